Background: an optimization exercise with open tools, aiming at small area and a short achievable clock period. Do not read the settings as production practice.
RTL that was checked went through simulation tests only; none was proved equivalent to the original.
Runs are listed by start time; runs that overlapped did not see each other's results, and the first one shown may already differ from the original design.
Some runs may be left out. An edit can pass the tests and still lose a function that they never use.
Function not checked in runs 4 and 5: the RTL went through the layout flow alone.
Power figures rest on the tool's default switching activity, not on a simulated workload.

**flow/design.v**
```verilog
module procesadorVonNeumann(
	input wire clk,			   
	input wire reset,		   
	input wire wr,			   
	input wire [5:0] direccion,	   
	input wire [11:0] datoEntrante,    
	output wire [11:0] datoSaliente    
);
parameter NOP   = 4'b0000;  
parameter LOAD  = 4'b0001;  
parameter STORE = 4'b0010;  
parameter ADD   = 4'b0011;  
parameter SUB   = 4'b0100;  
parameter MUL   = 4'b0101;  
parameter DIV   = 4'b0110;  
parameter AND   = 4'b0111;  
parameter OR    = 4'b1000;  
parameter XOR   = 4'b1001;  
parameter NOT   = 4'b1010;  
parameter JMP   = 4'b1011;  
parameter INC   = 4'b1100;  
parameter DEC   = 4'b1101;  
parameter SHL	= 4'b1110;  
parameter SHR   = 4'b1111;  
parameter LARGO_DIRECCION = 6;
parameter LARGO_DATO      = 12;
parameter LARGO_CODIGOOP  = 4;
reg [LARGO_DATO-1:0] acumulador;
reg [LARGO_CODIGOOP-1:0] registroInstruccion;
reg [LARGO_DATO-1:0] memoria [0:63];
reg [LARGO_DIRECCION-1:0] contador;
reg [LARGO_DATO-1:0] direccionOperando;
assign datoSaliente = acumulador;
always @(posedge clk or posedge reset) begin
	if (reset) begin
		acumulador          <= 0;
		registroInstruccion <= NOP;
		contador 	    <= 0;
	end else begin
		if (wr) begin
			memoria[direccion] <= datoEntrante;
		end else begin
			registroInstruccion <= memoria[contador][LARGO_DATO-1:LARGO_DATO-LARGO_CODIGOOP];
			direccionOperando   <= memoria[contador][LARGO_DATO-LARGO_CODIGOOP-1:0];
			case (registroInstruccion)
				NOP:   acumulador = acumulador;
				LOAD:  acumulador = memoria[direccionOperando[LARGO_DIRECCION-1:0]];
				STORE: memoria[direccionOperando[LARGO_DIRECCION-1:0]] = acumulador;
				ADD:   acumulador = acumulador + memoria[direccionOperando[LARGO_DIRECCION-1:0]];
				SUB:   acumulador = acumulador - memoria[direccionOperando[LARGO_DIRECCION-1:0]];
				MUL:   acumulador = acumulador * memoria[direccionOperando[LARGO_DIRECCION-1:0]];
				DIV:   acumulador = (memoria[direccionOperando[LARGO_DIRECCION-1:0]] == 0) ? {LARGO_DATO{1'b1}} : acumulador / memoria[direccionOperando[LARGO_DIRECCION-1:0]];
				AND:   acumulador = acumulador & memoria[direccionOperando[LARGO_DIRECCION-1:0]];
				OR:    acumulador = acumulador | memoria[direccionOperando[LARGO_DIRECCION-1:0]];
				XOR:   acumulador = acumulador ^ memoria[direccionOperando[LARGO_DIRECCION-1:0]];
				NOT:   acumulador = ~memoria[direccionOperando[LARGO_DIRECCION-1:0]][7:0];
				JMP:   contador   = memoria[direccionOperando[LARGO_DIRECCION-1:0]] - 1;
				INC:   acumulador = memoria[direccionOperando[LARGO_DIRECCION-1:0]] + 1;
				DEC:   acumulador = memoria[direccionOperando[LARGO_DIRECCION-1:0]] - 1;
				SHL:   acumulador = memoria[direccionOperando[LARGO_DIRECCION-1:0]] << 1;
				SHR:   acumulador = memoria[direccionOperando[LARGO_DIRECCION-1:0]] >> 1;
			endcase
			contador <= contador + 1;
		end
	end
end
endmodule
```
**flow/run.sh**
```bash
#!/bin/bash
# synth_recipe.tcl (not shown) runs the flow's synth.tcl, then flattens the netlist and writes it again
# the make line also repeats each setting of config.mk as NAME=value (left out here)
make -C /OpenROAD-flow-scripts/flow DESIGN_CONFIG=/design/flow/config.mk WORK_HOME=/design/flow/orfs CLKGATE_MAP_FILE= SYNTH_SCRIPT=/design/flow/synth_recipe.tcl finish
```
**flow/config.mk**
```make
export PLATFORM = sky130hd
export DESIGN_NAME = procesadorVonNeumann
export DESIGN_NICKNAME = procesadorVonNeumann
export VERILOG_FILES = /design/flow/design.v
export SDC_FILE = /design/flow/constraint.sdc
export NUM_CORES = 4
export LEC_CHECK = 0
export CAP_MARGIN = 20
export CORE_MARGIN = 2
export CORE_UTILIZATION = 40
export PLACE_DENSITY = 0.6
export SETUP_SLACK_MARGIN = 1.0
export SLEW_MARGIN = 20
```
**flow/constraint.sdc**
```tcl
create_clock -name core_clock -period 23.0 [get_ports {clk}]
set_input_delay 4.6000 -clock core_clock [delete_from_list [all_inputs] [get_ports {clk}]]
set_output_delay 4.6000 -clock core_clock [all_outputs]
set_load 0.01 [all_outputs]
```
==> metrics.md, run 1 <==
| Metric | Value |
|---|---|
| Mapped Avg Cell Area | 11.39 um^2 |
| Final setup fails | 0 |
| Net count reported at finish | 4,424 |
| Portion of the post-synthesis area used by sequential elements | 54.40% |
| Fraction of layout instances using a drive strength above 1 | 21.38% |
| Skew-Pair Late Insertion Delay | 0.73 ns |
| Global-route wire length before repair | 351,800 um |
| Number of buffer and inverter instances along the worst setup path | 10 |
| Library cells used by synthesis | 99 |
| Number of DRC markers after the initial detailed-route iteration | 8,315 |
| Routed length per instance | 46.93 um |
| Die outline width | 334.7 um |
| Maximum fanout along the worst path | 24 |
| CTS sink count | 796 |
| Share of the cycle needed by the critical path after routing | 92.37% |
| Input/output buffers | 32 |
| CTS clock-pin slew for the worst setup and hold paths | 0.07 ns |
| Post-Synthesis Cell Area | 0.04373 mm^2 |
| Setup Skew | 0.05225 ns |
| Arrival @ worst endpoint | 21.80 ns |
| Required time of the critical path | 23.55 ns |
| Most used flip-flop cell after synthesis | edfxtp_1 |
| Max stage delay cell, worst path | edfxtp_1 |
| Via Count | 42,820 |
| Least-Margin Pin Slew | 1.272 ns |
| CP endpoint kind | flop |
| Synthesized net count | 4,064 |
| Final Hold Vio Count | 0 |
| Row count | 121 |
| TritonCTS clock tree | built |
| EDFF count, synth | 774 |
| Post-synthesis async set-or-reset flop share | 2.764% |
| Element type at the critical path start | flop |
| Outcome | no timing/DRC/antenna violations |
| Weighted congestion at the end of routability-driven global placement | 1.069 |
| Library cell occupying the most area in the post-synthesis netlist | edfxtp_1 |
| Max-slew headroom | 15.02% |
| Total track usage | 46.78% |
| Post-Route Utilization | 48.91% |
| Root buffer cell | clkbuf_16 |
| R2R Setup Slk | 1.75 ns |
| Number of iterations in the first detailed-routing pass | 7 |
| Worst-case clock buffer depth | 3 |
| Largest cells by area after synthesis | edfxtp_1 (53%), nand3_1 (5.6%), ha_1 (4.6%) |
| Drc violations | 0 |
| Largest delay share family, worst path | compound AO/OA/AOI/OAI gates |
| Post-synthesis sequential element count | 796 |
| Gate Count Post-Synth | 3,841 |
| Ports | 33 |
| DIE AREA | 0.1120 mm^2 |
| Total number of H-tree levels | 3 |
| Number of antenna violations at the first check in global routing | 25 |
| Path type of the worst setup path | flop to flop |
| # Max-Cap Violations | 0 |
| RSZ-0062 raised after global routing | no |
| Detail-routed via count per cell | 7.481 |
| Pin count of the biggest net entering global routing | 66 |
| HPWL reported at the end of detailed placement | 182,300 um |
| Number of max-slew violations in the final report | 0 |
| Area Overhead vs Synth | 21.57% |
| Initial core utilization | 40.23% |
| Final Critical Period | 21.25 ns |
| Total wire length after detailed routing | 268,600 um |
| Number of buffers created by CTS | 87 |
| Yosys warns | 2 |
| Number of global-route vias before repair | 38,640 |
| Core outline area | 0.1087 mm^2 |
| Upper clock frequency limit | 47.07 MHz |
| Chip Height | 334.7 um |
| Crit path largest cell delay | 0.53 ns |
| Path class of the lowest-slack min-delay path | flop to flop |
| Area fraction of the dominant cell type after synthesis | 53.14% |
| Total overflow reported by the global router | 0 |
| Antenna viol nets, final | 0 |
| TNS Setup | 0 ns |
[worst register-to-register path: cells and delay by family, from the launching register on]
kind / cells / cell delay (ns)
mux: 5 / 1.67
buf+inv: 10 / 1.32
compound gates: 64 / 10.98
flops: 1 / 0.53
fa+ha+maj: 11 / 2.99
simple gates: 22 / 3.60
[final cells by class]
| cell class | instances | area (um^2) |
|---|---|---|
| fill | 9816 | 55530 |
| sequential | 796 | 23790 |
| multi-input combinational | 2664 | 19760 |
| timing repair buffer | 517 | 4284 |
| clock buffer | 98 | 2240 |
| tap | 1414 | 1769 |
| clock inverter | 65 | 730.7 |
| inverter | 135 | 510.5 |
| antenna | 34 | 85.08 |
[cell usage in the layout, fill, tap and decap left out, types with 69 or more instances in the layout]
| cell | Yosys | layout |
|---|---|---|
| buf_4 | 3 | 445 |
| a22o_1 | 81 | 81 |
| ha_1 | 161 | 158 |
| a22oi_1 | 210 | 209 |
| nand4_1 | 173 | 173 |
| nand3_1 | 493 | 491 |
| a32oi_1 | 79 | 77 |
| nand2_1 | 159 | 157 |
| nor2_1 | 267 | 190 |
| edfxtp_1 | 774 | 774 |
| a221oi_1 | 90 | 88 |
| inv_1 | 133 | 131 |
| and3_1 | 79 | 79 |
| o21ai_0 | 103 | 69 |
| clkbuf_16 | 0 | 89 |
[metal layers]
metal / routed length (um) / GRT usage, %
met5: 286 / 0.6079
met4: 23750 / 31.31
met3: 44000 / 22.23
met2: 105800 / 63.87
met1: 94750 / 58.33
[final timing paths]
kind	from	to	cells past startpoint
setup / recovery	direccionOperando[0]	acumulador[0]	112
hold / removal	contador[4]	contador[4]	2
setup reg to reg	direccionOperando[0]	acumulador[0]	112
hold reg to reg	contador[4]	contador[4]	2
max in group asynchronous	reset	registroInstruccion[2]	4
min in group asynchronous	reset	acumulador[11]	4
[timing repair]
item,CTS,global route
pin swaps,11,72
setup endpoints to repair,1,2
setup buffers,9,45
hold buffers,0,0
gates resized for setup,39,155
cloned,0,2
[through the flow]
stage	cell area, um^2	worst slack (ns)	hold slack [ns]	std cells
6_report	53170	1.755	0.6044	5723
5_1_grt	53090	0.7953	0.6575	5691
4_1_cts	51980	1.018	0.5970	5640
3_5_place_dp	48820	-0.1623	0.5763	5468
3_3_place_gp	48730	-0.4994	0.5717	5464
2_1_floorplan	43790	1.024	0.5122	3841
[cells in the mapped netlist, types with 26 or more instances]
master    number
a32oi_1       79
nor3_1        62
and3_1        79
xnor2_1       60
inv_1        133
mux2i_1       26
clkbuf_1     154
a22o_1        81
nand2_1      159
ha_1         161
o21ai_0      103
nor2_1       267
a21oi_1       72
a22oi_1      210
nand2b_1      32
a221oi_1      90
nor4_1        46
nand3_1      493
edfxtp_1     774
buf_2         52
fa_1          41
buf_1         28
nand4_1      173
mux2_2        36
[registers in the layout (all words and copies together), names as in the netlist]
register and flops:
acumulador 12, contador 6, direccionOperando 6, memoria 768
registroInstruccion 4
[logic make-up after synthesis]
logic type / count (synthesis) / synth area share [%]
XOR/XNOR: 78 / 1.594
buffers and inverters: 382 / 3.625
AO/OA/AOI/OAI: 876 / 15.22
flip-flops: 796 / 54.40
AND/OR/NAND/NOR: 1444 / 17.12
adder cells (fa/ha/maj): 202 / 6.483
multiplexers: 63 / 1.556
Power of run 1 is not shown: the default activity estimate is doubtful for this run.
==> inputs of run 2 (changes only) <==
==> flow/design.v (replaced) <==
module procesadorVonNeumann(
	input wire clk,
	input wire reset,
	input wire wr,
	input wire [5:0] direccion,
	input wire [11:0] datoEntrante,
	output wire [11:0] datoSaliente
);
localparam NOP   = 4'd0,  LOAD = 4'd1,  STORE = 4'd2,  ADD = 4'd3;
localparam SUB   = 4'd4,  MUL  = 4'd5,  DIV   = 4'd6,  AND = 4'd7;
localparam OR    = 4'd8,  XOR  = 4'd9,  NOT   = 4'd10, JMP = 4'd11;
localparam INC   = 4'd12, DEC  = 4'd13, SHL   = 4'd14, SHR = 4'd15;
reg [11:0] acumulador;
reg [3:0]  registroInstruccion;
reg [5:0]  contador;
reg [5:0]  direccionOperando;
reg [11:0] operando;       
reg [13:0] operando3;      
reg [11:0] memoria [0:63];
assign datoSaliente = acumulador;
function [63:0] decode6(input [5:0] a);
	integer i;
	begin
		for (i = 0; i < 64; i = i + 1) decode6[i] = (a == i);
	end
endfunction
wire [63:0] selPC = decode6(contador);
reg  [9:0]  instr;           
integer ri;
always @* begin
	instr = 10'd0;
	for (ri = 0; ri < 64; ri = ri + 1)
		instr = instr | ({10{selPC[ri]}} & {memoria[ri][11:8], memoria[ri][5:0]});
end
wire [5:0] oaNext = instr[5:0];
wire [63:0] selOA = decode6(oaNext);
reg  [11:0] rdOA;
always @* begin
	rdOA = 12'd0;
	for (ri = 0; ri < 64; ri = ri + 1)
		rdOA = rdOA | ({12{selOA[ri]}} & memoria[ri]);
end
function [14:0] sub14(input [13:0] x, input [13:0] k);
	reg [13:0] p, g, pp, gg;
	integer i, j;
	begin
		p = x ^ ~k;
		g = x & ~k;
		gg = g; pp = p;
		gg[0] = g[0] | p[0];
		for (i = 0; i < 4; i = i + 1)
			for (j = 13; j >= (1 << i); j = j - 1) begin
				gg[j] = gg[j] | (pp[j] & gg[j - (1 << i)]);
				pp[j] = pp[j] & pp[j - (1 << i)];
			end
		sub14[14] = gg[13];
		sub14[0]  = ~p[0];
		for (i = 1; i < 14; i = i + 1) sub14[i] = p[i] ^ gg[i-1];
	end
endfunction
reg [11:0] cociente;
reg [11:0] rem;
reg [13:0] x;
reg [14:0] d1, d2, d3;
reg s1, s2, s3;
integer dj;
always @* begin
	rem = 12'd0;
	for (dj = 5; dj >= 0; dj = dj - 1) begin
		x  = {rem, acumulador[2*dj+1], acumulador[2*dj]};
		d1 = sub14(x, {2'b00, operando});
		d2 = sub14(x, {1'b0, operando, 1'b0});
		d3 = sub14(x, operando3);
		s3 = d3[14];
		s2 = d2[14] & ~d3[14];
		s1 = d1[14] & ~d2[14];
		cociente[2*dj+1] = d2[14];
		cociente[2*dj]   = d3[14] | s1;
		rem = ({12{s3}} & d3[11:0]) | ({12{s2}} & d2[11:0]) |
		      ({12{s1}} & d1[11:0]) | ({12{~d1[14]}} & x[11:0]);
	end
end
reg [11:0] resultado;
always @* begin
	case (registroInstruccion)
		LOAD:    resultado = operando;
		ADD:     resultado = acumulador + operando;
		SUB:     resultado = acumulador - operando;
		MUL:     resultado = acumulador * operando;
		DIV:     resultado = cociente;
		AND:     resultado = acumulador & operando;
		OR:      resultado = acumulador | operando;
		XOR:     resultado = acumulador ^ operando;
		NOT:     resultado = {4'hF, ~operando[7:0]};
		INC:     resultado = operando + 12'd1;
		DEC:     resultado = operando - 12'd1;
		SHL:     resultado = {operando[10:0], 1'b0};
		SHR:     resultado = {1'b0, operando[11:1]};
		default: resultado = acumulador;    
	endcase
end
wire esStore = (registroInstruccion == STORE);
wire esJmp   = (registroInstruccion == JMP);
wire fwd     = esStore & (direccionOperando == oaNext);
wire [11:0] opNext = fwd ? acumulador : rdOA;
wire portHit = (direccion == direccionOperando);
always @(posedge clk or posedge reset) begin
	if (reset) begin
		acumulador          <= 12'd0;
		registroInstruccion <= NOP;
		contador            <= 6'd0;
	end else if (!wr) begin
		acumulador          <= resultado;
		registroInstruccion <= instr[9:6];
		contador            <= esJmp ? operando[5:0] : contador + 6'd1;
	end
end
always @(posedge clk) begin
	if (!reset) begin
		if (wr) begin
			memoria[direccion] <= datoEntrante;
			if (portHit) begin
				operando  <= datoEntrante;
				operando3 <= {2'b00, datoEntrante} + {1'b0, datoEntrante, 1'b0};
			end
		end else begin
			if (esStore) memoria[direccionOperando] <= acumulador;
			direccionOperando <= oaNext;
			operando  <= opNext;
			operando3 <= {2'b00, opNext} + {1'b0, opNext, 1'b0};
		end
	end
end
endmodule
==> flow/flow/run.sh (new file) <==
#!/bin/bash
# The standard layout, with Yosys's adder extraction (extract_fa and the
# sky130 fa/ha map) turned off so that ABC maps the arithmetic itself.
export ADDER_MAP_FILE=
bash standard.sh synth > synth.log 2>&1 || exit 1
bash standard.sh finish > layout.log 2>&1 || exit 1
==> flow/standard.sh (new file) <==
#!/bin/bash
# synth_recipe.tcl (not shown) runs the flow's synth.tcl, then flattens the netlist and writes it again
# the make line also repeats each setting of config.mk as NAME=value (left out here)
make -C /OpenROAD-flow-scripts/flow DESIGN_CONFIG=/design/flow/config.mk WORK_HOME=/design/flow/orfs CLKGATE_MAP_FILE= SYNTH_SCRIPT=/design/flow/synth_recipe.tcl "${@:-finish}"
removed: flow/run.sh
==> run 2 against run 1 <==
Die area up 0.85%. Final area down 3.3%. Sequential share of layout area increased by 3.0 points. Setup slack better by 9.1 ns. Critical path type unchanged.
==> metrics.md, run 2 <==
| Metric | Value |
|---|---|
| Row count | 121 |
| Portion of the post-synthesis area used by sequential elements | 55.64% |
| Weighted congestion at the end of routability-driven global placement | 1.083 |
| Worst Min Path Start | contador[1] |
| Endpoint, Worst Hold | contador[1] |
| Cell count of the worst hold path | 1 |
| Core outline area | 0.1092 mm^2 |
| FF/Latch Area | 0.02454 mm^2 |
| TritonCTS clock tree | built |
| Total wire length after detailed routing | 281,200 um |
| Global-route wire length before repair | 362,100 um |
| Worst setup slack after layout | 10.82 ns |
| Worst reg2reg endpoint | acumulador[0] |
| Number of iterations in the first detailed-routing pass | 12 |
| Total track usage | 48.62% |
| Initial core utilization | 40.41% |
| Skew-Pair Late Insertion Delay | 0.74 ns |
| Via Count | 44,090 |
| Pre-CTS setup slack | 11.39 ns |
| Max-slew headroom | 7.987% |
| Element type at the critical path start | flop |
| Root buffer cell | clkbuf_16 |
| Combined area of the multi-input logic cells | 0.01925 mm^2 |
| CP endpoint kind | flop |
| Most common library cell in the layout ignoring fill and taps | edfxtp_1 |
| Final Hold Vio Count | 0 |
| Input/output buffers | 32 |
| HPWL reported at the end of detailed placement | 187,300 um |
| Max FFs per register | 768 |
| CTS clock-pin slew for the worst setup and hold paths | 0.07 ns |
| Ports | 33 |
| Gate Count Post-Synth | 3,912 |
| Number of buffers inserted by post-CTS setup repair | 0 |
| Arrival @ worst endpoint | 12.74 ns |
| Chip Height | 336.1 um |
| EDFF count, synth | 799 |
| Maximum fanout along the worst path | 45 |
| Path type of the worst setup path | flop to flop |
| Largest delay share family, worst path | compound AO/OA/AOI/OAI gates |
| Number of hold-repair buffers added at the cts stage | 0 |
| Post-synthesis sequential element count | 821 |
| Fraction of layout instances using a drive strength above 1 | 14.70% |
| CTS sink count | 821 |
| Routed length per instance | 49.68 um |
| Yosys warns | 1 |
| Post-Synthesis Cell Area | 0.04411 mm^2 |
| DIE AREA | 0.1130 mm^2 |
| Worst slack on hold paths | 0.7277 ns |
| Worst-case clock buffer depth | 3 |
| Top flop regs | memoria x768, operando3 x14, acumulador x12 |
| Detail-routed via count per cell | 7.790 |
| Count of cells along the worst register-to-register path | 36 |
| Crit path largest cell delay | 0.86 ns |
| Total number of H-tree levels | 3 |
| Path class of the lowest-slack min-delay path | flop to flop |
| Die outline width | 336.1 um |
| Post_cts resized | 0 |
| Fill cells | 9,991 |
| Max stage delay cell, worst path | nor3_1 |
| Upper clock frequency limit | 82.11 MHz |
| Required time of the critical path | 23.56 ns |
| RSZ-0062 raised after global routing | no |
| Number of buffer and inverter instances along the worst setup path | 1 |
| Number of DRC markers after the initial detailed-route iteration | 10,140 |
| TNS Setup | 0 ns |
| Drc violations | 0 |
| Area Overhead vs Synth | 16.59% |
| Launch instance of the worst register-to-register path | operando[3] |
| Least-Margin Pin Slew | 1.375 ns |
| Commonest cells in the netlist | edfxtp_1 (799), a22oi_1 (405), nor2_1 (372) |
| Antenna viol nets, final | 0 |
| Library cells used by synthesis | 114 |
| Number of max-slew violations in the final report | 0 |
| Pin count of the biggest net entering global routing | 65 |
| Largest cells by area after synthesis | edfxtp_1 (54%), a22oi_1 (6.9%), xnor2_1 (3.9%) |
| Outcome | no timing/DRC/antenna violations |
| Final setup fails | 0 |
| Synthesized net count | 3,933 |
| Most frequent cells in the layout | edfxtp_1 (799), a22oi_1 (405), nand2_1 (328), nor2_1 (281), buf_4 (236) |
| Number of global-route vias before repair | 38,390 |
| Final Critical Period | 12.18 ns |
| Library cell occupying the most area in the post-synthesis netlist | edfxtp_1 |
| # Max-Cap Violations | 0 |
| Total overflow reported by the global router | 0 |
| Share of the cycle needed by the critical path after routing | 52.95% |
| Most used flip-flop cell after synthesis | edfxtp_1 |
| Mapped Avg Cell Area | 11.28 um^2 |
| Top register by number of flip-flops | memoria |
| Post-synthesis async set-or-reset flop share | 2.680% |
| Number of antenna violations at the first check in global routing | 26 |
| Area fraction of the dominant cell type after synthesis | 54.39% |
| Most repeated cell in the gate-level netlist after synthesis | edfxtp_1 |
| R2R Setup Slk | 10.82 ns |
| Setup Skew | 0.06930 ns |
| Net count reported at finish | 4,097 |
| Number of buffers created by CTS | 89 |
==> run 2: cell count changes in the layout (fill, tap and decap cells not counted), sizes merged, moves of 68 or more <==
cell    change
nand3     -355
buf       -223
a22oi     +197
nand2     +174
ha        -161
xnor2     +135
nor2      +111
inv        -85
nand4      -71
a221oi     +69
a32oi      -69
and3       -69
maj3       +68
==> run 2: worst max-delay path by stage <==
stage	start	endpoint	depth (start not counted)
after global routing	operando[3]	acumulador[0]	36
final	operando[3]	acumulador[0]	36
after global placement	operando[3]	acumulador[0]	36
after detailed placement	operando[3]	acumulador[0]	36
after CTS	operando[3]	acumulador[0]	36
after floorplan	operando3[13]	acumulador[0]	37
==> run 2: per-stage QoR <==
step	cells	util, %	instance area (um^2)
final	5660	47.12	51430
after floorplan	3912	-	44110
after global placement	5437	43.89	47900
after detailed placement	5438	43.90	47920
after global routing	5631	47.05	51360
after CTS	5602	46.53	50790
==> run 2: kinds of logic after synthesis <==
group | Yosys count | synth area share, %
multiplexers | 27 | 0.6552
XOR/XNOR | 264 | 5.242
buffers and inverters | 271 | 2.445
flip-flops | 821 | 55.64
adder cells (fa/ha/maj) | 68 | 1.577
AND/OR/NAND/NOR | 1205 | 12.84
AO/OA/AOI/OAI | 1256 | 21.60
==> run 2: cell type report <==
class | instances | area share [%]
antenna | 35 | 0.1703
clock buffer | 111 | 4.569
clock inverter | 53 | 1.010
inverter | 53 | 0.3868
multi-input combinational | 2820 | 37.43
sequential | 821 | 47.72
tap | 1476 | 3.591
timing repair buffer | 291 | 5.126
==> run 2: metal layers <==
layer	share of wire, %	global-route usage [%]	vias up
met5	0.38	6.936	-
met4	8.2	31.55	36
met3	18	29.08	1362
met2	37	62.14	4994
met1	36	60.20	21690
li1	-	-	16010
Power of run 2 is not shown: the default activity estimate is doubtful for this run.
==> inputs of run 3 (changes only) <==
==> flow/design.v (replaced) <==
module procesadorVonNeumann(
	input wire clk,
	input wire reset,
	input wire wr,
	input wire [5:0] direccion,
	input wire [11:0] datoEntrante,
	output wire [11:0] datoSaliente
);
localparam NOP   = 4'd0,  LOAD = 4'd1,  STORE = 4'd2,  ADD = 4'd3;
localparam SUB   = 4'd4,  MUL  = 4'd5,  DIV   = 4'd6,  AND = 4'd7;
localparam OR    = 4'd8,  XOR  = 4'd9,  NOT   = 4'd10, JMP = 4'd11;
localparam INC   = 4'd12, DEC  = 4'd13, SHL   = 4'd14, SHR = 4'd15;
reg [11:0] acumulador;
reg [3:0]  registroInstruccion;
reg [5:0]  contador;
reg [5:0]  direccionOperando;
reg [11:0] operando1;      
reg [14:0] operando3;       
reg [14:0] operando5;       
reg [14:0] operando7;       
reg [11:0] memoria [0:63];
assign datoSaliente = acumulador;
wire [11:0] palabraPC = memoria[contador];
wire [5:0]  oaNext    = palabraPC[5:0];
wire [11:0] rdOA      = memoria[oaNext];
wire [11:0] cociente;
function [15:0] subw(input [14:0] x, input [14:0] k);
	reg [14:0] p, g, pp, gg;
	integer i, j;
	begin
		p = x ^ ~k;
		g = x & ~k;
		gg = g; pp = p;
		gg[0] = g[0] | p[0];
		for (i = 0; i < 4; i = i + 1)
			for (j = 14; j >= (1 << i); j = j - 1) begin
				gg[j] = gg[j] | (pp[j] & gg[j - (1 << i)]);
				pp[j] = pp[j] & pp[j - (1 << i)];
			end
		subw[15] = gg[14];
		subw[0]  = ~p[0];
		for (i = 1; i < 15; i = i + 1) subw[i] = p[i] ^ gg[i-1];
	end
endfunction
wire [14:0] dx0 = {12'd0, acumulador[11:9]};
wire [15:0] dd0_1 = subw(dx0, 15'(operando1));
wire [15:0] dd0_2 = subw(dx0, 15'({operando1, 1'd0}));
wire [15:0] dd0_3 = subw(dx0, 15'(operando3));
wire [15:0] dd0_4 = subw(dx0, 15'({operando1, 2'd0}));
wire [15:0] dd0_5 = subw(dx0, 15'(operando5));
wire [15:0] dd0_6 = subw(dx0, 15'({operando3, 1'd0}));
wire [15:0] dd0_7 = subw(dx0, 15'(operando7));
wire ds0_1 = dd0_1[15] & ~dd0_2[15];
wire ds0_2 = dd0_2[15] & ~dd0_3[15];
wire ds0_3 = dd0_3[15] & ~dd0_4[15];
wire ds0_4 = dd0_4[15] & ~dd0_5[15];
wire ds0_5 = dd0_5[15] & ~dd0_6[15];
wire ds0_6 = dd0_6[15] & ~dd0_7[15];
wire ds0_7 = dd0_7[15];
assign cociente[9] = ds0_1 | ds0_3 | ds0_5 | ds0_7;
assign cociente[10] = ds0_2 | ds0_3 | ds0_6 | ds0_7;
assign cociente[11] = ds0_4 | ds0_5 | ds0_6 | ds0_7;
wire [11:0] dr0 = ({12{ds0_1}} & dd0_1[11:0]) |
	({12{ds0_2}} & dd0_2[11:0]) |
	({12{ds0_3}} & dd0_3[11:0]) |
	({12{ds0_4}} & dd0_4[11:0]) |
	({12{ds0_5}} & dd0_5[11:0]) |
	({12{ds0_6}} & dd0_6[11:0]) |
	({12{ds0_7}} & dd0_7[11:0]) |
	({12{~dd0_1[15]}} & dx0[11:0]);
wire [14:0] dx1 = {9'd0, dr0[2:0], acumulador[8:6]};
wire [15:0] dd1_1 = subw(dx1, 15'(operando1));
wire [15:0] dd1_2 = subw(dx1, 15'({operando1, 1'd0}));
wire [15:0] dd1_3 = subw(dx1, 15'(operando3));
wire [15:0] dd1_4 = subw(dx1, 15'({operando1, 2'd0}));
wire [15:0] dd1_5 = subw(dx1, 15'(operando5));
wire [15:0] dd1_6 = subw(dx1, 15'({operando3, 1'd0}));
wire [15:0] dd1_7 = subw(dx1, 15'(operando7));
wire ds1_1 = dd1_1[15] & ~dd1_2[15];
wire ds1_2 = dd1_2[15] & ~dd1_3[15];
wire ds1_3 = dd1_3[15] & ~dd1_4[15];
wire ds1_4 = dd1_4[15] & ~dd1_5[15];
wire ds1_5 = dd1_5[15] & ~dd1_6[15];
wire ds1_6 = dd1_6[15] & ~dd1_7[15];
wire ds1_7 = dd1_7[15];
assign cociente[6] = ds1_1 | ds1_3 | ds1_5 | ds1_7;
assign cociente[7] = ds1_2 | ds1_3 | ds1_6 | ds1_7;
assign cociente[8] = ds1_4 | ds1_5 | ds1_6 | ds1_7;
wire [11:0] dr1 = ({12{ds1_1}} & dd1_1[11:0]) |
	({12{ds1_2}} & dd1_2[11:0]) |
	({12{ds1_3}} & dd1_3[11:0]) |
	({12{ds1_4}} & dd1_4[11:0]) |
	({12{ds1_5}} & dd1_5[11:0]) |
	({12{ds1_6}} & dd1_6[11:0]) |
	({12{ds1_7}} & dd1_7[11:0]) |
	({12{~dd1_1[15]}} & dx1[11:0]);
wire [14:0] dx2 = {6'd0, dr1[5:0], acumulador[5:3]};
wire [15:0] dd2_1 = subw(dx2, 15'(operando1));
wire [15:0] dd2_2 = subw(dx2, 15'({operando1, 1'd0}));
wire [15:0] dd2_3 = subw(dx2, 15'(operando3));
wire [15:0] dd2_4 = subw(dx2, 15'({operando1, 2'd0}));
wire [15:0] dd2_5 = subw(dx2, 15'(operando5));
wire [15:0] dd2_6 = subw(dx2, 15'({operando3, 1'd0}));
wire [15:0] dd2_7 = subw(dx2, 15'(operando7));
wire ds2_1 = dd2_1[15] & ~dd2_2[15];
wire ds2_2 = dd2_2[15] & ~dd2_3[15];
wire ds2_3 = dd2_3[15] & ~dd2_4[15];
wire ds2_4 = dd2_4[15] & ~dd2_5[15];
wire ds2_5 = dd2_5[15] & ~dd2_6[15];
wire ds2_6 = dd2_6[15] & ~dd2_7[15];
wire ds2_7 = dd2_7[15];
assign cociente[3] = ds2_1 | ds2_3 | ds2_5 | ds2_7;
assign cociente[4] = ds2_2 | ds2_3 | ds2_6 | ds2_7;
assign cociente[5] = ds2_4 | ds2_5 | ds2_6 | ds2_7;
wire [11:0] dr2 = ({12{ds2_1}} & dd2_1[11:0]) |
	({12{ds2_2}} & dd2_2[11:0]) |
	({12{ds2_3}} & dd2_3[11:0]) |
	({12{ds2_4}} & dd2_4[11:0]) |
	({12{ds2_5}} & dd2_5[11:0]) |
	({12{ds2_6}} & dd2_6[11:0]) |
	({12{ds2_7}} & dd2_7[11:0]) |
	({12{~dd2_1[15]}} & dx2[11:0]);
wire [14:0] dx3 = {3'd0, dr2[8:0], acumulador[2:0]};
wire [15:0] dd3_1 = subw(dx3, 15'(operando1));
wire [15:0] dd3_2 = subw(dx3, 15'({operando1, 1'd0}));
wire [15:0] dd3_3 = subw(dx3, 15'(operando3));
wire [15:0] dd3_4 = subw(dx3, 15'({operando1, 2'd0}));
wire [15:0] dd3_5 = subw(dx3, 15'(operando5));
wire [15:0] dd3_6 = subw(dx3, 15'({operando3, 1'd0}));
wire [15:0] dd3_7 = subw(dx3, 15'(operando7));
wire ds3_1 = dd3_1[15] & ~dd3_2[15];
wire ds3_2 = dd3_2[15] & ~dd3_3[15];
wire ds3_3 = dd3_3[15] & ~dd3_4[15];
wire ds3_4 = dd3_4[15] & ~dd3_5[15];
wire ds3_5 = dd3_5[15] & ~dd3_6[15];
wire ds3_6 = dd3_6[15] & ~dd3_7[15];
wire ds3_7 = dd3_7[15];
assign cociente[0] = ds3_1 | ds3_3 | ds3_5 | ds3_7;
assign cociente[1] = ds3_2 | ds3_3 | ds3_6 | ds3_7;
assign cociente[2] = ds3_4 | ds3_5 | ds3_6 | ds3_7;
reg [11:0] resultado;
always @* begin
	case (registroInstruccion)
		LOAD:    resultado = operando1;
		ADD:     resultado = acumulador + operando1;
		SUB:     resultado = acumulador - operando1;
		MUL:     resultado = acumulador * operando1;
		DIV:     resultado = cociente;
		AND:     resultado = acumulador & operando1;
		OR:      resultado = acumulador | operando1;
		XOR:     resultado = acumulador ^ operando1;
		NOT:     resultado = {4'hF, ~operando1[7:0]};
		INC:     resultado = operando1 + 12'd1;
		DEC:     resultado = operando1 - 12'd1;
		SHL:     resultado = {operando1[10:0], 1'b0};
		SHR:     resultado = {1'b0, operando1[11:1]};
		default: resultado = acumulador;    
	endcase
end
wire esStore = (registroInstruccion == STORE);
wire esJmp   = (registroInstruccion == JMP);
wire fwd     = esStore & (direccionOperando == oaNext);
wire [11:0] opNext = fwd ? acumulador : rdOA;
wire portHit = (direccion == direccionOperando);
wire [11:0] opNew = wr ? datoEntrante : opNext;
wire [14:0] mNext3 = 15'd3 * opNew;
wire [14:0] mNext5 = 15'd5 * opNew;
wire [14:0] mNext7 = 15'd7 * opNew;
always @(posedge clk or posedge reset) begin
	if (reset) begin
		acumulador          <= 12'd0;
		registroInstruccion <= NOP;
		contador            <= 6'd0;
	end else if (!wr) begin
		acumulador          <= resultado;
		registroInstruccion <= palabraPC[11:8];
		contador            <= esJmp ? operando1[5:0] : contador + 6'd1;
	end
end
always @(posedge clk) begin
	if (!reset) begin
		if (wr) memoria[direccion] <= datoEntrante;
		else if (esStore) memoria[direccionOperando] <= acumulador;
		if (!wr) direccionOperando <= oaNext;
		if (!wr || portHit) begin
			operando1 <= opNew;
			operando3 <= mNext3;
			operando5 <= mNext5;
			operando7 <= mNext7;
		end
	end
end
endmodule
==> flow/flow/run.sh (replaced) <==
#!/bin/bash
# Own flow: the standard ORFS flow (standard.sh) with three changes.
#  - Yosys's adder extraction (extract_fa + sky130 fa/ha map) is off, so ABC
#    maps the arithmetic itself (much shorter paths through the divider).
#  - repair_timing works to a larger setup margin, so that the resizer also
#    improves paths that already meet the 23 ns clock; the SDC is unchanged.
#  - CTS builds the tree without dummy loads.
MARGIN=$(cat flow/margin.txt 2>/dev/null || echo 16)
export ADDER_MAP_FILE=
export CTS_ARGS="-sink_clustering_enable -repair_clock_nets -dont_use_dummy_load"
sed -e "s/SETUP_SLACK_MARGIN=[-0-9.]*/SETUP_SLACK_MARGIN=$MARGIN/" standard.sh > flow_standard.sh
bash flow_standard.sh synth > synth.log 2>&1 || exit 1
bash flow_standard.sh finish > layout.log 2>&1 || exit 1
==> flow/flow/margin.txt (new file) <==
16
--- a/flow/config.mk
+++ b/flow/config.mk
@@ -8,6 +8,6 @@
 export CAP_MARGIN = 20
 export CORE_MARGIN = 2
-export CORE_UTILIZATION = 40
-export PLACE_DENSITY = 0.6
+export CORE_UTILIZATION = 55
+export PLACE_DENSITY = 0.7
 export SETUP_SLACK_MARGIN = 1.0
 export SLEW_MARGIN = 20
==> run 3 against run 2 <==
Sequential share of layout area decreased by 6.7 points. Synthesized area increased by 14%. Via count decreased by 13%. Highest routed layer unchanged. Still clean on timing, DRC and antenna.
==> metrics.md, run 3 <==
| Metric | Value |
|---|---|
| Outcome | no timing/DRC/antenna violations |
| Pre-CTS setup slack | 11.72 ns |
| Endpoint, Worst Hold | contador[3] |
| Final Hold Vio Count | 0 |
| Worst setup slack after layout | 14.97 ns |
| Path type of the worst setup path | flop to flop |
| Global-route wire length before repair | 246,900 um |
| Setup Skew | 0.06950 ns |
| Fraction of layout instances using a drive strength above 1 | 37.39% |
| TNS Setup | 0 ns |
| Count of cells along the worst register-to-register path | 32 |
| R2R Setup Slk | 14.97 ns |
| Commonest cells in the netlist | edfxtp_1 (825), mux4_2 (401), nand2_1 (292) |
| Top flop regs | memoria x768, operando7 x15, operando5 x14 |
| Die outline width | 306.0 um |
| Portion of the post-synthesis area used by sequential elements | 50.47% |
| Largest cells by area after synthesis | edfxtp_1 (49%), mux4_2 (18%), xnor2_1 (4.5%) |
| Top register by number of flip-flops | memoria |
| Least-Margin Pin Slew | 1.086 ns |
| Pin count of the biggest net entering global routing | 65 |
| Detail-routed via count per cell | 7.267 |
| Input/output buffers | 32 |
| Worst-case clock buffer depth | 3 |
| Final Critical Period | 8.026 ns |
| Number of iterations in the first detailed-routing pass | 6 |
| Area fraction of the dominant cell type after synthesis | 49.38% |
| Chip Height | 306.0 um |
| Largest delay share family, worst path | compound AO/OA/AOI/OAI gates |
| CTS sink count | 847 |
| DIE AREA | 0.09365 mm^2 |
| Most used flip-flop cell after synthesis | edfxtp_1 |
| Max FFs per register | 768 |
| Routed length per instance | 32.73 um |
| Arrival @ worst endpoint | 8.56 ns |
| Crit path largest cell delay | 0.73 ns |
| Via Count | 38,160 |
| # Max-Cap Violations | 0 |
| Required time of the critical path | 23.54 ns |
| Core outline area | 0.09015 mm^2 |
| Launch instance of the worst register-to-register path | operando5[1] |
| Root buffer cell | clkbuf_16 |
| Row count | 110 |
| Mapped Avg Cell Area | 13.48 um^2 |
| Worst slack on hold paths | 0.5507 ns |
| Max-slew headroom | 27.60% |
| Most frequent cells in the layout | edfxtp_1 (825), mux4_2 (401), buf_4 (336), nand2_1 (278), xnor2_1 (248) |
| Worst Min Path Start | contador[3] |
| TritonCTS clock tree | built |
| Element type at the critical path start | flop |
| Critical path's most frequent cell | buf_6 |
| Number of hold-repair buffers added at the cts stage | 0 |
| Share of the cycle needed by the critical path after routing | 34.89% |
| Drc violations | 0 |
| RSZ-0062 raised after global routing | yes |
| Total wire length after detailed routing | 171,900 um |
| Most common library cell in the layout ignoring fill and taps | edfxtp_1 |
| Total number of H-tree levels | 3 |
| Number of global-route vias before repair | 36,570 |
| Initial core utilization | 55.66% |
| CTS clock-pin slew for the worst setup and hold paths | 0.06 ns |
| Final setup fails | 0 |
| Post-synthesis sequential element count | 847 |
| Most repeated cell in the gate-level netlist after synthesis | edfxtp_1 |
| CP endpoint kind | flop |
| HPWL reported at the end of detailed placement | 93,460 um |
| Total overflow reported by the global router | 0 |
| Gate Count Post-Synth | 3,723 |
| Synthesized net count | 3,744 |
| Post-synthesis async set-or-reset flop share | 2.597% |
| Worst reg2reg endpoint | acumulador[0] |
| Antenna viol nets, final | 0 |
| Number of buffer and inverter instances along the worst setup path | 8 |
| Number of buffers created by CTS | 87 |
| Yosys warns | 1 |
| Net count reported at finish | 4,096 |
| Path class of the lowest-slack min-delay path | flop to flop |
| Post-Synthesis Cell Area | 0.05017 mm^2 |
| Cell count of the worst hold path | 1 |
| Filler-free cell count of the finished design | 5,251 |
| EDFF count, synth | 825 |
| Number of antenna violations at the first check in global routing | 5 |
| Weighted congestion at the end of routability-driven global placement | 0.9633 |
| Number of max-slew violations in the final report | 0 |
| Area Overhead vs Synth | 23.12% |
| Ports | 33 |
| Number of placed instances with taps included | 4,720 |
| Maximum fanout along the worst path | 44 |
| Total track usage | 35.88% |
| Upper clock frequency limit | 124.6 MHz |
| Library cell occupying the most area in the post-synthesis netlist | edfxtp_1 |
| Library cells used by synthesis | 111 |
| Skew-Pair Late Insertion Delay | 0.67 ns |
| Max stage delay cell, worst path | a2111oi_0 |
| Number of DRC markers after the initial detailed-route iteration | 6,050 |
==> run 3: worst reg2reg max path, delay by kind of cell, from the launching register on <==
family	cells	cell delay, ns
flops	1	0.40
fa+ha+maj	2	0.81
simple gates	5	0.91
buf+inv	8	1.34
compound gates	17	4.45
==> run 3: per-layer routing <==
layer	up-vias	global-route usage, %	routed length, um
li1	15440	-	-
met1	18890	46.58	59040
met2	3048	56.42	79180
met3	783	8.004	20920
met4	4	20.05	12730
met5	-	0	20
==> run 3: logic make-up (layout without fill, tap and decap cells) <==
group	Yosys count	in the layout	share of synthesized area (%)
buffers and inverters	363	699	3.035
AND/OR/NAND/NOR	815	822	7.524
multiplexers	495	501	19.96
adder cells (fa/ha/maj)	109	109	2.212
flip-flops	847	847	50.47
other	0	2	0
XOR/XNOR	348	348	6.075
AO/OA/AOI/OAI	746	747	10.72
==> run 3: how the worst max path moves through the flow <==
| stage | startpoint | endpoint | slack, ns | cells after the start |
|---|---|---|---|---|
| after floorplan | wr | operando5[11] | 15.43 | 15 |
| after global placement | contador[0] | operando7[13] | 11.82 | 29 |
| after detailed placement | contador[0] | operando7[13] | 11.72 | 29 |
| after CTS | operando7[0] | acumulador[0] | 15.49 | 29 |
| after global routing | operando7[0] | acumulador[1] | 14.91 | 33 |
| final | operando5[1] | acumulador[0] | 14.97 | 32 |
==> run 3: timing repair <==
action,in CTS,in global routing
gates resized for setup,373,145
setup endpoints to repair,826,496
pin swaps,198,109
setup buffers,289,114
cloned,35,3
==> run 3: cell type report <==
cell class              count  area, um^2
multi-input cells        2527       26170
well taps                1176        1471
fillers                  5771       28370
inverters                  63       281.5
flip-flops and latches    847       25330
diodes                      2       5.005
clock buffers              87        2177
repair buffers            549        6341
==> run 3: stage by stage <==
| stage | utilization [%] | instance area, um^2 |
|---|---|---|
| 2_1_floorplan | - | 51090 |
| 3_3_place_gp | 57.98 | 52260 |
| 3_5_place_dp | 57.98 | 52270 |
| 4_1_cts | 66.57 | 60020 |
| 5_1_grt | 68.52 | 61770 |
| 6_report | 68.53 | 61780 |
Power of run 3 is left out: the tool's default activity adds up to more than one toggle a clock period on the data nets, which glitch-free logic cannot reach.
==> inputs of run 4 (changes only) <==
--- a/flow/design.v
+++ b/flow/design.v
@@ -21,7 +21,18 @@
 reg [11:0] memoria [0:63];
 assign datoSaliente = acumulador;
-wire [11:0] palabraPC = memoria[contador];
-wire [5:0]  oaNext    = palabraPC[5:0];
-wire [11:0] rdOA      = memoria[oaNext];
+reg  [11:0] palabraPC;      
+reg  [11:0] rdOA;           
+wire [5:0]  oaNext = palabraPC[5:0];
+integer ri;
+always @* begin
+	palabraPC = 12'd0;
+	for (ri = 0; ri < 64; ri = ri + 1)
+		palabraPC = palabraPC | ({12{contador == ri}} & memoria[ri]);
+end
+always @* begin
+	rdOA = 12'd0;
+	for (ri = 0; ri < 64; ri = ri + 1)
+		rdOA = rdOA | ({12{oaNext == ri}} & memoria[ri]);
+end
 wire [11:0] cociente;
 function [15:0] subw(input [14:0] x, input [14:0] k);
--- a/flow/config.mk
+++ b/flow/config.mk
@@ -8,6 +8,7 @@
 export CAP_MARGIN = 20
 export CORE_MARGIN = 2
-export CORE_UTILIZATION = 55
-export PLACE_DENSITY = 0.7
+export CORE_UTILIZATION = 40
+export PLACE_DENSITY = 0.6
 export SETUP_SLACK_MARGIN = 1.0
 export SLEW_MARGIN = 20
+export TNS_END_PERCENT = 1
==> run 4 against run 3 <==
Critical path type unchanged. Critical endpoint is now operando7[11]. Register-to-register slack worse by 0.34 ns. Die area is 35% higher. Still clean. Synthesized area is 1.8% lower.
==> metrics.md, run 4 <==
| Metric | Value |
|---|---|
| CTS sink count | 847 |
| TNS Setup | 0 ns |
| DIE AREA | 0.1260 mm^2 |
| Die outline width | 355 um |
| Crit path largest cell delay | 0.55 ns |
| Yosys warns | 1 |
| Total track usage | 52.18% |
| Antenna viol nets, final | 0 |
| Number of iterations in the first detailed-routing pass | 9 |
| Most used flip-flop cell after synthesis | edfxtp_1 |
| Element type at the critical path start | flop |
| Post-synthesis mux area share | 0.7363% |
| Drc violations | 0 |
| Initial core utilization | 40.38% |
| Required time of the critical path | 23.46 ns |
| Most repeated cell in the gate-level netlist after synthesis | edfxtp_1 |
| Fraction of layout instances using a drive strength above 1 | 27.52% |
| Detail-routed via count per cell | 7.709 |
| CTS clock-pin slew for the worst setup and hold paths | 0.06 ns |
| Portion of the post-synthesis area used by sequential elements | 51.39% |
| Number of buffers created by CTS | 93 |
| HPWL reported at the end of detailed placement | 230,000 um |
| Fill cells | 10,740 |
| Total wire length after detailed routing | 341,300 um |
| # Max-Cap Violations | 0 |
| Compound-Gate Fraction of Synth Area | 18.69% |
| Largest cells by area after synthesis | edfxtp_1 (50%), xnor2_1 (4.5%), a22oi_1 (4.3%) |
| Xor and xnor area share after synthesis | 5.603% |
| Post-synthesis async set-or-reset flop share | 2.597% |
| Area Overhead vs Synth | 27.28% |
| Global-route wire length before repair | 437,400 um |
| Max stage delay cell, worst path | or4_4 |
| Worst slack on hold paths | 0.7380 ns |
| Path class of the lowest-slack min-delay path | flop to flop |
| Area fraction of the dominant cell type after synthesis | 50.27% |
| Worst setup slack after layout | 14.64 ns |
| Synthesized net count | 4,615 |
| Final Critical Period | 8.363 ns |
| Final setup fails | 0 |
| Share of the cycle needed by the critical path after routing | 36.36% |
| Ports | 33 |
| Area share of and/or/nand/nor cells after synthesis | 17.35% |
| Post-Synthesis Cell Area | 0.04928 mm^2 |
| Chip Height | 355 um |
| Synth Area in Adders | 2.282% |
| CP endpoint kind | flop |
| Worst-case clock buffer depth | 3 |
| EDFF count, synth | 825 |
| Combinational family with the most area after synthesis | compound AO/OA/AOI/OAI gates |
| Library cell occupying the most area in the post-synthesis netlist | edfxtp_1 |
| Final Hold Vio Count | 0 |
| RSZ-0062 raised after global routing | yes |
| Path type of the worst setup path | flop to flop |
| Via Count | 51,670 |
| Number of antenna violations at the first check in global routing | 19 |
| Core outline area | 0.1220 mm^2 |
| Input/output buffers | 32 |
| Row count | 128 |
| Number of placed instances with taps included | 6,140 |
| Outcome | no timing/DRC/antenna violations |
| Most frequent cells in the layout | edfxtp_1 (825), buf_4 (510), nand3_1 (376), a22oi_1 (274), nand2_1 (268) |
| Number of max-slew violations in the final report | 0 |
| Gate Count Post-Synth | 4,594 |
| Max FFs per register | 768 |
| Net count reported at finish | 5,067 |
| TritonCTS clock tree | built |
| Max-slew headroom | 14.41% |
| Mapped Avg Cell Area | 10.73 um^2 |
| Number of global-route vias before repair | 45,560 |
| Library cells used by synthesis | 135 |
| Setup Skew | 0.07637 ns |
| Maximum fanout along the worst path | 39 |
| Routed length per instance | 50.93 um |
| Weighted congestion at the end of routability-driven global placement | 1.105 |
| Number of DRC markers after the initial detailed-route iteration | 10,600 |
| Total overflow reported by the global router | 0 |
| Root buffer cell | clkbuf_16 |
| Upper clock frequency limit | 119.6 MHz |
| Total number of H-tree levels | 3 |
| Most common library cell in the layout ignoring fill and taps | edfxtp_1 |
| Filler-free cell count of the finished design | 6,702 |
| Top flop regs | memoria x768, operando7 x15, operando5 x14 |
| Least-Margin Pin Slew | 1.281 ns |
| Top register by number of flip-flops | memoria |
| Post-synthesis sequential element count | 847 |
| Commonest cells in the netlist | edfxtp_1 (825), nand3_1 (396), a22oi_1 (283) |
| Skew-Pair Late Insertion Delay | 0.73 ns |
| Critical path's most frequent cell | buf_12 |
| Arrival @ worst endpoint | 8.83 ns |
| Pre-CTS setup slack | 12.40 ns |
| Pin count of the biggest net entering global routing | 65 |
## run 4: changes by cell type after synthesis, moves of 34 or more
cell,before,now
xor2_1,92,56
mux2i_1,59,25
clkbuf_1,169,214
a22oi_1,9,283
and2_1,14,64
nand3_1,45,396
nand4_1,14,178
and3_1,10,87
nor3_1,48,111
mux4_2,401,2
a22o_1,4,109
a221oi_1,12,108
a211oi_1,88,31
## run 4: cell families (layout without fill, tap and decap cells)
family	after synthesis	after routing
AND/OR/NAND/NOR	1627	1633
AO/OA/AOI/OAI	1210	1210
flip-flops	847	847
buffers and inverters	454	897
XOR/XNOR	312	312
adder cells (fa/ha/maj)	111	111
multiplexers	33	34
other	0	33
## run 4: routing by layer
| layer | vias to the layer above | part of all wire [%] | GRT usage, % |
|---|---|---|---|
| li1 | 19020 | - | - |
| met1 | 25750 | 37 | 66.85 |
| met4 | 10 | 8.4 | 33.45 |
| met2 | 5499 | 37 | 67.67 |
| met3 | 1386 | 17 | 27.53 |
| met5 | - | 0.074 | 0.6415 |
## run 4: repair_timing
item,4_1_cts,5_1_grt
gates resized for setup,581,170
hold endpoints to repair,0,0
setup buffers,296,116
gates cloned,18,5
endpoints found under the setup margin,826,795
hold buffers,0,0
pin swaps,176,98
## run 4: through the flow
| step | util [%] | cell area [um^2] |
|---|---|---|
| after floorplan | - | 49390 |
| after detailed placement | 43.44 | 53010 |
| final | 51.40 | 62720 |
| after global placement | 43.28 | 52820 |
| after CTS | 49.80 | 60780 |
| after global routing | 51.34 | 62650 |
## run 4: path summary, 6_finish.rpt
kind / start / endpoint / slack [ns] / depth (start not counted)
max in group asynchronous: reset / acumulador[11] / 17.95 / 3
worst min register to register: memoria[6][9] / registroInstruccion[1] / 0.74 / 4
min in group asynchronous: reset / acumulador[1] / 4.67 / 3
worst max register to register: contador[4] / operando7[11] / 14.64 / 35
worst max-delay path: contador[4] / operando7[11] / 14.64 / 35
worst min-delay path: memoria[6][9] / registroInstruccion[1] / 0.74 / 4
## run 4: worst max-delay path, delay by kind of cell (launching register included)
family          cells  cell delay, ns
simple gates       12            3.10
mux                 1            0.14
fa+ha+maj           1            0.34
flops               1            0.44
xor+xnor            1            0.13
compound gates     11            2.55
buf+inv             9            1.39
## run 4: layout make-up
cell class                      instances  area [um^2]  area share [%]
Timing Repair Buffer                  716         7062           11.26
Sequential cell                       847        25340           40.40
Clock buffer                           93         2327           3.710
Inverter                               88        375.4          0.5984
Multi-Input combinational cell       3300        25510           40.66
Antenna cell                           33        82.58          0.1317
Tap cell                             1625         2033           3.242
Power of run 4 is not shown: the default activity estimate is doubtful for this run.
==> inputs of run 5 (changes only) <==
==> flow/flow/margin.txt (replaced) <==
14
==> run 5 against run 4 <==
Global-route usage shrank 2.0 points. Final area shrank 9.2%. Clock skew grew 0.058 ns. Synthesized cell count is the same. Fmax shrank 6.7%. Wire length shrank 4.6%. Synthesized area is the same. Non-clock buffer count shrank 360. Utilization shrank 4.7 points. Cell count shrank 5.4%. Flip-flop and latch count is the same. Critical path type unchanged. Highest routed layer unchanged.
==> metrics.md, run 5 <==
| Metric | Value |
|---|---|
| Final Hold Vio Count | 0 |
| Weighted congestion at the end of routability-driven global placement | 1.120 |
| Detail-routed via count per cell | 7.718 |
| Largest cells by area after synthesis | edfxtp_1 (50%), xnor2_1 (4.5%), a22oi_1 (4.3%) |
| Row count | 128 |
| Area fraction of the dominant cell type after synthesis | 50.27% |
| Timing startpoint of the critical path | contador[5] |
| Most used flip-flop cell after synthesis | edfxtp_1 |
| Path type of the worst setup path | flop to flop |
| Root buffer cell | clkbuf_16 |
| HPWL reported at the end of detailed placement | 227,500 um |
| Post-synthesis sequential element count | 847 |
| Antenna viol nets, final | 0 |
| Commonest cells in the netlist | edfxtp_1 (825), nand3_1 (396), a22oi_1 (283) |
| Library cell occupying the most area in the post-synthesis netlist | edfxtp_1 |
| Number of hold-repair buffers added at the cts stage | 0 |
| Mapped Avg Cell Area | 10.73 um^2 |
| Die outline width | 355 um |
| Number of buffers created by CTS | 95 |
| Synthesized net count | 4,615 |
| Initial core utilization | 40.38% |
| EDFF count, synth | 825 |
| Total track usage | 50.20% |
| CTS clock-pin slew for the worst setup and hold paths | 0.06 ns |
| Number of max-slew violations in the final report | 0 |
| Final setup fails | 0 |
| Most common library cell in the layout ignoring fill and taps | edfxtp_1 |
| Launch instance of the worst register-to-register path | contador[5] |
| Most frequent cells in the layout | edfxtp_1 (825), nand3_1 (391), buf_4 (295), a22oi_1 (282), nand2_1 (270) |
| DIE AREA | 0.1260 mm^2 |
| Total number of H-tree levels | 3 |
| Top register by number of flip-flops | memoria |
| Input/output buffers | 32 |
| Number of buffer and inverter instances along the worst setup path | 6 |
| Portion of the post-synthesis area used by sequential elements | 51.39% |
| Library cells used by synthesis | 135 |
| Max stage delay cell, worst path | or4_4 |
| Total overflow reported by the global router | 0 |
| Arrival @ worst endpoint | 9.45 ns |
| Worst setup slack after layout | 14.04 ns |
| Skew-Pair Late Insertion Delay | 0.77 ns |
| Number of global-route vias before repair | 43,330 |
| Number of antenna violations at the first check in global routing | 30 |
| Crit path largest cell delay | 0.67 ns |
| Top flop regs | memoria x768, operando7 x15, operando5 x14 |
| Chip Height | 355 um |
| Most repeated cell in the gate-level netlist after synthesis | edfxtp_1 |
| Max FFs per register | 768 |
| Share of the cycle needed by the critical path after routing | 38.96% |
| Outcome | no timing/DRC/antenna violations |
| Ports | 33 |
| Gate Count Post-Synth | 4,594 |
| Path class of the lowest-slack min-delay path | flop to flop |
| CTS sink count | 847 |
| Drc violations | 0 |
| Global-route wire length before repair | 420,500 um |
| Largest delay share family, worst path | simple AND/OR/NAND/NOR gates |
| Post-Synthesis Cell Area | 0.04928 mm^2 |
| Upper clock frequency limit | 111.6 MHz |
| # Max-Cap Violations | 0 |
| Total wire length after detailed routing | 325,500 um |
| TNS Setup | 0 ns |
| Via Count | 48,910 |
| Worst-case clock buffer depth | 3 |
| Least-Margin Pin Slew | 1.328 ns |
| Final Critical Period | 8.960 ns |
| Pin count of the biggest net entering global routing | 65 |
| Setup Skew | 0.1344 ns |
| Routed length per instance | 51.37 um |
| Fraction of layout instances using a drive strength above 1 | 17.84% |
| Core outline area | 0.1220 mm^2 |
| Maximum fanout along the worst path | 34 |
| Pre-CTS setup slack | 12.18 ns |
| Yosys warns | 1 |
| Area Overhead vs Synth | 15.60% |
| Post-synthesis async set-or-reset flop share | 2.597% |
| Max-slew headroom | 11.27% |
| TritonCTS clock tree | built |
| Worst Min Path Start | contador[5] |
| Required time of the critical path | 23.49 ns |
| RSZ-0062 raised after global routing | yes |
| CP endpoint kind | flop |
| Element type at the critical path start | flop |
| Number of DRC markers after the initial detailed-route iteration | 10,440 |
| Net count reported at finish | 4,704 |
| Number of iterations in the first detailed-routing pass | 7 |
run 5: cell counts after synthesis:
Identical to the previous run, type by type.
run 5: kinds of logic after synthesis:
family,count (synthesis),share of synthesized area (%)
multiplexers,33,0.7363
flip-flops,847,51.39
AO/OA/AOI/OAI,1210,18.69
buffers and inverters,454,3.951
adder cells (fa/ha/maj),111,2.282
XOR/XNOR,312,5.603
AND/OR/NAND/NOR,1627,17.35
run 5: cell type report:
class | instances | area [um^2]
antenna | 31 | 77.57
clock buffer | 95 | 2377
fill | 11280 | 65070
inverter | 88 | 332.8
multi-input combinational | 3295 | 23770
sequential | 847 | 25340
tap | 1625 | 2033
timing repair buffer | 356 | 3037
run 5: metrics by stage:
stage | hold WS [ns] | utilization [%] | instances | cell area (um^2)
4_1_cts | 0.6566 | 45.76 | 6249 | 55850
5_1_grt | 0.6447 | 46.62 | 6308 | 56900
3_3_place_gp | 0.5642 | 43.21 | 6122 | 52740
2_1_floorplan | 0.6236 | - | 4594 | 49280
3_5_place_dp | 0.5878 | 43.28 | 6125 | 52820
6_report | 0.6033 | 46.68 | 6337 | 56970
run 5: layer usage:
layer | part of all wire [%] | wire length [um] | GRT usage (%) | vias to the layer above
met2 | 39 | 126400 | 66.82 | 5082
li1 | - | - | - | 18270
met1 | 36 | 117800 | 64.33 | 24200
met4 | 8.7 | 28250 | 34.27 | 20
met3 | 16 | 52830 | 22.91 | 1336
met5 | 0.078 | 254 | 0.6415 | -
run 5: repair_timing:
action	in CTS	in global routing
resized for setup	121	116
endpoints found under the hold margin	0	0
buffers inserted	28	46
gates cloned	1	1
pin swaps	11	21
setup endpoints to repair	24	13
run 5: final timing paths:
check                                    endpoint  slack, ns  cells after the start
setup reg to reg                    operando5[14]      14.04                     32
hold / removal                        contador[5]       0.60                      1
min in group asynchronous  registroInstruccion[2]       4.63                      3
hold reg to reg                       contador[5]       0.60                      1
setup / recovery                    operando5[14]      14.04                     32
max in group asynchronous             contador[2]      18.02                      3
run 5: worst register-to-register path, delay by kind of cell (launching register included):
| family | cells | cell delay (ns) |
|---|---|---|
| and+or+nand+nor | 15 | 4.46 |
| buffers and inverters | 6 | 1.32 |
| AOI/OAI and AO/OA | 8 | 1.57 |
| DFF | 1 | 0.45 |
| adders and majority gates | 3 | 1.06 |
Power of run 5 is not shown: the default activity estimate is doubtful for this run.
==> inputs of run 6 (changes only) <==
--- a/flow/design.v
+++ b/flow/design.v
@@ -21,18 +21,7 @@
 reg [11:0] memoria [0:63];
 assign datoSaliente = acumulador;
-reg  [11:0] palabraPC;      
-reg  [11:0] rdOA;           
-wire [5:0]  oaNext = palabraPC[5:0];
-integer ri;
-always @* begin
-	palabraPC = 12'd0;
-	for (ri = 0; ri < 64; ri = ri + 1)
-		palabraPC = palabraPC | ({12{contador == ri}} & memoria[ri]);
-end
-always @* begin
-	rdOA = 12'd0;
-	for (ri = 0; ri < 64; ri = ri + 1)
-		rdOA = rdOA | ({12{oaNext == ri}} & memoria[ri]);
-end
+wire [11:0] palabraPC = memoria[contador];
+wire [5:0]  oaNext    = palabraPC[5:0];
+wire [11:0] rdOA      = memoria[oaNext];
 wire [11:0] cociente;
 function [15:0] subw(input [14:0] x, input [14:0] k);
==> flow/flow/margin.txt (replaced) <==
16
--- a/flow/config.mk
+++ b/flow/config.mk
@@ -12,3 +12,2 @@
 export SETUP_SLACK_MARGIN = 1.0
 export SLEW_MARGIN = 20
-export TNS_END_PERCENT = 1
==> run 6 against run 5 <==
Critical path depth rose by 1. Clock skew down 0.089 ns. Non-clock buffer count grew 230. Sequential share of layout area fell by 4.2 points. Hold slack worse by 0.055 ns. Utilization increased by 4.0 points. Global-route usage shrank 24 points. Count of clock-buffer cells in the layout down 7.
==> metrics.md, run 6 <==
| Metric | Value |
|---|---|
| Outcome | no timing/DRC/antenna violations |
| Worst reg2reg endpoint | acumulador[0] |
| Arrival @ worst endpoint | 8.41 ns |
| Yosys warns | 1 |
| Top register by number of flip-flops | memoria |
| Area fraction of the dominant cell type after synthesis | 49.38% |
| Area Overhead vs Synth | 25.26% |
| Fraction of layout instances using a drive strength above 1 | 38.19% |
| Number of hold-repair buffers added at the cts stage | 0 |
| CTS sink count | 847 |
| Post-synthesis async set-or-reset flop share | 2.597% |
| Worst Min Path Start | contador[3] |
| Input/output buffers | 32 |
| Total number of H-tree levels | 3 |
| Least-Margin Pin Slew | 1.157 ns |
| Number of global-route vias before repair | 35,490 |
| Fill cells | 10,080 |
| Most used flip-flop cell after synthesis | edfxtp_1 |
| Setup Skew | 0.04582 ns |
| Synthesized net count | 3,744 |
| Net count reported at finish | 4,134 |
| Element type at the critical path start | flop |
| Final setup fails | 0 |
| RSZ-0062 raised after global routing | yes |
| Number of max-slew violations in the final report | 0 |
| Path class of the lowest-slack min-delay path | flop to flop |
| Maximum fanout along the worst path | 9 |
| Pin count of the biggest net entering global routing | 65 |
| HPWL reported at the end of detailed placement | 95,050 um |
| Drc violations | 0 |
| Placed Area | 0.05288 mm^2 |
| Detail-routed via count per cell | 6.489 |
| Initial core utilization | 40.42% |
| Skew-Pair Late Insertion Delay | 0.66 ns |
| DIE AREA | 0.1283 mm^2 |
| Library cells used by synthesis | 111 |
| Upper clock frequency limit | 127.4 MHz |
| Commonest cells in the netlist | edfxtp_1 (825), mux4_2 (401), nand2_1 (292) |
| Number of buffers created by CTS | 88 |
| Required time of the critical path | 23.56 ns |
| # Max-Cap Violations | 0 |
| Top flop regs | memoria x768, operando7 x15, operando5 x14 |
| Cell count of the worst hold path | 1 |
| Finished layout cell area | 0.06285 mm^2 |
| Max-slew headroom | 22.04% |
| Path type of the worst setup path | flop to flop |
| Number of iterations in the first detailed-routing pass | 8 |
| Library cell occupying the most area in the post-synthesis netlist | edfxtp_1 |
| Weighted congestion at the end of routability-driven global placement | 0.9327 |
| Number of DRC markers after the initial detailed-route iteration | 4,771 |
| Portion of the post-synthesis area used by sequential elements | 50.47% |
| Ports | 33 |
| Endpoint, Worst Hold | contador[3] |
| Launch instance of the worst register-to-register path | operando1[9] |
| CTS clock-pin slew for the worst setup and hold paths | 0.06 ns |
| Max FFs per register | 768 |
| Post-synthesis sequential element count | 847 |
| EDFF count, synth | 825 |
| TNS Setup | 0 ns |
| CP endpoint kind | flop |
| Count of cells along the worst register-to-register path | 33 |
| Crit path largest cell delay | 0.46 ns |
| TritonCTS clock tree | built |
| Number of antenna violations at the first check in global routing | 6 |
| Total wire length after detailed routing | 173,700 um |
| Root buffer cell | clkbuf_16 |
| Via Count | 37,310 |
| R2R Setup Slk | 15.15 ns |
| Most common library cell in the layout ignoring fill and taps | edfxtp_1 |
| Die outline width | 358.2 um |
| Gate Count Post-Synth | 3,723 |
| Total track usage | 26.08% |
| Most repeated cell in the gate-level netlist after synthesis | edfxtp_1 |
| Mapped Avg Cell Area | 13.48 um^2 |
| Largest cells by area after synthesis | edfxtp_1 (49%), mux4_2 (18%), xnor2_1 (4.5%) |
| Final Critical Period | 7.851 ns |
| Routed length per instance | 30.20 um |
| Row count | 129 |
| Worst-case clock buffer depth | 3 |
| Post-Synthesis Cell Area | 0.05017 mm^2 |
| Most frequent cells in the layout | edfxtp_1 (825), mux4_2 (403), buf_4 (361), nand2_1 (270), xnor2_1 (247) |
| Critical path's most frequent cell | buf_4 |
| Max stage delay cell, worst path | o211ai_1 |
| Post-Route Utilization | 50.63% |
| Core outline area | 0.1241 mm^2 |
| Global-route wire length before repair | 244,200 um |
| Antenna viol nets, final | 0 |
| Final Hold Vio Count | 0 |
| Share of the cycle needed by the critical path after routing | 34.14% |
| Chip Height | 358.2 um |
| Total overflow reported by the global router | 0 |
[run 6: cell types whose count changed in the layout (fill, tap and decap cells not counted), sizes merged, moves of 57 or more]
cell    change
mux4      +407
nand3     -351
a22oi     -271
buf       +212
nand4     -164
a22o      -105
a221oi     -95
and3       -78
nor3       -62
a211oi     +60
and2       -57
[run 6: how the worst max path moves through the flow]
stage            startpoint            end  slack (ns)  cells after the start
2_1_floorplan            wr  operando5[11]       15.43                     15
3_3_place_gp    contador[0]  operando7[13]       12.38                     28
3_5_place_dp    contador[0]  operando7[13]       12.32                     28
4_1_cts        operando7[0]  acumulador[0]       15.55                     33
5_1_grt        operando7[0]  acumulador[0]       15.02                     34
6_report       operando1[9]  acumulador[0]       15.15                     33
[run 6: kinds of logic after synthesis]
kind of cell | Yosys count | synth area share (%)
flops | 847 | 50.47
simple gates | 815 | 7.524
xor+xnor | 348 | 6.075
mux | 495 | 19.96
compound gates | 746 | 10.72
fa+ha+maj | 109 | 2.212
buf+inv | 363 | 3.035
[run 6: final cells by class]
cell class              count  area [um^2]  area share [%]
diodes                      2        5.005        0.007964
clock buffers              88         2202           3.504
inverters                  63        267.8          0.4260
multi-input cells        2527        26340           41.91
flip-flops and latches    847        25330           40.31
well taps                1637         2048           3.259
repair buffers            586         6651           10.58
[run 6: worst max-delay path, delay by kind of cell (launching register included)]
family	cells	cell delay [ns]
compound gates	9	2.12
buf+inv	8	1.23
flops	1	0.42
fa+ha+maj	3	0.96
simple gates	13	3.03
[run 6: per-layer routing]
layer | GRT usage [%] | wire (um) | vias to the layer above
met5 | 0 | 7 | -
met4 | 11.96 | 9680 | 2
met3 | 5.150 | 17590 | 552
met2 | 42.12 | 81490 | 2340
met1 | 34.02 | 64910 | 18890
li1 | - | - | 15530
[run 6: what timing repair did]
| action | 4_1_cts | 5_1_grt |
|---|---|---|
| setup endpoints to repair | 829 | 401 |
| buffers inserted | 279 | 147 |
| cloned | 40 | 10 |
| pin swaps | 169 | 175 |
| gates resized for setup | 387 | 188 |
[run 6: per-stage QoR]
stage	hold slack (ns)	setup WS, ns	cells
CTS	0.5454	15.55	5590
finish	0.5480	15.15	5750
floorplan	0.4817	15.43	3723
global placement	0.5247	12.38	5183
detailed placement	0.5325	12.32	5183
global route	0.5731	15.02	5748
Power of run 6 is left out: the tool's default activity adds up to more than one toggle a clock period on the data nets, which glitch-free logic cannot reach.
==> inputs of run 7 (changes only) <==
==> flow/design.v (replaced) <==
module procesadorVonNeumann(
	input wire clk,
	input wire reset,
	input wire wr,
	input wire [5:0] direccion,
	input wire [11:0] datoEntrante,
	output wire [11:0] datoSaliente
);
localparam NOP   = 4'd0,  LOAD = 4'd1,  STORE = 4'd2,  ADD = 4'd3;
localparam SUB   = 4'd4,  MUL  = 4'd5,  DIV   = 4'd6,  AND = 4'd7;
localparam OR    = 4'd8,  XOR  = 4'd9,  NOT   = 4'd10, JMP = 4'd11;
localparam INC   = 4'd12, DEC  = 4'd13, SHL   = 4'd14, SHR = 4'd15;
reg [11:0] acumulador;
reg [3:0]  registroInstruccion;
reg [5:0]  contador;
reg [5:0]  direccionOperando;
reg [11:0] operando1;      
reg        operandoMenor9;   
reg        operandoMenor6;   
reg        operandoMenor3;   
reg [11:0] memoria [0:63];
reg [9:0]  palabra;        
reg        recienReset;    
reg        escPend;        
reg [5:0]  escDir;
reg [11:0] escDato;
assign datoSaliente = acumulador;
wire [11:0] palabra0  = (escPend && escDir == 6'd0) ? escDato : memoria[0];
wire [9:0]  palabraM0 = {palabra0[11:8], palabra0[5:0]};
wire [9:0]  palabraPC = recienReset ? palabraM0 : palabra;
wire [5:0]  oaNext    = palabraPC[5:0];
function [11:0] leer(input [5:0] dir);
	integer i;
	begin
		leer = 12'd0;
		for (i = 0; i < 64; i = i + 1)
			leer = leer | ({12{dir == i}} & memoria[i]);
		if (escPend && escDir == dir) leer = escDato;
	end
endfunction
wire [11:0] rdOA = leer(oaNext);
wire [14:0] operando3 = 15'd3 * operando1;
wire [14:0] operando5 = 15'd5 * operando1;
wire [14:0] operando7 = 15'd7 * operando1;
wire [11:0] cociente;
function [12:0] subn(input [11:0] x, input [11:0] k);
	reg [11:0] p, g, pp, gg;
	integer i, j;
	begin
		p = x ^ ~k;
		g = x & ~k;
		gg = g; pp = p;
		gg[0] = g[0] | p[0];
		for (i = 0; i < 4; i = i + 1)
			for (j = 11; j >= (1 << i); j = j - 1) begin
				gg[j] = gg[j] | (pp[j] & gg[j - (1 << i)]);
				pp[j] = pp[j] & pp[j - (1 << i)];
			end
		subn[12] = gg[11];
		subn[0]  = ~p[0];
		for (i = 1; i < 12; i = i + 1) subn[i] = p[i] ^ gg[i-1];
	end
endfunction
wire [14:0] dk1 = 15'(operando1);
wire [14:0] dk2 = 15'({operando1, 1'd0});
wire [14:0] dk3 = 15'(operando3);
wire [14:0] dk4 = 15'({operando1, 2'd0});
wire [14:0] dk5 = 15'(operando5);
wire [14:0] dk6 = 15'({operando3, 1'd0});
wire [14:0] dk7 = 15'(operando7);
wire [2:0] dx0 = acumulador[11:9];
wire [12:0] dd0_1 = subn({9'd0, dx0}, {9'd0, dk1[2:0]});
wire ge0_1 = operandoMenor3 & ~|dk1[5:3] & dd0_1[12];
wire [12:0] dd0_2 = subn({9'd0, dx0}, {9'd0, dk2[2:0]});
wire ge0_2 = operandoMenor3 & ~|dk2[5:3] & dd0_2[12];
wire [12:0] dd0_3 = subn({9'd0, dx0}, {9'd0, dk3[2:0]});
wire ge0_3 = operandoMenor3 & ~|dk3[5:3] & dd0_3[12];
wire [12:0] dd0_4 = subn({9'd0, dx0}, {9'd0, dk4[2:0]});
wire ge0_4 = operandoMenor3 & ~|dk4[5:3] & dd0_4[12];
wire [12:0] dd0_5 = subn({9'd0, dx0}, {9'd0, dk5[2:0]});
wire ge0_5 = operandoMenor3 & ~|dk5[5:3] & dd0_5[12];
wire [12:0] dd0_6 = subn({9'd0, dx0}, {9'd0, dk6[2:0]});
wire ge0_6 = operandoMenor3 & ~|dk6[5:3] & dd0_6[12];
wire [12:0] dd0_7 = subn({9'd0, dx0}, {9'd0, dk7[2:0]});
wire ge0_7 = operandoMenor3 & ~|dk7[5:3] & dd0_7[12];
wire ds0_1 = ge0_1 & ~ge0_2;
wire ds0_2 = ge0_2 & ~ge0_3;
wire ds0_3 = ge0_3 & ~ge0_4;
wire ds0_4 = ge0_4 & ~ge0_5;
wire ds0_5 = ge0_5 & ~ge0_6;
wire ds0_6 = ge0_6 & ~ge0_7;
wire ds0_7 = ge0_7;
assign cociente[9] = ds0_1 | ds0_3 | ds0_5 | ds0_7;
assign cociente[10] = ds0_2 | ds0_3 | ds0_6 | ds0_7;
assign cociente[11] = ds0_4 | ds0_5 | ds0_6 | ds0_7;
wire [2:0] dr0 = ({3{ds0_1}} & dd0_1[2:0]) |
	({3{ds0_2}} & dd0_2[2:0]) |
	({3{ds0_3}} & dd0_3[2:0]) |
	({3{ds0_4}} & dd0_4[2:0]) |
	({3{ds0_5}} & dd0_5[2:0]) |
	({3{ds0_6}} & dd0_6[2:0]) |
	({3{ds0_7}} & dd0_7[2:0]) |
	({3{~ge0_1}} & dx0);
wire [5:0] dx1 = {dr0, acumulador[8:6]};
wire [12:0] dd1_1 = subn({6'd0, dx1}, {6'd0, dk1[5:0]});
wire ge1_1 = operandoMenor6 & ~|dk1[8:6] & dd1_1[12];
wire [12:0] dd1_2 = subn({6'd0, dx1}, {6'd0, dk2[5:0]});
wire ge1_2 = operandoMenor6 & ~|dk2[8:6] & dd1_2[12];
wire [12:0] dd1_3 = subn({6'd0, dx1}, {6'd0, dk3[5:0]});
wire ge1_3 = operandoMenor6 & ~|dk3[8:6] & dd1_3[12];
wire [12:0] dd1_4 = subn({6'd0, dx1}, {6'd0, dk4[5:0]});
wire ge1_4 = operandoMenor6 & ~|dk4[8:6] & dd1_4[12];
wire [12:0] dd1_5 = subn({6'd0, dx1}, {6'd0, dk5[5:0]});
wire ge1_5 = operandoMenor6 & ~|dk5[8:6] & dd1_5[12];
wire [12:0] dd1_6 = subn({6'd0, dx1}, {6'd0, dk6[5:0]});
wire ge1_6 = operandoMenor6 & ~|dk6[8:6] & dd1_6[12];
wire [12:0] dd1_7 = subn({6'd0, dx1}, {6'd0, dk7[5:0]});
wire ge1_7 = operandoMenor6 & ~|dk7[8:6] & dd1_7[12];
wire ds1_1 = ge1_1 & ~ge1_2;
wire ds1_2 = ge1_2 & ~ge1_3;
wire ds1_3 = ge1_3 & ~ge1_4;
wire ds1_4 = ge1_4 & ~ge1_5;
wire ds1_5 = ge1_5 & ~ge1_6;
wire ds1_6 = ge1_6 & ~ge1_7;
wire ds1_7 = ge1_7;
assign cociente[6] = ds1_1 | ds1_3 | ds1_5 | ds1_7;
assign cociente[7] = ds1_2 | ds1_3 | ds1_6 | ds1_7;
assign cociente[8] = ds1_4 | ds1_5 | ds1_6 | ds1_7;
wire [5:0] dr1 = ({6{ds1_1}} & dd1_1[5:0]) |
	({6{ds1_2}} & dd1_2[5:0]) |
	({6{ds1_3}} & dd1_3[5:0]) |
	({6{ds1_4}} & dd1_4[5:0]) |
	({6{ds1_5}} & dd1_5[5:0]) |
	({6{ds1_6}} & dd1_6[5:0]) |
	({6{ds1_7}} & dd1_7[5:0]) |
	({6{~ge1_1}} & dx1);
wire [8:0] dx2 = {dr1, acumulador[5:3]};
wire [12:0] dd2_1 = subn({3'd0, dx2}, {3'd0, dk1[8:0]});
wire ge2_1 = operandoMenor9 & ~|dk1[11:9] & dd2_1[12];
wire [12:0] dd2_2 = subn({3'd0, dx2}, {3'd0, dk2[8:0]});
wire ge2_2 = operandoMenor9 & ~|dk2[11:9] & dd2_2[12];
wire [12:0] dd2_3 = subn({3'd0, dx2}, {3'd0, dk3[8:0]});
wire ge2_3 = operandoMenor9 & ~|dk3[11:9] & dd2_3[12];
wire [12:0] dd2_4 = subn({3'd0, dx2}, {3'd0, dk4[8:0]});
wire ge2_4 = operandoMenor9 & ~|dk4[11:9] & dd2_4[12];
wire [12:0] dd2_5 = subn({3'd0, dx2}, {3'd0, dk5[8:0]});
wire ge2_5 = operandoMenor9 & ~|dk5[11:9] & dd2_5[12];
wire [12:0] dd2_6 = subn({3'd0, dx2}, {3'd0, dk6[8:0]});
wire ge2_6 = operandoMenor9 & ~|dk6[11:9] & dd2_6[12];
wire [12:0] dd2_7 = subn({3'd0, dx2}, {3'd0, dk7[8:0]});
wire ge2_7 = operandoMenor9 & ~|dk7[11:9] & dd2_7[12];
wire ds2_1 = ge2_1 & ~ge2_2;
wire ds2_2 = ge2_2 & ~ge2_3;
wire ds2_3 = ge2_3 & ~ge2_4;
wire ds2_4 = ge2_4 & ~ge2_5;
wire ds2_5 = ge2_5 & ~ge2_6;
wire ds2_6 = ge2_6 & ~ge2_7;
wire ds2_7 = ge2_7;
assign cociente[3] = ds2_1 | ds2_3 | ds2_5 | ds2_7;
assign cociente[4] = ds2_2 | ds2_3 | ds2_6 | ds2_7;
assign cociente[5] = ds2_4 | ds2_5 | ds2_6 | ds2_7;
wire [8:0] dr2 = ({9{ds2_1}} & dd2_1[8:0]) |
	({9{ds2_2}} & dd2_2[8:0]) |
	({9{ds2_3}} & dd2_3[8:0]) |
	({9{ds2_4}} & dd2_4[8:0]) |
	({9{ds2_5}} & dd2_5[8:0]) |
	({9{ds2_6}} & dd2_6[8:0]) |
	({9{ds2_7}} & dd2_7[8:0]) |
	({9{~ge2_1}} & dx2);
wire [11:0] dx3 = {dr2, acumulador[2:0]};
wire [12:0] dd3_1 = subn(dx3, dk1[11:0]);
wire ge3_1 = ~|dk1[14:12] & dd3_1[12];
wire [12:0] dd3_2 = subn(dx3, dk2[11:0]);
wire ge3_2 = ~|dk2[14:12] & dd3_2[12];
wire [12:0] dd3_3 = subn(dx3, dk3[11:0]);
wire ge3_3 = ~|dk3[14:12] & dd3_3[12];
wire [12:0] dd3_4 = subn(dx3, dk4[11:0]);
wire ge3_4 = ~|dk4[14:12] & dd3_4[12];
wire [12:0] dd3_5 = subn(dx3, dk5[11:0]);
wire ge3_5 = ~|dk5[14:12] & dd3_5[12];
wire [12:0] dd3_6 = subn(dx3, dk6[11:0]);
wire ge3_6 = ~|dk6[14:12] & dd3_6[12];
wire [12:0] dd3_7 = subn(dx3, dk7[11:0]);
wire ge3_7 = ~|dk7[14:12] & dd3_7[12];
wire ds3_1 = ge3_1 & ~ge3_2;
wire ds3_2 = ge3_2 & ~ge3_3;
wire ds3_3 = ge3_3 & ~ge3_4;
wire ds3_4 = ge3_4 & ~ge3_5;
wire ds3_5 = ge3_5 & ~ge3_6;
wire ds3_6 = ge3_6 & ~ge3_7;
wire ds3_7 = ge3_7;
assign cociente[0] = ds3_1 | ds3_3 | ds3_5 | ds3_7;
assign cociente[1] = ds3_2 | ds3_3 | ds3_6 | ds3_7;
assign cociente[2] = ds3_4 | ds3_5 | ds3_6 | ds3_7;
reg [11:0] resultado;
always @* begin
	case (registroInstruccion)
		LOAD:    resultado = operando1;
		ADD:     resultado = acumulador + operando1;
		SUB:     resultado = acumulador - operando1;
		MUL:     resultado = acumulador * operando1;
		DIV:     resultado = cociente;
		AND:     resultado = acumulador & operando1;
		OR:      resultado = acumulador | operando1;
		XOR:     resultado = acumulador ^ operando1;
		NOT:     resultado = {4'hF, ~operando1[7:0]};
		INC:     resultado = operando1 + 12'd1;
		DEC:     resultado = operando1 - 12'd1;
		SHL:     resultado = {operando1[10:0], 1'b0};
		SHR:     resultado = {1'b0, operando1[11:1]};
		default: resultado = acumulador;    
	endcase
end
wire esStore = (registroInstruccion == STORE);
wire esJmp   = (registroInstruccion == JMP);
wire [5:0] pcNext = esJmp ? operando1[5:0] : contador + 6'd1;
wire fwd     = esStore & (direccionOperando == oaNext);
wire [11:0] opNext = fwd ? acumulador : rdOA;
wire fwdPC   = esStore & (direccionOperando == pcNext);
wire [11:0] rdPC = leer(pcNext);
wire [9:0]  palabraNext = fwdPC ? {acumulador[11:8], acumulador[5:0]} : {rdPC[11:8], rdPC[5:0]};
wire portHit   = (direccion == direccionOperando);
wire portHitPC = (direccion == contador);
wire [11:0] opNew = wr ? datoEntrante : opNext;
always @(posedge clk or posedge reset) begin
	if (reset) begin
		acumulador          <= 12'd0;
		registroInstruccion <= NOP;
		contador            <= 6'd0;
		recienReset         <= 1'b1;
	end else if (!wr) begin
		acumulador          <= resultado;
		registroInstruccion <= palabraPC[9:6];
		contador            <= pcNext;
		recienReset         <= 1'b0;
	end
end
always @(posedge clk) begin
	if (escPend) memoria[escDir] <= escDato;
	if (reset) escPend <= 1'b0;
	else begin
		escPend <= wr | esStore;
		escDir  <= wr ? direccion : direccionOperando;
		escDato <= wr ? datoEntrante : acumulador;
		if (!wr) direccionOperando <= oaNext;
		if (!wr || portHit) begin
			operando1 <= opNew;
			operandoMenor9 <= (opNew[11:9] == 0);
			operandoMenor6 <= (opNew[11:6] == 0);
			operandoMenor3 <= (opNew[11:3] == 0);
		end
		if (!wr) palabra <= palabraNext;
		else if (portHitPC) palabra <= {datoEntrante[11:8], datoEntrante[5:0]};
	end
end
endmodule
--- a/flow/flow/run.sh
+++ b/flow/flow/run.sh
@@ -8,5 +8,5 @@
 MARGIN=$(cat flow/margin.txt 2>/dev/null || echo 16)
 export ADDER_MAP_FILE=
-export CTS_ARGS="-sink_clustering_enable -repair_clock_nets -dont_use_dummy_load"
+export CTS_ARGS="-sink_clustering_enable -repair_clock_nets -dont_use_dummy_load $(cat flow/cts_args.txt 2>/dev/null)"
 sed -e "s/SETUP_SLACK_MARGIN=[-0-9.]*/SETUP_SLACK_MARGIN=$MARGIN/" standard.sh > flow_standard.sh
 bash flow_standard.sh synth > synth.log 2>&1 || exit 1
==> flow/flow/cts_args.txt (new file) <==
-sink_clustering_size 20 -sink_clustering_max_diameter 150
==> run 7 against run 6 <==
Now fails the layout checks on slew limit. Synthesized area decreased by 4.9%. Critical endpoint unchanged. First-iteration DRC count increased by 110%. Final area decreased by 10%. Die area decreased by 4.9%.
==> metrics.md, run 7 <==
| Metric | Value |
|---|---|
| Outcome | finished with violations |
| Blocking Checks | slew limit |
| Post-synthesis async set-or-reset flop share | 2.735% |
| Library cells used by synthesis | 112 |
| Most common library cell in the layout ignoring fill and taps | edfxtp_1 |
| Number of global-route vias before repair | 42,880 |
| Net count reported at finish | 4,602 |
| Max FFs per register | 768 |
| Mapped Avg Cell Area | 10.96 um^2 |
| Worst Min Path Start | contador[5] |
| Synthesized net count | 4,373 |
| Pin count of the biggest net entering global routing | 69 |
| Portion of the post-synthesis area used by sequential elements | 52.68% |
| Post-Synthesis Cell Area | 0.04770 mm^2 |
| CTS clock-pin slew for the worst setup and hold paths | 0.10 ns |
| Arrival @ worst endpoint | 8.39 ns |
| Initial core utilization | 40.35% |
| Pre-CTS setup slack | 13.04 ns |
| Most used flip-flop cell after synthesis | edfxtp_1 |
| Maximum fanout along the worst path | 6 |
| Total track usage | 48.13% |
| Number of hold-repair buffers added at the cts stage | 0 |
| FF/Latch Area | 0.02514 mm^2 |
| Least-Margin Pin Slew | 1.648 ns |
| Chip Height | 349.3 um |
| Number of antenna violations at the first check in global routing | 29 |
| HPWL reported at the end of detailed placement | 193,400 um |
| Largest cells by area after synthesis | edfxtp_1 (51%), xnor2_1 (5.1%), a221oi_1 (5.0%) |
| Final setup fails | 0 |
| Worst reg2reg endpoint | acumulador[0] |
| Count of cells along the worst register-to-register path | 32 |
| Total wire length after detailed routing | 302,700 um |
| Commonest cells in the netlist | edfxtp_1 (817), nor2_1 (390), nand2_1 (360) |
| Gate Count Post-Synth | 4,352 |
| Total overflow reported by the global router | 0 |
| Crit path largest cell delay | 0.48 ns |
| Number of iterations in the first detailed-routing pass | 10 |
| Launch instance of the worst register-to-register path | operando1[0] |
| R2R Setup Slk | 15.09 ns |
| Yosys warns | 1 |
| Area fraction of the dominant cell type after synthesis | 51.43% |
| Cell count of the worst hold path | 2 |
| Final Critical Period | 7.911 ns |
| RSZ-0062 raised after global routing | yes |
| Detail-routed via count per cell | 7.879 |
| Area Overhead vs Synth | 18.46% |
| Endpoint, Worst Hold | contador[5] |
| Skew-Pair Late Insertion Delay | 0.69 ns |
| # Max-Cap Violations | 1 |
| Core outline area | 0.1182 mm^2 |
| Critical path's most frequent cell | maj3_2 |
| Max stage delay cell, worst path | edfxtp_1 |
| Routed length per instance | 49.25 um |
| TNS Setup | 0 ns |
| CTS sink count | 841 |
| Worst slack on hold paths | 0.5868 ns |
| Final Hold Vio Count | 0 |
| DIE AREA | 0.1220 mm^2 |
| Drc violations | 0 |
| Most frequent cells in the layout | edfxtp_1 (817), buf_4 (371), nand2_1 (350), xnor2_1 (262), a221oi_1 (262) |
| Path class of the lowest-slack min-delay path | flop to flop |
| Path type of the worst setup path | flop to flop |
| Number of buffers created by CTS | 48 |
| Power density over the cells | 131.9 mW/mm^2 |
| Row count | 126 |
| Post-synthesis sequential element count | 841 |
| Top register by number of flip-flops | memoria |
| TritonCTS clock tree | built |
| CP endpoint kind | flop |
| Share of the cycle needed by the critical path after routing | 34.39% |
| Fraction of layout instances using a drive strength above 1 | 20.09% |
| Static leakage | 17.94 nW |
| Combined area of the multi-input logic cells | 0.02379 mm^2 |
| Element type at the critical path start | flop |
| Fill cells | 10,660 |
| Required time of the critical path | 23.48 ns |
| Total number of H-tree levels | 2 |
| Max-slew headroom | -9.884% |
| Via Count | 48,420 |
| Global-route wire length before repair | 394,000 um |
| Ports | 33 |
| Upper clock frequency limit | 126.4 MHz |
| Weighted congestion at the end of routability-driven global placement | 1.103 |
| Number of DRC markers after the initial detailed-route iteration | 9,924 |
| Most repeated cell in the gate-level netlist after synthesis | edfxtp_1 |
| Antenna viol nets, final | 0 |
| Setup Skew | 0.08948 ns |
| EDFF count, synth | 817 |
| Die outline width | 349.3 um |
| Root buffer cell | clkbuf_16 |
| Library cell occupying the most area in the post-synthesis netlist | edfxtp_1 |
| Worst-case clock buffer depth | 3 |
| Worst setup slack after layout | 15.09 ns |
| Number of max-slew violations in the final report | 5 |
| Post-Route Utilization | 47.80% |
| Input/output buffers | 32 |
| Peak ir drop on the vdd network | 0.2142 mV |
[run 7: cell types whose count changed after synthesis, sizes merged, moves of 65 or more]
cell	previous run	this run
a221oi	14	271
a22o	4	262
a22oi	12	212
mux4	401	0
nand2	292	360
nand3	45	110
nand4	14	110
nor2	233	391
[run 7: worst max-delay path by stage]
stage	startpoint	end	slack [ns]	cells past startpoint
after floorplan	operando1[1]	acumulador[0]	15.72	29
after global placement	operando1[4]	acumulador[1]	13.04	28
after detailed placement	operando1[2]	acumulador[1]	13.04	27
after CTS	operando1[0]	acumulador[0]	15.27	30
after global routing	operando1[0]	acumulador[0]	14.77	35
final	operando1[0]	acumulador[0]	15.09	32
[run 7: critical path, delay by kind of cell (launching register included)]
kind | cells | cell delay [ns]
AND/OR/NAND/NOR | 7 | 1.33
adder cells (fa/ha/maj) | 5 | 1.58
flip-flops | 1 | 0.48
buffers and inverters | 6 | 0.94
AO/OA/AOI/OAI | 14 | 3.40
[run 7: area by class of cell]
type	count	area share, %
flip-flops and latches	841	44.48
multi-input cells	3169	42.09
repair buffers	461	7.344
well taps	1536	3.401
clock buffers	48	2.125
inverters	60	0.4229
diodes	31	0.1373
[run 7: cells by family after synthesis]
group / share of synthesized area, %
compound gates: 23.43
xor+xnor: 6.408
fa+ha+maj: 1.870
buf+inv: 2.830
flops: 52.68
mux: 0.7291
simple gates: 12.05
[run 7: repair_timing]
action	in CTS	in global routing
pin swaps	88	57
gates cloned	8	5
buffers inserted	118	40
setup endpoints to repair	14	6
resized for setup	264	107
[run 7: metal layers]
layer	up-vias	wire length (um)	global-route usage, %	share of wire, %
met2	5364	119900	67.10	40
met4	24	34790	39.74	11
li1	17820	-	-	-
met5	-	463	3.964	0.15
met1	23350	99620	54.41	33
met3	1863	47930	24.56	16
[run 7: power by group]
part	total [mW]	switching [mW]	internal [mW]
Combinational	4.73	3.02	1.71
Clock	0.894	0.523	0.372
Sequential	1.83	0.0477	1.78
[run 7: per-stage QoR]
step	instances	cell area, um^2	power (mW)
detailed placement	5891	51630	5.786
global route	6119	56450	7.630
CTS	6065	55300	7.017
floorplan	4352	47910	4.402
global placement	5889	51590	5.793
finish	6146	56510	7.452
==> inputs of run 8 (changes only) <==
==> flow/flow/margin.txt (replaced) <==
15
==> run 8 against run 7 <==
The run now finishes clean. Setup slack lost 0.20 ns. Critical path type unchanged. Sequential power hardly changed. Register-to-register slack lost 0.20 ns.
==> metrics.md, run 8 <==
| Metric | Value |
|---|---|
| HPWL reported at the end of detailed placement | 206,700 um |
| Synth Area in Adders | 1.870% |
| Via Count | 49,450 |
| Top register by number of flip-flops | memoria |
| Combinational family with the most area after synthesis | compound AO/OA/AOI/OAI gates |
| Compound-Gate Fraction of Synth Area | 23.43% |
| Chip Height | 349.3 um |
| Portion of the post-synthesis area used by sequential elements | 52.68% |
| TNS Setup | 0 ns |
| Largest delay share family, worst path | compound AO/OA/AOI/OAI gates |
| Largest cells by area after synthesis | edfxtp_1 (51%), xnor2_1 (5.1%), a221oi_1 (5.0%) |
| Final Critical Period | 8.113 ns |
| Detail-routed via count per cell | 8.038 |
| Number of antenna violations at the first check in global routing | 39 |
| Final setup fails | 0 |
| TritonCTS clock tree | built |
| Post-synthesis mux area share | 0.7291% |
| Global-route wire length before repair | 401,800 um |
| Path class of the lowest-slack min-delay path | flop to flop |
| Max-slew headroom | 9.834% |
| Share of the cycle needed by the critical path after routing | 35.27% |
| Critical path's most frequent cell | maj3_2 |
| Total wire length after detailed routing | 312,100 um |
| Post-Route Utilization | 47.41% |
| Area fraction of the dominant cell type after synthesis | 51.43% |
| Power after layout | 7.380 mW |
| Launch instance of the worst register-to-register path | operando1[1] |
| Commonest cells in the netlist | edfxtp_1 (817), nor2_1 (390), nand2_1 (360) |
| Maximum fanout along the worst path | 7 |
| Static leakage | 17.74 nW |
| Most repeated cell in the gate-level netlist after synthesis | edfxtp_1 |
| Library cells used by synthesis | 112 |
| Routed length per instance | 50.73 um |
| Library cell occupying the most area in the post-synthesis netlist | edfxtp_1 |
| Pin count of the biggest net entering global routing | 68 |
| Synthesized net count | 4,373 |
| Root buffer cell | clkbuf_16 |
| Fraction of layout instances using a drive strength above 1 | 18.64% |
| EDFF count, synth | 817 |
| Final Hold Vio Count | 0 |
| Area Overhead vs Synth | 17.52% |
| Xor and xnor area share after synthesis | 6.408% |
| Number of hold-repair buffers added at the cts stage | 0 |
| Worst Min Path Start | palabra[9] |
| Max FFs per register | 768 |
| Number of max-slew violations in the final report | 0 |
| Post-synthesis async set-or-reset flop share | 2.735% |
| Die outline width | 349.3 um |
| CP endpoint kind | flop |
| Post-synthesis sequential element count | 841 |
| Least-Margin Pin Slew | 1.349 ns |
| Setup Skew | 0.08838 ns |
| Number of global-route vias before repair | 42,640 |
| Area share of and/or/nand/nor cells after synthesis | 12.05% |
| Most common library cell in the layout ignoring fill and taps | edfxtp_1 |
| Post-Synthesis Cell Area | 0.04770 mm^2 |
| Upper clock frequency limit | 123.3 MHz |
| Path type of the worst setup path | flop to flop |
| Core outline area | 0.1182 mm^2 |
| Row count | 126 |
| Power density over the cells | 131.6 mW/mm^2 |
| Ports | 33 |
| Number of buffers created by CTS | 48 |
| Number of buffer and inverter instances along the worst setup path | 3 |
| Total overflow reported by the global router | 0 |
| Max stage delay cell, worst path | a221o_2 |
| Mapped Avg Cell Area | 10.96 um^2 |
| Input/output buffers | 32 |
| Weighted congestion at the end of routability-driven global placement | 1.090 |
| CTS sink count | 841 |
| Required time of the critical path | 23.48 ns |
| # Max-Cap Violations | 0 |
| Outcome | no timing/DRC/antenna violations |
| Drc violations | 0 |
| Total track usage | 49.44% |
| Skew-Pair Late Insertion Delay | 0.72 ns |
| Total number of H-tree levels | 2 |
| Initial core utilization | 40.35% |
| Yosys warns | 1 |
| Peak ir drop on the vdd network | 0.2141 mV |
| DIE AREA | 0.1220 mm^2 |
| Number of iterations in the first detailed-routing pass | 10 |
| Worst-case clock buffer depth | 3 |
| Worst slack on hold paths | 0.5612 ns |
| Most frequent cells in the layout | edfxtp_1 (817), buf_4 (366), nand2_1 (351), a221oi_1 (266), xnor2_1 (264) |
| Gate Count Post-Synth | 4,352 |
| Element type at the critical path start | flop |
| Most used flip-flop cell after synthesis | edfxtp_1 |
| Net count reported at finish | 4,589 |
| CTS clock-pin slew for the worst setup and hold paths | 0.11 ns |
| Number of DRC markers after the initial detailed-route iteration | 10,920 |
| RSZ-0062 raised after global routing | yes |
| Arrival @ worst endpoint | 8.60 ns |
| Antenna viol nets, final | 0 |
| Crit path largest cell delay | 0.49 ns |
| Timing startpoint of the critical path | operando1[1] |
-- run 8: final cells by class --
cell class | count | area, um^2
fill | 10890 | 62180
sequential | 841 | 25130
multi-input combinational | 3168 | 23370
timing repair buffer | 449 | 4066
tap | 1536 | 1922
clock buffer | 48 | 1201
inverter | 60 | 251.5
antenna | 50 | 125.1
-- run 8: routing by layer --
layer	part of all wire, %	wire length, um	vias up	global-route usage, %
met5	0.47	1469	-	7.064
met4	8.3	25960	37	29.27
met3	18	55570	1547	27.70
met2	37	116900	5699	64.29
met1	36	112200	24370	62.50
li1	-	-	17800	-
-- run 8: through the flow --
| stage | instance area (um^2) | setup slack (ns) | cells |
|---|---|---|---|
| finish | 56060 | 14.89 | 6152 |
| floorplan | 47700 | 15.55 | 4352 |
| global route | 55950 | 14.70 | 6109 |
| CTS | 54320 | 14.98 | 6013 |
| detailed placement | 51530 | 12.97 | 5894 |
| global placement | 51490 | 13.10 | 5893 |
-- run 8: final timing paths --
path,endpoint,slack (ns),cells past startpoint
min in group asynchronous,registroInstruccion[0],4.50,2
max in group asynchronous,acumulador[0],17.63,3
worst min-delay path,registroInstruccion[3],0.56,2
worst max register to register,acumulador[0],14.89,29
worst max-delay path,acumulador[0],14.89,29
worst min register to register,registroInstruccion[3],0.56,2
-- run 8: worst min-delay path, cell delays in order (launching register included) --
cell and delay (ns):
edfxtp_1 0.33, o21ai_0 0.07, o21ai_0 0.14
-- run 8: repair_timing --
item / CTS / global route
buffers inserted: 65 / 75
setup endpoints to repair: 5 / 5
gates resized for setup: 172 / 138
gates cloned: 6 / 6
pin swaps: 39 / 79
-- run 8: cells by family after synthesis --
logic type	count (synthesis)
compound gates	1461
simple gates	1237
flops	841
xor+xnor	349
buf+inv	343
fa+ha+maj	88
mux	33
-- run 8: power breakdown --
| group | switching (mW) | internal (mW) |
|---|---|---|
| Clock | 0.528 | 0.371 |
| Combinational | 3.04 | 1.63 |
| Sequential | 0.0340 | 1.78 |
| Total | 3.61 | 3.77 |

what the ideal ports hide:
In the flow no input, the clock included, has a driving cell. The finished layouts below were timed again as built, in two steps. Step 1 (the two cells are an assumption about what drives the block):
set clk [get_ports {clk}]
set_driving_cell -lib_cell sky130_fd_sc_hd__clkbuf_16 $clk
set_driving_cell -lib_cell sky130_fd_sc_hd__buf_2 [delete_from_list [all_inputs] $clk]
Step 2 adds t to the input delays and takes it off the output delays; t is the mean of the earliest and latest rising clock arrival at the registers after step 1. Input paths then give back, and output paths get back, about the clock's delay inside the block. a / b / c = ideal / step 1 / step 2; a / b = the first two.
run | t, ns | slack for setup (ns) | latest minus earliest clock arrival (ns) | worst data-port slew with drivers (ns) | cell pins on the clock port's net
run 1 | 0.776 | 1.755 / 1.755 / 1.755 | 0.058 / 0.059 | 0.05 | 1
run 2 | 0.778 | 10.821 / 10.821 / 10.821 | 0.069 / 0.069 | 0.07 | 1
run 3 | 0.698 | 14.974 / 14.974 / 14.803 | 0.070 / 0.069 | 0.22 | 1
run 4 | 0.768 | 14.637 / 14.637 / 14.072 | 0.077 / 0.077 | 0.07 | 1
run 5 | 0.783 | 14.040 / 14.040 / 13.621 | 0.136 / 0.136 | 0.11 | 1
run 6 | 0.706 | 15.149 / 15.149 / 14.994 | 0.046 / 0.046 | 0.22 | 1
run 7 | 0.729 | 15.089 / 15.089 / 15.089 | 0.091 / 0.091 | 0.09 | 1
run 8 | 0.735 | 14.887 / 14.887 / 14.887 | 0.113 / 0.113 | 0.12 | 1
The setup slack of run 4, which loses most, moves by 0.000 ns with the drivers and by -0.565 ns with both steps.
